From an optimization exercise on the open Yosys and OpenROAD flow, aimed at small area; shortcuts taken in it are not production practice. Where RTL was checked, it was by simulation tests only, not by an equivalence proof against the original. The runs stand in the order in which they began. Some may have run side by side, so a run need not build on the results above it, and the first need not be the original design. Not every run is shown, and edits may drop behaviour that the tests do not exercise. Function not checked in runs 1 to 3: the RTL went through the layout flow alone. The clock port is modelled as an ideal driver; clocking choices that lean on that would not hold on a real chip.

==> design/flow/design.v <==
module uart_rx
(
    input clock,
    input n_reset,
    input rx,
    output reg [2:0] rx_class,
    output wire rx_ready
);
reg rx_sync_1;
reg rx_sync_2;
reg [3:0] st;
reg [7:0] baud_counter;
wire idle = (st == 4'd11) || (st == 4'd12);
wire tick = (baud_counter == 8'd233);
assign rx_ready = (st == 4'd11);
always @(posedge clock or negedge n_reset)
begin
    if (!n_reset)
      begin
        rx_sync_1 <= 1;
        rx_sync_2 <= 1;
        st <= 4'd12;
      end
    else
      begin
        rx_sync_1 <= rx;
        rx_sync_2 <= rx_sync_1;
        if (idle)
            st <= rx_sync_2 ? 4'd12 : 4'd15;
        else if (st == 4'd15)
          begin
            if (tick)
                st <= rx_sync_2 ? 4'd12 : 4'd0;
          end
        else if (st <= 4'd9)
          begin
            if (tick)
                st <= st + 1'b1;
          end
        else if (st == 4'd10)
            st <= 4'd11;
        else
            st <= 4'd12;
      end
end
always @(posedge clock)
begin
    if (idle)
        baud_counter <= 8'd117;
    else if (tick)
        baud_counter <= 0;
    else
        baud_counter <= baud_counter + 1'b1;
end
always @(posedge clock)
begin
    if (tick && st <= 4'd7)
      begin
        case (st[2:0])
            3'd0: rx_class <= {2'b00, rx_sync_2};
            3'd1: rx_class <= {1'b0, rx_sync_2, rx_class[0]};
            3'd2: case ({rx_sync_2, rx_class[1:0]})
                      3'd0: rx_class <= 3'b000;
                      3'd1: rx_class <= 3'b100;
                      3'd2: rx_class <= 3'b101;
                      3'd3: rx_class <= 3'b110;
                      3'd4: rx_class <= 3'b111;
                      default: rx_class <= 3'b001;
                  endcase
            3'd6: if (rx_class[2] ? !rx_sync_2 : (rx_sync_2 || rx_class != 3'b000))
                      rx_class <= 3'b001;
            default: if (rx_sync_2)
                      rx_class <= 3'b001;
        endcase
      end
end
endmodule
module uart_tx
(
    input clock,
    input n_reset,
    input send,
    input send_r,
    output wire tx,
    output wire tx_busy
);
reg [3:0] idx;
reg [7:0] baud_counter;
reg is_r;
wire tick = (baud_counter == 8'd234);
assign tx_busy = (idx <= 4'd11);
wire [9:0] frame = is_r ? {1'b1, 8'h52, 1'b0} : {1'b1, 8'h45, 1'b0};
assign tx = (idx >= 4'd1 && idx <= 4'd10) ? frame[idx - 1'b1] : 1'b1;
always @(posedge clock or negedge n_reset)
begin
    if (!n_reset)
        idx <= 4'd12;
    else if (idx == 4'd11 || idx == 4'd12 || idx == 4'd13 || idx == 4'd14)
        idx <= send ? 4'd15 : 4'd12;
    else if (idx == 4'd15)
        idx <= 4'd0;
    else if (tick)
        idx <= idx + 1'b1;
end
always @(posedge clock)
begin
    if (idx >= 4'd11)
        baud_counter <= 0;
    else if (tick)
        baud_counter <= 0;
    else
        baud_counter <= baud_counter + 1'b1;
end
always @(posedge clock)
begin
    if ((idx == 4'd11 || idx == 4'd12) && send)
        is_r <= send_r;
end
endmodule
module out_trigger
(
    input clock,
    input n_reset,
    input new_pattern_in,
    input [1:0] pulse_rate,
    output wire [5:0] led
);
reg [1:0] phase;
reg [18:0] pulse_counter;
assign led = {5'b11111, phase != 2'b10};
always @(posedge clock or negedge n_reset)
begin
    if (!n_reset)
        phase <= 2'b00;
    else
        case (phase)
            2'b00: if (new_pattern_in) phase <= 2'b01;
            2'b01: phase <= 2'b11;
            2'b11: phase <= 2'b10;
            2'b10: if (pulse_counter == 0) phase <= 2'b00;
        endcase
end
always @(posedge clock)
begin
    if (phase != 2'b10)
        case (pulse_rate)
            2'b00: pulse_counter <= 19'd26999;
            2'b01: pulse_counter <= 19'd53999;
            2'b10: pulse_counter <= 19'd134999;
            2'b11: pulse_counter <= 19'd269999;
        endcase
    else
        pulse_counter <= pulse_counter - 1'b1;
end
endmodule
module top #(parameter  BAUDRATE =  115200,
                        CLOCK_FREQ = 27000000)
(
    input sys_clk,           
    input sys_rst_n,         
    input rx,
    input button,
    output wire tx,
    output wire [5:0] led    
);
wire [2:0] rx_class;
wire rx_ready;
wire tx_busy;
reg button_prev;
reg [1:0] state;
uart_rx rx1 (.clock(sys_clk), .n_reset(sys_rst_n), .rx(rx), .rx_class(rx_class), .rx_ready(rx_ready));
uart_tx tx1 (.clock(sys_clk), .n_reset(sys_rst_n), .send(state[1]), .send_r(state[0]), .tx(tx), .tx_busy(tx_busy));
out_trigger outt1 (.clock(sys_clk), .n_reset(sys_rst_n), .new_pattern_in(state == 2'b11), .pulse_rate(rx_class[1:0]), .led(led));
always @(posedge sys_clk or negedge sys_rst_n)
begin
    if (!sys_rst_n)
      begin
        button_prev <= 0;
        state <= 2'b00;
      end
    else
      begin
        button_prev <= button;
        case (state)
            2'b00:
                if (rx_ready)
                  begin
                    if (rx_class != 3'b000)
                        state <= 2'b01;
                  end
                else if (button_prev && !button && !tx_busy)
                    state <= 2'b10;
            2'b01:
                state <= rx_class[2] ? 2'b11 : 2'b00;
            default:
                state <= 2'b00;
        endcase
      end
end
endmodule
==> design/flow/run.sh <==
#!/bin/bash
# synth_recipe.tcl (not shown) runs the flow's synth.tcl, then flattens the netlist and writes it again
# the make line also repeats each setting of config.mk as NAME=value (left out here)
make -C /OpenROAD-flow-scripts/flow DESIGN_CONFIG=/design/flow/config.mk WORK_HOME=/design/flow/orfs CLKGATE_MAP_FILE= SYNTH_SCRIPT=/design/flow/synth_recipe.tcl finish
==> design/flow/config.mk <==
export PLATFORM = sky130hd
export DESIGN_NAME = top
export DESIGN_NICKNAME = top
export VERILOG_FILES = /design/flow/design.v
export SDC_FILE = /design/flow/constraint.sdc
export NUM_CORES = 4
export LEC_CHECK = 0
export CAP_MARGIN = 20
export CORE_MARGIN = 2
export CORE_UTILIZATION = 40
export SLEW_MARGIN = 20
==> design/flow/constraint.sdc <==
create_clock -name core_clock -period 10.0 [get_ports {sys_clk}]
set_input_delay 2.0000 -clock core_clock [delete_from_list [all_inputs] [get_ports {sys_clk}]]
set_output_delay 2.0000 -clock core_clock [all_outputs]
set_load 0.01 [all_outputs]
==> results of run 1 <==
per-stage QoR:
stage	util	hold slack, ns
6_report	0.4370	0.3598
5_1_grt	0.4370	0.3702
4_1_cts	0.4370	0.3614
3_5_place_dp	0.4242	0.3473
3_3_place_gp	0.4242	0.3485
2_1_floorplan	-	0.3452
kinds of logic (layout without fill, tap and decap cells):
kind of cell,Yosys count,after routing,synth area share
fa+ha+maj,17,17,0.07252
simple gates,122,122,0.2236
buf+inv,33,30,0.04949
xor+xnor,27,27,0.08063
mux,6,6,0.02560
other cells,1,5,0.001279
compound gates,67,67,0.1365
flops,54,54,0.4104
worst max-delay path by stage:
stage               endpoint  depth (start not counted)
CTS                       tx                          7
detailed placement        tx                          7
finish                    tx                          7
floorplan                 tx                          6
global placement          tx                          7
global route              tx                          7
cell usage after synthesis, types with 8 or more instances:
library cell / count / area, sq um
nor3_1: 11 / 55.05
nand2_1: 24 / 90.09
o21ai_0: 23 / 115.1
clkbuf_1: 8 / 30.03
ha_1: 17 / 212.7
dfxtp_1: 35 / 700.7
nand3_1: 13 / 65.06
inv_1: 15 / 56.30
dfrtp_1: 9 / 225.2
nor2_1: 36 / 135.1
xnor2_1: 15 / 131.4
xor2_1: 12 / 105.1
a21oi_1: 17 / 85.08
final cells by class:
cell class,count,area (sq um)
inverters,16,60.06
multi-input cells,244,1599
clock buffers,7,86.33
fillers,702,4040
well taps,99,123.9
repair buffers,6,57.56
flip-flops and latches,54,1204
clock inverters,1,5.005
flip-flops by register name, summed over array words and instances, names as in the netlist:
| register | flops |
|---|---|
| rx1.st | 4 |
| state | 2 |
| tx1.baud_counter | 8 |
| outt1.pulse_counter | 19 |
| rx1.rx_sync_2 | 1 |
| rx1.baud_counter | 8 |
| outt1.phase | 2 |
| tx1.idx | 4 |
| rx1.rx_sync_1 | 1 |
| tx1.is_r | 1 |
| rx1.rx_class | 3 |
| button_prev | 1 |
routing by layer:
metal	up-vias	global-route usage	part of all wire
li1	1136	-	-
met1	1019	0.2028	0.50
met2	29	0.2360	0.45
met3	7	0.02925	0.027
met4	0	0.05156	0.015
met5	-	0	0
critical path: cells and delay by family, from the launching register on:
kind                       cells  cell delay [ns]
xor gates and xnor gates       1             0.24
muxes                          1             0.53
and+or+nand+nor                1             0.06
AOI/OAI and AO/OA              1             0.11
buffers and inverters          2             0.68
DFF                            1             0.48
adders and majority gates      1             0.26
==> reports/results.txt, run 1 <==
Hold Path Class: flip-flop to flip-flop
Hold Path Origin: rx1.rx_sync_1$_DFF_PN1_
Yosys cell types: 57
CP max-delay cell: mux4_2
Fmax: 214.6 MHz
Die W: 89.63 um
Slew Limit Fails: 0
Post-route cell area: 3136 sq um
Commonest non-fill, non-tap cells in the layout: nor2_1 (36), dfxtp_1 (35), nand2_1 (24)
Worst setup path startpoint: tx1.idx[0]$_DFFE_PN0P_
Minimum clock period: 4.659 ns
Worst EP required: 8.00 ns
Commonest non-fill, non-tap cell in the layout: nor2_1
Post-Syn Instances: 327
Vias in the first global route: 2086
GRT Residual Overflow: 0
GP Congestion: 0.7660
Clk pin slew, worst setup/hold paths: 0.09 ns
RSZ-0062 raised after global routing: no
Yosys synthesis warning count: 4
WL/cell: 12.26 um
R2R Setup Slk: 8.06 ns
Synth Area per Inst: 8.969 sq um
Final net count: 348
Chip Height: 89.63 um
Asr flop ratio synth: 0.2778
Pre-CTS setup slack: 5.654 ns
Main synth FF type: dfxtp_1
First-pass GRT wire length: 9453 um
Worst skew pair latency: 0.30 ns
Initial core utilization: 0.4087
Synth Register Bits: 54
Resized Gates After CTS: 0
Worst Hold Depth: 0
Vias: 2191
Dpl cells: 419
Setup CP Type: flip-flop to output pin
Post-CTS Setup Inserts: 0
Synthesis-to-layout area growth: 6.911%
CP Cell Sequence: inv_1 -> ha_1 -> xor2_1 -> mux4_2 -> nand2_1 -> o311ai_0 -> clkdlybuf4s50_1
Initial antenna violation count: 0
Final ANT Viol Nets: 0
Largest net degree at the start of global routing: 19
IO Port Bufs: 5
Total Neg Setup Slack: 0 ns
GR Util All Layers: 0.1488
Hold Buf Count CTS: 0
Placed Area: 3044 sq um
Number of vias per cell: 5.131
Final Worst Setup Slack: 5.341 ns
Crit-path max FO: 7
Post-Syn Area: 2933 sq um
Antenna fix cells: 0
Hold Vio Cnt, Final: 0
Cell Rows: 31
RR Endpoint: rx1.rx_class[0]$_DFFE_PP_
Post-synth EDFFs: 4
Drc violations: 0
Root Driver: clkbuf_8
I/O pins: 11
Crit path capture type: output pin
Share of layout cells above drive strength 1: 0.07317
Critical Path AT: 2.66 ns
Finished Layout Cells: 427
CTS tree: yes
CTS Buf Count: 5
Final setup vio count: 0
Clock Path Buffers: 2
Startpoint types: flip-flop
Final period util: 0.4659
Slew @ Worst Pin: 0.6691 ns
Max cap viols: 0
Hold Crit Endpoint: rx1.rx_sync_2$_DFF_PN1_
Dpl hpwl: 3856 um
Core Area: 7176 sq um
Max-slew headroom: 0.5525
WL final: 5233 um
DIE AREA: 8033 sq um
R2R cell count: 5
Part of the Yosys area used for sequential elements: 0.4104
Outcome: no timing/DRC/antenna violations
Fin Clk Skew: 0.004767 ns
Reg-to-reg startpoint: rx1.baud_counter[0]$_SDFF_PP1_
Initial DRC Count: 82
Clock Sinks: 54
Slowest Stage Delay on Critical Path: 0.53 ns
Pre-antenna DRT Iters: 4
# H-tree levels: 2
Power of run 1 is not shown: the default activity estimate is doubtful for this run.
==> run 2, diff against run 1 <==
==> design/flow/design.v (replaced) <==
module uart_rx
(
    input clock,
    input n_reset,
    input rx,
    output reg [2:0] rx_class,
    output wire rx_ready
);
localparam [3:0] S_IDLE = 4'd12, S_RDY = 4'd11, S_START = 4'd15, S_DONE = 4'd10,
                 S_B0 = 4'd0, S_B1 = 4'd1, S_B2 = 4'd2, S_B3 = 4'd3, S_B4 = 4'd4,
                 S_B5 = 4'd5, S_B6 = 4'd6, S_B7 = 4'd7, S_B8 = 4'd8, S_B9 = 4'd9;
reg rx_sync_1;
reg rx_sync_2;
reg [3:0] st;
reg [7:0] baud_counter;
wire idle = (st == S_IDLE) || (st == S_RDY);
wire tick = (baud_counter == 8'd233);
assign rx_ready = (st == S_RDY);
always @(posedge clock or negedge n_reset)
begin
    if (!n_reset)
      begin
        rx_sync_1 <= 1;
        rx_sync_2 <= 1;
        st <= S_IDLE;
      end
    else
      begin
        rx_sync_1 <= rx;
        rx_sync_2 <= rx_sync_1;
        case (st)
            S_IDLE, S_RDY: st <= rx_sync_2 ? S_IDLE : S_START;
            S_START: if (tick) st <= rx_sync_2 ? S_IDLE : S_B0;
            S_B0: if (tick) st <= S_B1;
            S_B1: if (tick) st <= S_B2;
            S_B2: if (tick) st <= S_B3;
            S_B3: if (tick) st <= S_B4;
            S_B4: if (tick) st <= S_B5;
            S_B5: if (tick) st <= S_B6;
            S_B6: if (tick) st <= S_B7;
            S_B7: if (tick) st <= S_B8;
            S_B8: if (tick) st <= S_B9;
            S_B9: if (tick) st <= S_DONE;
            S_DONE: st <= S_RDY;
            default: st <= S_IDLE;
        endcase
      end
end
always @(posedge clock)
begin
    if (idle)
        baud_counter <= 8'd150;
    else if (tick)
        baud_counter <= 8'd22;
    else
        baud_counter <= {baud_counter[6:0], ^(baud_counter & 8'h8e)};
end
wire b = rx_sync_2;
wire mis = ((st == S_B3 || st == S_B4 || st == S_B5 || st == S_B7) && b) || (st == S_B6 && (b != rx_class[2]));
always @(posedge clock)
begin
    if (tick)
      begin
        if (st == S_B0) rx_class[0] <= b;
        else if (mis) rx_class[0] <= 1'b1;
        if (st == S_B1) rx_class[1] <= b;
        if (st == S_B2) rx_class[2] <= b ^ (rx_class[1] | rx_class[0]);
        else if (mis) rx_class[2] <= 1'b0;
      end
end
endmodule
module uart_tx
(
    input clock,
    input n_reset,
    input send,
    input send_r,
    output reg tx,
    output wire tx_busy
);
localparam [3:0] T_IDLE = 4'd12, T_PEND = 4'd15, T_DONE = 4'd11,
                 T_B0 = 4'd0, T_B1 = 4'd1, T_B2 = 4'd2, T_B3 = 4'd3, T_B4 = 4'd4, T_B5 = 4'd5,
                 T_B6 = 4'd6, T_B7 = 4'd7, T_B8 = 4'd8, T_B9 = 4'd9, T_B10 = 4'd10;
reg [3:0] idx;
reg [7:0] baud_counter;
reg is_r;
wire tick = (baud_counter == 8'd11);
wire free = (idx == T_IDLE) || (idx == T_DONE);
assign tx_busy = !(idx == T_IDLE || idx == T_PEND);
always @(*)
    case (idx)
        T_B1, T_B5, T_B7, T_B9: tx = 1'b0;
        T_B2, T_B4: tx = !is_r;
        T_B3, T_B6: tx = is_r;
        default: tx = 1'b1;
    endcase
always @(posedge clock or negedge n_reset)
begin
    if (!n_reset)
        idx <= T_IDLE;
    else
        case (idx)
            T_IDLE, T_DONE: idx <= send ? T_PEND : T_IDLE;
            T_PEND: idx <= T_B0;
            T_B0: if (tick) idx <= T_B1;
            T_B1: if (tick) idx <= T_B2;
            T_B2: if (tick) idx <= T_B3;
            T_B3: if (tick) idx <= T_B4;
            T_B4: if (tick) idx <= T_B5;
            T_B5: if (tick) idx <= T_B6;
            T_B6: if (tick) idx <= T_B7;
            T_B7: if (tick) idx <= T_B8;
            T_B8: if (tick) idx <= T_B9;
            T_B9: if (tick) idx <= T_B10;
            T_B10: if (tick) idx <= T_DONE;
            default: idx <= T_IDLE;
        endcase
end
always @(posedge clock)
begin
    if (idx == T_PEND || tick)
        baud_counter <= 8'hff;
    else
        baud_counter <= {baud_counter[6:0], ^(baud_counter & 8'h8e)};
end
always @(posedge clock)
begin
    if (free && send)
        is_r <= send_r;
end
endmodule
module out_trigger
(
    input clock,
    input n_reset,
    input new_pattern_in,
    input [1:0] pulse_rate,    
    output wire [5:0] led
);
reg [1:0] phase;
reg [14:0] pre;
reg [3:0] mult;
wire pulse = phase[1] && !phase[0];
wire pre_end = (pre == 15'd21474);
wire last = pre_end && (mult == 4'd10);
assign led = {5'b11111, !pulse};
always @(posedge clock or negedge n_reset)
begin
    if (!n_reset)
        phase <= 2'b00;
    else
      begin
        phase[0] <= !phase[1] && (phase[0] || new_pattern_in);
        phase[1] <= phase[0] || (phase[1] && !last);
      end
end
always @(posedge clock)
begin
    if (!pulse || pre_end)
        pre <= 15'd1;
    else
        pre <= {pre[13:0], pre[14] ^ pre[13]};
    if (!pulse)
        mult <= {1'b1, !pulse_rate[0], pulse_rate[0] && !pulse_rate[1], pulse_rate[1]};
    else if (pre_end)
        mult <= {mult[2:0], mult[3] ^ mult[2]};
end
endmodule
module top #(parameter  BAUDRATE =  115200,
                        CLOCK_FREQ = 27000000)
(
    input sys_clk,           
    input sys_rst_n,         
    input rx,
    input button,
    output wire tx,
    output wire [5:0] led    
);
wire [2:0] rx_class;
wire rx_ready;
wire tx_busy;
reg button_prev;
reg [1:0] state;
uart_rx rx1 (.clock(sys_clk), .n_reset(sys_rst_n), .rx(rx), .rx_class(rx_class), .rx_ready(rx_ready));
uart_tx tx1 (.clock(sys_clk), .n_reset(sys_rst_n), .send(state[1]), .send_r(state[0]), .tx(tx), .tx_busy(tx_busy));
out_trigger outt1 (.clock(sys_clk), .n_reset(sys_rst_n), .new_pattern_in(state == 2'b11), .pulse_rate(rx_class[1:0]), .led(led));
always @(posedge sys_clk or negedge sys_rst_n)
begin
    if (!sys_rst_n)
      begin
        button_prev <= 0;
        state <= 2'b00;
      end
    else
      begin
        button_prev <= button;
        case (state)
            2'b00:
                if (rx_ready)
                    state <= {1'b0, rx_class != 3'b000};
                else if (button_prev && !button && !tx_busy)
                    state <= 2'b10;
            2'b01:
                state <= {rx_class[2], rx_class[2]};
            default:
                state <= 2'b00;
        endcase
      end
end
endmodule
==> reports/results.txt, run 2 <==
Asr flop ratio synth: 0.2778 (unchanged)
Max-slew headroom: 0.4021 (-0.1504)
Max cap viols: 0 (unchanged)
IO Port Bufs: 5 (unchanged)
Synth Area per Inst: 9.924 sq um (+11%)
Hold Vio Cnt, Final: 0 (unchanged)
Crit-path max FO: 18 (+11)
Pre-antenna DRT Iters: 4 (unchanged)
Worst skew pair latency: 0.30 ns (about the same)
Slew Limit Fails: 0 (unchanged)
Setup CP Type: flip-flop to output pin
Multi-input logic area: 969.7 sq um (-39%)
Fmax: 239.2 MHz (+11%)
Most common cell in the netlist: dfxtp_1
RSZ-0062 raised after global routing: no
I/O pins: 11 (unchanged)
Synth area leaders: dfxtp_1 (28%), dfrtp_1 (9.7%), edfxtp_1 (9.1%), dfstp_2 (6.8%), and3_1 (3.8%)
Yosys cell types: 51 (-11%)
Chip Height: 80.20 um (-11%)
Synth Register Bits: 54 (unchanged)
Synth top cells by count: dfxtp_1 (32), nand2_1 (23), and3_1 (14), nor2_1 (14), inv_1 (10)
Commonest non-fill, non-tap cell in the layout: dfxtp_1
WL final: 3572 um (-32%)
Dpl hpwl: 2493 um (-35%)
WL/cell: 11.64 um (-5.1%)
Core Area: 5540 sq um (-23%)
Final setup vio count: 0 (unchanged)
Hold Buf Count CTS: 0 (unchanged)
Post-Syn Area: 2322 sq um (-21%)
Drc violations: 0 (unchanged)
DIE AREA: 6431 sq um (-20%)
First-pass GRT wire length: 6327 um (-33%)
Total Neg Setup Slack: 0 ns (unchanged)
Startpoint types: flip-flop
Vias in the first global route: 1393 (-33%)
Vias: 1544 (-30%)
Final period util: 0.4181 (-0.04781)
Part of the Yosys area used for sequential elements: 0.5313 (+0.1208)
Crit path capture type: output pin
CTS tree: yes
Register Area: 1234 sq um (+2.5%)
# H-tree levels: 2 (unchanged)
Clock Sinks: 54 (unchanged)
Largest net degree at the start of global routing: 19 (unchanged)
Finished Layout Cells: 307 (-28%)
Final net count: 241 (-31%)
GRT Residual Overflow: 0 (unchanged)
FILL cells: 535 (-24%)
GP Congestion: 0.7496 (-2.1%)
Clk pin slew, worst setup/hold paths: 0.10 ns (about the same)
Share of layout cells above drive strength 1: 0.09362 (+0.02045)
Dominant cell type by area after synthesis: dfxtp_1
Main synth FF type: dfxtp_1
Final ANT Viol Nets: 0 (unchanged)
Post-synth EDFFs: 7 (+3)
Max reg flops: 15 (-4)
Initial DRC Count: 97 (+18%)
Resized Gates After CTS: 0 (unchanged)
Outcome: no timing/DRC/antenna violations
Post-CTS Setup Inserts: 0 (unchanged)
Initial antenna violation count: 0 (unchanged)
Cell Rows: 27 (-13%)
Clock Path Buffers: 2 (unchanged)
Commonest non-fill, non-tap cells in the layout: dfxtp_1 (32), nand2_1 (23), nor2_1 (14), and3_1 (14), inv_1 (10)
Worst EP required: 8.00 ns (about the same)
Number of vias per cell: 5.029 (-2.0%)
Synth top area share: 0.2759 (+0.03695)
Root Driver: clkbuf_8
Antenna fix cells: 0 (unchanged)
Initial core utilization: 0.4192 (+0.01043)
Slew @ Worst Pin: 0.8950 ns (+0.2259 ns)
Critical Path AT: 2.18 ns (-0.48 ns)
Fin util: 0.4503 (+0.01335)
Hold Path Class: flip-flop to flip-flop
Die W: 80.20 um (-11%)
Yosys synthesis warning count: 4 (unchanged)
Synthesis-to-layout area growth: 7.435%
Most flop-heavy register: outt1.pre
Regs by FF count: outt1.pre: 15 flops, rx1.baud_counter: 8 flops, tx1.baud_counter: 8 flops
Fin Clk Skew: 0.007854 ns (+0.003087 ns)
GR Util All Layers: 0.1236 (-0.02515)
Post-Syn Instances: 234 (-28%)
Dpl cells: 299 (-29%)
Minimum clock period: 4.181 ns (-0.4781 ns)
CTS Buf Count: 5 (unchanged)
Hold Slack: 0.3600 ns (+0.0002660 ns)
==> run 2: path summary, 6_finish.rpt <==
check / startpoint / end / slack, ns / cells after the start
max in group asynchronous: sys_rst_n / button_prev$_DFF_PN0_ / 7.46 / 1
worst max-delay path: outt1.phase[0]$_DFF_PN0_ / led[0] / 5.82 / 3
worst min register to register: rx1.rx_sync_1$_DFF_PN1_ / rx1.rx_sync_2$_DFF_PN1_ / 0.36 / 0
min in group asynchronous: sys_rst_n / outt1.phase[0]$_DFF_PN0_ / 2.10 / 1
worst min-delay path: rx1.rx_sync_1$_DFF_PN1_ / rx1.rx_sync_2$_DFF_PN1_ / 0.36 / 0
worst max register to register: rx1.baud_counter[2]$_SDFF_PP1_ / rx1.rx_class[1]$_DFFE_PP_ / 7.98 / 5
==> run 2: kinds of logic (layout without fill, tap and decap cells) <==
logic type	after synthesis	in the layout	synth area share
AND/OR/NAND/NOR	105	105	0.2559
flip-flops	54	54	0.5312
AO/OA/AOI/OAI	35	35	0.09806
buffers and inverters	26	23	0.05765
XOR/XNOR	8	8	0.03017
adder cells (fa/ha/maj)	3	3	0.01617
multiplexers	2	2	0.009159
other	1	5	0.001615
==> run 2: stage by stage <==
step / worst slack, ns / cell area, sq um
2_1_floorplan: 6.735 / 2337
3_3_place_gp: 6.170 / 2381
3_5_place_dp: 6.163 / 2381
4_1_cts: 5.818 / 2495
5_1_grt: 5.585 / 2495
6_report: 5.819 / 2495
==> run 2: per-layer routing <==
metal	share of wire	wire [um]	vias up	GRT usage
li1	-	-	807	-
met1	0.51	1836	715	0.1726
met2	0.45	1614	20	0.1850
met3	0.027	96	2	0.03371
met4	0.0070	25	0	0.04068
met5	0	0	-	0
==> run 2: layout make-up <==
cell class | count | share of cell area
sequential | 54 | 0.4945
clock buffer | 5 | 0.02758
tap | 72 | 0.03611
timing repair buffer | 5 | 0.02006
multi-input combinational | 158 | 0.3887
clock inverter | 3 | 0.01805
inverter | 10 | 0.01505
==> run 2: worst max-delay path, stage by stage (launching register included) <==
cell and delay (ns):
dfrtp_1 0.40, nor2b_1 0.70, inv_1 0.24, clkdlybuf4s50_1 0.54
Power of run 2 is not shown: the default activity estimate is doubtful for this run.
==> run 3, diff against run 2 <==
--- a/design/flow/config.mk
+++ b/design/flow/config.mk
@@ -8,4 +8,7 @@
 export CAP_MARGIN = 20
 export CORE_MARGIN = 2
 export CORE_UTILIZATION = 40
+export CTS_BUF_LIST = sky130_fd_sc_hd__clkbuf_16
+export CTS_CLUSTER_DIAMETER = 500
+export CTS_CLUSTER_SIZE = 60
 export SLEW_MARGIN = 20
==> reports/results.txt, run 3 <==
Post-CTS Setup Inserts: 0 (unchanged)
CTS Buf Count: 5 (unchanged)
Synth top area share: 0.2759 (unchanged)
Dpl cells: 299 (unchanged)
Hold Vio Cnt, Final: 0 (unchanged)
Total Neg Setup Slack: 0 ns (unchanged)
Setup CP Type: flip-flop to output pin
Slew @ Worst Pin: 0.8970 ns (+0.002040 ns)
Clk pin slew, worst setup/hold paths: 0.07 ns (-0.03 ns)
Finished Layout Cells: 307 (unchanged)
Post-Syn Instances: 234 (unchanged)
Post-synth EDFFs: 7 (unchanged)
DIE AREA: 6431 sq um (unchanged)
IO Port Bufs: 5 (unchanged)
FILL cells: 532 (-0.56%)
Critical Path End: led[0]
Initial core utilization: 0.4192 (unchanged)
Max reg flops: 15 (unchanged)
Most common cell in the netlist: dfxtp_1
Hold Path Class: flip-flop to flip-flop
Synth top cells by count: dfxtp_1 (32), nand2_1 (23), and3_1 (14), nor2_1 (14), inv_1 (10)
Post-Syn Area: 2322 sq um (unchanged)
Crit path capture type: output pin
WL final: 3633 um (+1.7%)
# H-tree levels: 2 (unchanged)
Synthesis-to-layout area growth: 9.860%
First-pass GRT wire length: 6396 um (+1.1%)
Clock Sinks: 54 (unchanged)
Reg-to-reg startpoint: rx1.baud_counter[2]$_SDFF_PP1_
Final setup vio count: 0 (unchanged)
Yosys cell types: 51 (unchanged)
Critical Path AT: 2.16 ns (-0.02 ns)
Minimum clock period: 4.158 ns (-0.02341 ns)
Vias: 1555 (+0.71%)
Die W: 80.20 um (unchanged)
Chip Height: 80.20 um (unchanged)
Pre-antenna DRT Iters: 4 (unchanged)
Max-slew headroom: 0.4008 (-0.001363)
WL/cell: 11.83 um (+1.7%)
Asr flop ratio synth: 0.2778 (unchanged)
Dominant cell type by area after synthesis: dfxtp_1
Final period util: 0.4157 (-0.002341)
R2R cell count: 5 (unchanged)
Final ANT Viol Nets: 0 (unchanged)
Regs by FF count: outt1.pre: 15 flops, rx1.baud_counter: 8 flops, tx1.baud_counter: 8 flops
Largest net degree at the start of global routing: 19 (unchanged)
Initial antenna violation count: 0 (unchanged)
CTS tree: yes
Cell Rows: 27 (unchanged)
Drc violations: 0 (unchanged)
Antenna fix cells: 0 (unchanged)
RR Endpoint: rx1.rx_class[1]$_DFFE_PP_
Dpl hpwl: 2493 um (unchanged)
Worst EP required: 8.00 ns (about the same)
Final net count: 241 (unchanged)
I/O pins: 11 (unchanged)
GRT Residual Overflow: 0 (unchanged)
GR Util All Layers: 0.1248 (+0.001191)
RSZ-0062 raised after global routing: no
Vias in the first global route: 1409 (+1.1%)
Share of layout cells above drive strength 1: 0.09362 (unchanged)
Synth area leaders: dfxtp_1 (28%), dfrtp_1 (9.7%), edfxtp_1 (9.1%), dfstp_2 (6.8%), and3_1 (3.8%)
Commonest non-fill, non-tap cells in the layout: dfxtp_1 (32), nand2_1 (23), nor2_1 (14), and3_1 (14), inv_1 (10)
Yosys synthesis warning count: 4 (unchanged)
Hold Buf Count CTS: 0 (unchanged)
Most flop-heavy register: outt1.pre
Fmax: 240.5 MHz (+0.56%)
Worst skew pair latency: 0.29 ns (about the same)
Root Driver: clkbuf_16
Outcome: no timing/DRC/antenna violations
Number of vias per cell: 5.065 (+0.71%)
Crit-path max FO: 18 (unchanged)
Commonest non-fill, non-tap cell in the layout: dfxtp_1
Part of the Yosys area used for sequential elements: 0.5313 (unchanged)
Fin Clk Skew: 0.004731 ns (-0.003123 ns)
Initial DRC Count: 92 (-5.2%)
Synth Area per Inst: 9.924 sq um (unchanged)
GP Congestion: 0.7496 (unchanged)
R2R Setup Slk: 7.97 ns (about the same)
Max cap viols: 0 (unchanged)
Startpoint types: flip-flop
Clock Path Buffers: 2 (unchanged)
Resized Gates After CTS: 0 (unchanged)
Core Area: 5540 sq um (unchanged)
Main synth FF type: dfxtp_1
Slew Limit Fails: 0 (unchanged)
Worst setup path startpoint: outt1.phase[0]$_DFF_PN0_
Synth Register Bits: 54 (unchanged)
==> run 3: cell count changes in the layout (fill, tap and decap cells not counted) <==
cell / change
clkbuf_8: -5
clkbuf_16: +5
==> run 3: metal layers <==
metal  GRT usage  wire, um
met4     0.04068        44
met1      0.1690      1821
met2      0.1958      1654
met5           0         0
met3     0.03034       113
==> run 3: cell type report <==
type	instances	area [sq um]	area share
sequential	54	1234	0.4836
multi-input combinational	158	969.7	0.3801
clock buffer	5	125.1	0.04904
tap	72	90.09	0.03531
timing repair buffer	5	50.05	0.01962
clock inverter	3	45.04	0.01766
inverter	10	37.54	0.01471
==> run 3: kinds of logic (layout without fill, tap and decap cells) <==
group,after synthesis,after routing,share of synthesized area
AO/OA/AOI/OAI,35,35,0.09806
XOR/XNOR,8,8,0.03017
adder cells (fa/ha/maj),3,3,0.01617
buffers and inverters,26,23,0.05765
flip-flops,54,54,0.5312
multiplexers,2,2,0.009159
other,1,5,0.001615
AND/OR/NAND/NOR,105,105,0.2559
==> run 3: critical path, stage by stage, from the launching register on <==
cell and delay, ns:
dfrtp_1 0.39, nor2b_1 0.70, inv_1 0.24, clkdlybuf4s50_1 0.54
==> run 3: worst min path at each step <==
stage	from	end	slack, ns	depth (start not counted)
finish	rx1.rx_sync_1$_DFF_PN1_	rx1.rx_sync_2$_DFF_PN1_	0.36	0
global route	rx1.rx_sync_1$_DFF_PN1_	rx1.rx_sync_2$_DFF_PN1_	0.36	0
CTS	rx1.rx_sync_1$_DFF_PN1_	rx1.rx_sync_2$_DFF_PN1_	0.36	0
detailed placement	rx1.rx_sync_1$_DFF_PN1_	rx1.rx_sync_2$_DFF_PN1_	0.35	0
global placement	rx1.rx_sync_1$_DFF_PN1_	rx1.rx_sync_2$_DFF_PN1_	0.35	0
floorplan	rx1.rx_sync_1$_DFF_PN1_	rx1.rx_sync_2$_DFF_PN1_	0.35	0
==> run 3: through the flow <==
step / hold WS, ns / cell area (sq um) / util / setup slack [ns]
4_1_cts: 0.3571 / 2551 / 0.4605 / 5.850
2_1_floorplan: 0.3452 / 2337 / - / 6.735
6_report: 0.3566 / 2551 / 0.4605 / 5.843
3_5_place_dp: 0.3472 / 2381 / 0.4298 / 6.163
5_1_grt: 0.3615 / 2551 / 0.4605 / 5.624
3_3_place_gp: 0.3463 / 2381 / 0.4298 / 6.170
Power of run 3 is not shown: the default activity estimate is doubtful for this run.
==> run 4, diff against run 3 <==
--- a/design/flow/design.v
+++ b/design/flow/design.v
@@ -6,9 +6,7 @@
     output reg [2:0] rx_class,
     output wire rx_ready
 );
-localparam [3:0] S_IDLE = 4'd12, S_RDY = 4'd11, S_START = 4'd15, S_DONE = 4'd10,
-                 S_B0 = 4'd0, S_B1 = 4'd1, S_B2 = 4'd2, S_B3 = 4'd3, S_B4 = 4'd4,
-                 S_B5 = 4'd5, S_B6 = 4'd6, S_B7 = 4'd7, S_B8 = 4'd8, S_B9 = 4'd9;
+localparam [3:0] S_IDLE = 4'd12, S_RDY = 4'd14, S_START = 4'd8, S_DONE = 4'd15, S_B0 = 4'd0, S_B1 = 4'd3, S_B2 = 4'd7, S_B3 = 4'd6, S_B4 = 4'd4, S_B5 = 4'd5, S_B6 = 4'd1, S_B7 = 4'd2, S_B8 = 4'd13, S_B9 = 4'd9;
 reg rx_sync_1;
 reg rx_sync_2;
 reg [3:0] st;
@@ -78,9 +76,7 @@
     output reg tx,
     output wire tx_busy
 );
-localparam [3:0] T_IDLE = 4'd12, T_PEND = 4'd15, T_DONE = 4'd11,
-                 T_B0 = 4'd0, T_B1 = 4'd1, T_B2 = 4'd2, T_B3 = 4'd3, T_B4 = 4'd4, T_B5 = 4'd5,
-                 T_B6 = 4'd6, T_B7 = 4'd7, T_B8 = 4'd8, T_B9 = 4'd9, T_B10 = 4'd10;
+localparam [3:0] T_IDLE = 4'd15, T_PEND = 4'd14, T_DONE = 4'd7, T_B0 = 4'd0, T_B1 = 4'd1, T_B2 = 4'd2, T_B3 = 4'd3, T_B4 = 4'd4, T_B5 = 4'd5, T_B6 = 4'd6, T_B7 = 4'd11, T_B8 = 4'd8, T_B9 = 4'd9, T_B10 = 4'd10;
 reg [3:0] idx;
 reg [7:0] baud_counter;
 reg is_r;
@@ -137,33 +133,51 @@
     input [1:0] pulse_rate,    
     output wire [5:0] led
 );
-reg [1:0] phase;
+localparam [3:0] P_IDLE = 4'd0, P_SEL = 4'd14, P_S0 = 4'd2, P_L1 = 4'd3, P_L2 = 4'd5, P_L3 = 4'd4, P_L4 = 4'd6, P_L5 = 4'd7, P_L6 = 4'd9, P_L7 = 4'd8, P_L8 = 4'd10, P_L9 = 4'd11, P_L10 = 4'd1;
+reg [3:0] st;
 reg [14:0] pre;
-reg [3:0] mult;
-wire pulse = phase[1] && !phase[0];
-wire pre_end = (pre == 15'd21474);
-wire last = pre_end && (mult == 4'd10);
+reg pulse;
+always @(*)
+    case (st)
+        P_L1, P_L2, P_L3, P_L4, P_L5, P_L6, P_L7, P_L8, P_L9, P_L10: pulse = 1'b1;
+        default: pulse = 1'b0;
+    endcase
+wire pre_end = (pre == (15'd21474 ^ 15'h2aaa));
 assign led = {5'b11111, !pulse};
 always @(posedge clock or negedge n_reset)
 begin
     if (!n_reset)
-        phase <= 2'b00;
-    else
-      begin
-        phase[0] <= !phase[1] && (phase[0] || new_pattern_in);
-        phase[1] <= phase[0] || (phase[1] && !last);
-      end
+        st <= P_IDLE;
+    else
+        case (st)
+            P_IDLE: if (new_pattern_in) st <= P_SEL;
+            P_SEL: st <= P_S0;
+            P_S0:
+                case (pulse_rate)
+                    2'b01: st <= P_L1;
+                    2'b10: st <= P_L2;
+                    2'b11: st <= P_L5;
+                    default: st <= P_L10;
+                endcase
+            P_L1: if (pre_end) st <= P_IDLE;
+            P_L2: if (pre_end) st <= P_L1;
+            P_L3: if (pre_end) st <= P_L2;
+            P_L4: if (pre_end) st <= P_L3;
+            P_L5: if (pre_end) st <= P_L4;
+            P_L6: if (pre_end) st <= P_L5;
+            P_L7: if (pre_end) st <= P_L6;
+            P_L8: if (pre_end) st <= P_L7;
+            P_L9: if (pre_end) st <= P_L8;
+            P_L10: if (pre_end) st <= P_L9;
+            default: st <= P_IDLE;
+        endcase
 end
 always @(posedge clock)
 begin
     if (!pulse || pre_end)
-        pre <= 15'd1;
-    else
-        pre <= {pre[13:0], pre[14] ^ pre[13]};
-    if (!pulse)
-        mult <= {1'b1, !pulse_rate[0], pulse_rate[0] && !pulse_rate[1], pulse_rate[1]};
-    else if (pre_end)
-        mult <= {mult[2:0], mult[3] ^ mult[2]};
+        pre <= 15'd1 ^ 15'h2aaa;
+    else
+        pre <= {~pre[13:0], pre[14] ~^ pre[13]};
 end
 endmodule
 module top #(parameter  BAUDRATE =  115200,
==> design/flow/flow/run.sh (new file) <==
#!/bin/bash
# Standard ORFS layout with two changes: ports are buffered with the smallest buffer, and the
# clock is buffered by hand (pre_cts.tcl: a few clkbuf_8, each feeding a group of nearby
# registers) instead of by TritonCTS's H-tree with its dummy loads.
set -euo pipefail
here=$(pwd)
export BUFFER_PORTS_ARGS="-buffer_cell sky130_fd_sc_hd__buf_1"
export MANUAL_CLK_BUF=sky130_fd_sc_hd__clkbuf_8
export MANUAL_CLK_N=3
export PRE_CTS_TCL="$here/flow/pre_cts.tcl"
bash standard.sh > "$here/standard.log" 2>&1
==> design/flow/flow/pre_cts.tcl (new file) <==
# clock buffers between the clock port and the register clock pins: the registers are split
# into MANUAL_CLK_N groups by position, each group fed by one buffer at its centre
set block [ord::get_db_block]
set clk_net [$block findNet sys_clk]
set dbu [[ord::get_db_tech] getDbUnitsPerMicron]
set sinks {}
foreach it [$clk_net getITerms] {
  set bb [[$it getInst] getBBox]
  lappend sinks [list [expr {([$bb xMin] + [$bb xMax]) / 2.0 / $dbu}] [expr {([$bb yMin] + [$bb yMax]) / 2.0 / $dbu}] [$it getInst]]
}
set ngroups $::env(MANUAL_CLK_N)
# split along the wider side
set xs [lmap s $sinks {lindex $s 0}]
set ys [lmap s $sinks {lindex $s 1}]
set xr [expr {[tcl::mathfunc::max {*}$xs] - [tcl::mathfunc::min {*}$xs]}]
set yr [expr {[tcl::mathfunc::max {*}$ys] - [tcl::mathfunc::min {*}$ys]}]
set key [expr {$xr >= $yr ? 0 : 1}]
set sinks [lsort -real -index $key $sinks]
set n [llength $sinks]
for {set g 0} {$g < $ngroups} {incr g} {
  set lo [expr {$g * $n / $ngroups}]
  set hi [expr {($g + 1) * $n / $ngroups - 1}]
  set grp [lrange $sinks $lo $hi]
  set sx 0; set sy 0; set pins {}
  foreach s $grp {
    set sx [expr {$sx + [lindex $s 0]}]
    set sy [expr {$sy + [lindex $s 1]}]
    lappend pins [get_pins [[lindex $s 2] getName]/CLK]
  }
  set x [expr {$sx / [llength $grp]}]
  set y [expr {$sy / [llength $grp]}]
  puts "clock buffer $g for [llength $grp] registers at $x $y"
  insert_buffer -buffer_cell $::env(MANUAL_CLK_BUF) -net sys_clk -load_pins $pins -location [list $x $y] -buffer_name clkbuf_$g -net_name clknet_$g
}
global_connect
detailed_placement
==> design/flow/standard.sh (new file) <==
#!/bin/bash
# synth_recipe.tcl (not shown) runs the flow's synth.tcl, then flattens the netlist and writes it again
# the make line also repeats each setting of config.mk as NAME=value (left out here)
make -C /OpenROAD-flow-scripts/flow DESIGN_CONFIG=/design/flow/config.mk WORK_HOME=/design/flow/orfs CLKGATE_MAP_FILE= SYNTH_SCRIPT=/design/flow/synth_recipe.tcl "${@:-finish}"
--- a/design/flow/config.mk
+++ b/design/flow/config.mk
@@ -8,7 +8,4 @@
 export CAP_MARGIN = 20
 export CORE_MARGIN = 2
 export CORE_UTILIZATION = 40
-export CTS_BUF_LIST = sky130_fd_sc_hd__clkbuf_16
-export CTS_CLUSTER_DIAMETER = 500
-export CTS_CLUSTER_SIZE = 60
 export SLEW_MARGIN = 20
removed: design/flow/run.sh
==> reports/results.txt, run 4 <==
Outcome: no timing/DRC/antenna violations
Number of stages on the worst setup path: 4 (+1)
Initial core utilization: 0.4186 (-0.0005200)
Cell Rows: 27 (unchanged)
Largest net degree at the start of global routing: 19 (unchanged)
Asr flop ratio synth: 0.3269 (+0.04915)
R2R cell count: 4 (-1)
Post-CTS Setup Inserts: 0 (unchanged)
Most common cell in the netlist: dfxtp_1
Dpl hpwl: 2646 um (+6.1%)
Final net count: 242 (+0.41%)
RSZ-0062 raised after global routing: no
Chip Height: 80.38 um (+0.23%)
Final setup vio count: 0 (unchanged)
CP Cell Sequence: nor2b_1 -> a21oi_1 -> o22a_1 -> buf_1
Post-synth EDFFs: 4 (-3)
Vias: 1548 (-0.45%)
Hold Slack: 0.3610 ns (+0.004333 ns)
I/O pins: 11 (unchanged)
Most flop-heavy register: outt1.pre
CP max-delay cell: dfstp_2
Max reg flops: 15 (unchanged)
Resized Gates After CTS: 0 (unchanged)
Synth top cells by count: dfxtp_1 (31), nand2_1 (26), nor2_1 (25)
Startpoint types: flip-flop
Total Neg Setup Slack: 0 ns (unchanged)
Critical Path End: tx
Worst skew pair latency: 0.16 ns (-0.13 ns)
WL/cell: 11.94 um (+0.91%)
Regs by FF count: outt1.pre: 15 flops, rx1.baud_counter: 8 flops, tx1.baud_counter: 8 flops
GR Util All Layers: 0.1199 (-0.004936)
Share of layout cells above drive strength 1: 0.1368 (+0.04314)
Post-Syn Instances: 241 (+3.0%)
Commonest non-fill, non-tap cell in the layout: dfxtp_1
GP Congestion: 0.7227 (-3.6%)
Worst EP required: 8.00 ns (about the same)
Part of the Yosys area used for sequential elements: 0.5040 (-0.02723)
Pre-antenna DRT Iters: 4 (unchanged)
Initial DRC Count: 100 (+8.7%)
Yosys synthesis warning count: 4 (unchanged)
DIE AREA: 6461 sq um (+0.46%)
Clk pin slew, worst setup/hold paths: 0.10 ns (+0.03 ns)
Hold Path Class: flip-flop to flip-flop
Slowest Stage Delay on Critical Path: 0.62 ns (-0.08 ns)
Initial antenna violation count: 0 (unchanged)
Slew @ Worst Pin: 0.5500 ns (-0.3470 ns)
Setup CP Type: flip-flop to output pin
RR Endpoint: rx1.rx_class[2]$_SDFFCE_PN0P_
Max cap viols: 0 (unchanged)
IO Port Bufs: 5 (unchanged)
Crit-path max FO: 9 (-9)
Register Area: 1176 sq um (-4.7%)
Critical Path AT: 1.44 ns (-0.72 ns)
Finished Layout Cells: 306 (-0.33%)
Yosys cell types: 63 (+24%)
Reg-to-reg startpoint: rx1.st[2]$_DFFE_PN1P_
Die W: 80.38 um (+0.23%)
Antenna fix cells: 0 (unchanged)
Fmax: 291.1 MHz (+21%)
Synth area leaders: dfxtp_1 (27%), dfrtp_1 (9.7%), dfstp_2 (9.0%), edfxtp_1 (5.1%), nand2_1 (4.2%)
Crit path max-delay family: flip-flops
Max-slew headroom: 0.6333 (+0.2326)
FILL cells: 559 (+5.1%)
Synthesis-to-layout area growth: 2.359%
Multi-input logic area: 1020 sq um (+5.2%)
Synth Area per Inst: 9.683 sq um (-2.4%)
Fin util: 0.4285 (-0.03197)
Drc violations: 0 (unchanged)
Post-Syn Area: 2333 sq um (+0.48%)
Final period util: 0.3436 (-0.07219)
Fin Clk Skew: 0.006455 ns (+0.001724 ns)
Core Area: 5574 sq um (+0.61%)
Hold Vio Cnt, Final: 0 (unchanged)
Slew Limit Fails: 0 (unchanged)
Dominant cell type by area after synthesis: dfxtp_1
First-pass GRT wire length: 6555 um (+2.5%)
GRT Residual Overflow: 0 (unchanged)
Hold Buf Count CTS: 0 (unchanged)
Vias in the first global route: 1466 (+4.0%)
Number of vias per cell: 5.059 (-0.12%)
Commonest non-fill, non-tap cells in the layout: dfxtp_1 (31), nand2_1 (26), nor2_1 (25)
WL final: 3654 um (+0.58%)
Worst path bufs/invs: 1 (-1)
Main synth FF type: dfxtp_1
Crit path capture type: output pin
Final ANT Viol Nets: 0 (unchanged)
Minimum clock period: 3.436 ns (-0.7219 ns)
Worst setup path startpoint: tx1.idx[1]$_DFFE_PN1P_
Synth Register Bits: 52 (-3.7%)
Dpl cells: 303 (+1.3%)
R2R Setup Slk: 8.26 ns (+0.29 ns)
Synth top area share: 0.2660 (-0.009910)
run 4: layer usage:
metal	up-vias	wire length [um]	GRT usage
met1	709	2019	0.1867
li1	813	-	-
met3	5	97	0.005618
met4	0	44	0.01186
met5	-	0	0
met2	21	1492	0.1900
run 4: area by class of cell, clock buffers not listed:
cell class,instances,area share
Timing Repair Buffer,5,0.008381
Inverter,11,0.01729
Multi-Input combinational cell,163,0.4269
Sequential cell,52,0.4924
Tap cell,72,0.03772
run 4: kinds of logic (layout without fill, tap and decap cells):
| kind of cell | count (synthesis) | in the layout | synth area share |
|---|---|---|---|
| buf+inv | 30 | 19 | 0.06542 |
| flops | 52 | 52 | 0.5040 |
| simple gates | 100 | 100 | 0.2316 |
| other cells | 1 | 5 | 0.001607 |
| xor+xnor | 7 | 7 | 0.02627 |
| mux | 2 | 2 | 0.01126 |
| fa+ha+maj | 3 | 3 | 0.01501 |
| compound gates | 46 | 46 | 0.1448 |
run 4: worst min-delay path by stage:
stage | startpoint | end | slack, ns | cells past startpoint
floorplan | rx1.rx_sync_1$_DFF_PN1_ | rx1.rx_sync_2$_DFF_PN1_ | 0.35 | 0
global placement | rx1.rx_sync_1$_DFF_PN1_ | rx1.rx_sync_2$_DFF_PN1_ | 0.35 | 0
detailed placement | rx1.rx_sync_1$_DFF_PN1_ | rx1.rx_sync_2$_DFF_PN1_ | 0.35 | 0
CTS | rx1.rx_sync_1$_DFF_PN1_ | rx1.rx_sync_2$_DFF_PN1_ | 0.35 | 0
global route | rx1.rx_sync_1$_DFF_PN1_ | rx1.rx_sync_2$_DFF_PN1_ | 0.37 | 0
finish | rx1.rx_sync_1$_DFF_PN1_ | rx1.rx_sync_2$_DFF_PN1_ | 0.36 | 0
run 4: worst register-to-register path, cell delays in order (launching register included):
cell      delay [ns]
dfstp_2         0.68
nor2_1          0.10
mux2_2          0.27
a222oi_1        0.35
nor3_1          0.10
run 4: metrics by stage:
stage	cell area (sq um)	worst slack, ns
final	2389	6.564
after global routing	2389	6.457
after CTS	2387	6.758
after detailed placement	2346	6.767
after global placement	2346	6.799
after floorplan	2349	6.778
Power of run 4 is not shown: the default activity estimate is doubtful for this run.
==> run 5, diff against run 4 <==
--- a/design/flow/design.v
+++ b/design/flow/design.v
@@ -6,13 +6,14 @@
     output reg [2:0] rx_class,
     output wire rx_ready
 );
-localparam [3:0] S_IDLE = 4'd12, S_RDY = 4'd14, S_START = 4'd8, S_DONE = 4'd15, S_B0 = 4'd0, S_B1 = 4'd3, S_B2 = 4'd7, S_B3 = 4'd6, S_B4 = 4'd4, S_B5 = 4'd5, S_B6 = 4'd1, S_B7 = 4'd2, S_B8 = 4'd13, S_B9 = 4'd9;
+localparam [3:0] S_IDLE = 4'd12, S_RDY = 4'd14, S_START = 4'd8, S_DONE = 4'd11, S_B0 = 4'd4, S_B1 = 4'd3, S_B2 = 4'd7, S_B3 = 4'd0, S_B4 = 4'd6, S_B5 = 4'd5, S_B6 = 4'd1, S_B7 = 4'd2, S_B8 = 4'd13, S_B9 = 4'd9;
 reg rx_sync_1;
 reg rx_sync_2;
 reg [3:0] st;
 reg [7:0] baud_counter;
+wire [7:0] bc_true = baud_counter ^ 8'd85;
 wire idle = (st == S_IDLE) || (st == S_RDY);
-wire tick = (baud_counter == 8'd233);
+wire tick = (baud_counter == (8'd233 ^ 8'd85));
 assign rx_ready = (st == S_RDY);
 always @(posedge clock or negedge n_reset)
 begin
@@ -47,11 +48,11 @@
 always @(posedge clock)
 begin
     if (idle)
-        baud_counter <= 8'd150;
+        baud_counter <= 8'd157 ^ 8'd85;
     else if (tick)
-        baud_counter <= 8'd22;
-    else
-        baud_counter <= {baud_counter[6:0], ^(baud_counter & 8'h8e)};
+        baud_counter <= 8'd158 ^ 8'd85;
+    else
+        baud_counter <= {bc_true[6:0], bc_true[7] ^ (bc_true[3] | bc_true[4])} ^ 8'd85;
 end
 wire b = rx_sync_2;
 wire mis = ((st == S_B3 || st == S_B4 || st == S_B5 || st == S_B7) && b) || (st == S_B6 && (b != rx_class[2]));
@@ -76,11 +77,12 @@
     output reg tx,
     output wire tx_busy
 );
-localparam [3:0] T_IDLE = 4'd15, T_PEND = 4'd14, T_DONE = 4'd7, T_B0 = 4'd0, T_B1 = 4'd1, T_B2 = 4'd2, T_B3 = 4'd3, T_B4 = 4'd4, T_B5 = 4'd5, T_B6 = 4'd6, T_B7 = 4'd11, T_B8 = 4'd8, T_B9 = 4'd9, T_B10 = 4'd10;
+localparam [3:0] T_IDLE = 4'd15, T_PEND = 4'd14, T_DONE = 4'd7, T_B0 = 4'd0, T_B1 = 4'd1, T_B2 = 4'd2, T_B3 = 4'd3, T_B4 = 4'd4, T_B5 = 4'd12, T_B6 = 4'd6, T_B7 = 4'd11, T_B8 = 4'd8, T_B9 = 4'd9, T_B10 = 4'd10;
 reg [3:0] idx;
 reg [7:0] baud_counter;
+wire [7:0] bc_true = baud_counter ^ 8'd85;
 reg is_r;
-wire tick = (baud_counter == 8'd11);
+wire tick = (baud_counter == (8'd233 ^ 8'd85));
 wire free = (idx == T_IDLE) || (idx == T_DONE);
 assign tx_busy = !(idx == T_IDLE || idx == T_PEND);
 always @(*)
@@ -115,9 +117,9 @@
 always @(posedge clock)
 begin
     if (idx == T_PEND || tick)
-        baud_counter <= 8'hff;
-    else
-        baud_counter <= {baud_counter[6:0], ^(baud_counter & 8'h8e)};
+        baud_counter <= 8'd207 ^ 8'd85;
+    else
+        baud_counter <= {bc_true[6:0], bc_true[7] ^ (bc_true[3] | bc_true[4])} ^ 8'd85;
 end
 always @(posedge clock)
 begin
@@ -133,51 +135,36 @@
     input [1:0] pulse_rate,    
     output wire [5:0] led
 );
-localparam [3:0] P_IDLE = 4'd0, P_SEL = 4'd14, P_S0 = 4'd2, P_L1 = 4'd3, P_L2 = 4'd5, P_L3 = 4'd4, P_L4 = 4'd6, P_L5 = 4'd7, P_L6 = 4'd9, P_L7 = 4'd8, P_L8 = 4'd10, P_L9 = 4'd11, P_L10 = 4'd1;
-reg [3:0] st;
-reg [14:0] pre;
-reg pulse;
+reg [1:0] phase;
+reg [18:0] cnt;
+wire [18:0] ct = cnt ^ 19'd174762;
+wire pulse = phase[1] && !phase[0];
+wire done = (cnt == (19'd266405 ^ 19'd174762));
+reg [18:0] seed;
 always @(*)
-    case (st)
-        P_L1, P_L2, P_L3, P_L4, P_L5, P_L6, P_L7, P_L8, P_L9, P_L10: pulse = 1'b1;
-        default: pulse = 1'b0;
+    case (pulse_rate)
+        2'b01: seed = 19'd147069;    
+        2'b10: seed = 19'd210556;    
+        2'b11: seed = 19'd81533;    
+        default: seed = 19'd210029;  
     endcase
-wire pre_end = (pre == (15'd21474 ^ 15'h2aaa));
 assign led = {5'b11111, !pulse};
 always @(posedge clock or negedge n_reset)
 begin
     if (!n_reset)
-        st <= P_IDLE;
-    else
-        case (st)
-            P_IDLE: if (new_pattern_in) st <= P_SEL;
-            P_SEL: st <= P_S0;
-            P_S0:
-                case (pulse_rate)
-                    2'b01: st <= P_L1;
-                    2'b10: st <= P_L2;
-                    2'b11: st <= P_L5;
-                    default: st <= P_L10;
-                endcase
-            P_L1: if (pre_end) st <= P_IDLE;
-            P_L2: if (pre_end) st <= P_L1;
-            P_L3: if (pre_end) st <= P_L2;
-            P_L4: if (pre_end) st <= P_L3;
-            P_L5: if (pre_end) st <= P_L4;
-            P_L6: if (pre_end) st <= P_L5;
-            P_L7: if (pre_end) st <= P_L6;
-            P_L8: if (pre_end) st <= P_L7;
-            P_L9: if (pre_end) st <= P_L8;
-            P_L10: if (pre_end) st <= P_L9;
-            default: st <= P_IDLE;
-        endcase
-end
-always @(posedge clock)
-begin
-    if (!pulse || pre_end)
-        pre <= 15'd1 ^ 15'h2aaa;
-    else
-        pre <= {~pre[13:0], pre[14] ~^ pre[13]};
+        phase <= 2'b00;
+    else
+      begin
+        phase[0] <= !phase[1] && (phase[0] || new_pattern_in);
+        phase[1] <= phase[0] || (phase[1] && !done);
+      end
+end
+always @(posedge clock)
+begin
+    if (!pulse)
+        cnt <= seed ^ 19'd174762;
+    else
+        cnt <= {ct[17:0], ct[18] ^ (ct[13] | ct[17])} ^ 19'd174762;
 end
 endmodule
 module top #(parameter  BAUDRATE =  115200,
==> design/flow/flow/run.sh (replaced) <==
#!/bin/bash
# ORFS layout with three changes from the standard one:
#  - synthesis is ORFS's own script, run unchanged except that abc maps with an
#    area-oriented script (abc_area_iter.script) in place of ORFS's delay-oriented one;
#    the flip-flops are mapped before abc, so they are the standard synthesis's;
#  - ports are buffered with the smallest buffer (buf_1);
#  - the clock is buffered by hand (pre_cts.tcl: a few clkbuf_8, each feeding a group of
#    nearby registers) in place of TritonCTS's H-tree with its dummy loads.
# Each tool's output goes to a log file in this folder (and ORFS's own logs under orfs/logs).
set -euo pipefail
here=$(pwd)

# a copy of ORFS's scripts whose synthesis takes the abc script from ABC_SCRIPT_OVERRIDE
rm -rf "$here/orfs_scripts"
cp -r "$FLOW_HOME/scripts" "$here/orfs_scripts"
python3 - "$here/orfs_scripts/synth_preamble.tcl" <<'PY'
import sys
f = sys.argv[1]
s = open(f).read()
old = "set abc_args [list -script $abc_script"
assert old in s
s = s.replace(old, "if { [info exists ::env(ABC_SCRIPT_OVERRIDE)] } { set abc_script $::env(ABC_SCRIPT_OVERRIDE) }\n" + old, 1)
open(f, "w").write(s)
PY
export ABC_SCRIPT_OVERRIDE="$here/flow/abc_area_iter.script"

# synthesis: the make call of standard.sh, with the scripts copy
sed -e "s#make -C \([^ ]*\) #make -C \1 SCRIPTS_DIR=$here/orfs_scripts #" standard.sh > "$here/synth_only.sh"
grep -q "SCRIPTS_DIR=$here/orfs_scripts" "$here/synth_only.sh"
bash "$here/synth_only.sh" synth > "$here/synth.log" 2>&1
unset ABC_SCRIPT_OVERRIDE

# the rest of the layout with the standard scripts
export BUFFER_PORTS_ARGS="-buffer_cell sky130_fd_sc_hd__buf_1"
export MANUAL_CLK_BUF=sky130_fd_sc_hd__clkbuf_8
export MANUAL_CLK_N=3
export PRE_CTS_TCL="$here/flow/pre_cts.tcl"
bash standard.sh > "$here/standard.log" 2>&1
==> design/flow/flow/abc_area_iter.script (new file) <==
&get -n
&st
&syn3
&dc2
&dch -f
&nf -R 1000 -p
&st
&syn3
&dc2
&dch -f
&nf -R 1000 -p
&st
&syn3
&dc2
&dch -f
&nf -R 1000 -p
&st
&dch -f
&nf -R 1000 -p
&put
topo
dnsize -c
==> reports/results.txt, run 5 <==
Minimum clock period: 3.926 ns (+0.4907 ns)
Final period util: 0.3926 (+0.04907)
Total Neg Setup Slack: 0 ns (unchanged)
RSZ-0062 raised after global routing: no
Synthesis-to-layout area growth: 6.063%
Number of vias per cell: 5.000 (-1.2%)
Most common cell in the netlist: dfxtp_1
Fmax: 254.7 MHz (-12%)
Main synth FF type: dfxtp_1
GRT Residual Overflow: 0 (unchanged)
Dpl hpwl: 2418 um (-8.6%)
Initial core utilization: 0.4183 (about the same)
Most flop-heavy register: outt1.cnt
Worst setup path startpoint: outt1.phase[0]$_DFF_PN0_
Max-slew headroom: 0.4400 (-0.1934)
Core Area: 4786 sq um (-14%)
IO Port Bufs: 5 (unchanged)
I/O pins: 11 (unchanged)
Outcome: no timing/DRC/antenna violations
Vias: 1405 (-9.2%)
Worst skew pair latency: 0.16 ns (about the same)
Synth area leaders: dfxtp_1 (35%), dfstp_2 (11%), dfrtp_1 (8.8%), edfxtp_1 (6.0%), nor2_1 (5.6%)
Startpoint types: flip-flop
Slew @ Worst Pin: 0.8383 ns (+0.2883 ns)
Clk pin slew, worst setup/hold paths: 0.10 ns (about the same)
Reg-to-reg startpoint: outt1.phase[0]$_DFF_PN0_
Hold Vio Cnt, Final: 0 (unchanged)
Yosys synthesis warning count: 4 (unchanged)
Share of layout cells above drive strength 1: 0.05140 (-0.08535)
Drc violations: 0 (unchanged)
Crit path capture type: output pin
Cell Rows: 25 (-7.4%)
FILL cells: 463 (-17%)
Multi-input logic area: 743.2 sq um (-27%)
Part of the Yosys area used for sequential elements: 0.6025 (+0.09848)
Post-Syn Instances: 207 (-14%)
WL/cell: 11.84 um (-0.82%)
Worst EP required: 8.00 ns (about the same)
Initial DRC Count: 26 (-74%)
WL final: 3328 um (-8.9%)
Post-synth EDFFs: 4 (unchanged)
DIE AREA: 5587 sq um (-14%)
Antenna fix cells: 0 (unchanged)
Slew Limit Fails: 0 (unchanged)
Post-Syn Area: 2002 sq um (-14%)
First-pass GRT wire length: 5664 um (-14%)
Max reg flops: 19 (+4)
Die W: 74.75 um (-7.0%)
Initial antenna violation count: 0 (unchanged)
Hold Path Class: flip-flop to flip-flop
Hold Path Origin: rx1.rx_sync_1$_DFF_PN1_
GP Congestion: 0.8060 (+12%)
Setup CP Type: flip-flop to output pin
Resized Gates After CTS: 0 (unchanged)
Vias in the first global route: 1316 (-10%)
Crit-path max FO: 14 (+5)
Chip Height: 74.75 um (-7.0%)
Pre-antenna DRT Iters: 4 (unchanged)
Dominant cell type by area after synthesis: dfxtp_1
Final setup vio count: 0 (unchanged)
Regs by FF count: outt1.cnt: 19 flops, rx1.baud_counter: 8 flops, tx1.baud_counter: 8 flops
Register Area: 1206 sq um (+2.6%)
Yosys cell types: 36 (-43%)
Fin Clk Skew: 0.009746 ns (+0.003291 ns)
Asr flop ratio synth: 0.2778 (-0.04915)
Synth top area share: 0.3500 (+0.08405)
Post-CTS Setup Inserts: 0 (unchanged)
Synth top cells by count: dfxtp_1 (35), nor2_1 (30), nand2_1 (28)
Commonest non-fill, non-tap cell in the layout: dfxtp_1
Commonest non-fill, non-tap cells in the layout: dfxtp_1 (35), nor2_1 (30), nand2_1 (28)
Synth Area per Inst: 9.671 sq um (-0.12%)
Hold Buf Count CTS: 0 (unchanged)
Largest net degree at the start of global routing: 19 (unchanged)
GR Util All Layers: 0.1224 (+0.002552)
Final net count: 220 (-9.1%)
Final ANT Viol Nets: 0 (unchanged)
Max cap viols: 0 (unchanged)
Synth Register Bits: 54 (+3.8%)
Critical Path AT: 1.93 ns (+0.49 ns)
-- run 5: cell count changes in the layout (fill, tap and decap cells not counted), moves of 3 or more --
cell / change
a21oi_1: +4
a31oi_1: +4
clkinv_1: +8
dfxtp_1: +4
inv_1: -11
nor2_1: +5
nor3_1: +7
o21ai_0: -3
or2_2: -5
xnor2_1: -3
-- run 5: per-stage QoR --
| stage | instance area [sq um] | hold WS, ns | util | std cells | worst slack (ns) |
|---|---|---|---|---|---|
| after floorplan | 2017 | 0.3452 | - | 211 | 6.697 |
| after global placement | 2082 | 0.3470 | 0.4350 | 278 | 6.306 |
| after detailed placement | 2082 | 0.3485 | 0.4350 | 278 | 6.285 |
| after CTS | 2123 | 0.3485 | 0.4437 | 281 | 6.285 |
| after global routing | 2123 | 0.3655 | 0.4437 | 281 | 5.903 |
| final | 2123 | 0.3624 | 0.4437 | 281 | 6.074 |
-- run 5: cell type report, clock buffers not listed --
class / count / share of cell area
Tap cell: 67 / 0.03948
Timing Repair Buffer: 5 / 0.008839
Sequential cell: 54 / 0.5681
Multi-Input combinational cell: 144 / 0.3500
Inverter: 8 / 0.01414
-- run 5: worst paths after layout --
path | to | slack, ns | cells after the start
setup reg to reg | outt1.cnt[11]$_DFF_P_ | 7.99 | 4
setup / recovery | led[0] | 6.07 | 3
min in group asynchronous | state[1]$_DFFE_PN0P_ | 1.89 | 1
hold / removal | rx1.rx_sync_2$_DFF_PN1_ | 0.36 | 0
max in group asynchronous | rx1.st[1]$_DFFE_PN0P_ | 7.62 | 1
hold reg to reg | rx1.rx_sync_2$_DFF_PN1_ | 0.36 | 0
-- run 5: cells by family (layout without fill, tap and decap cells) --
kind of cell    Yosys count  in the layout  share of synthesized area
simple gates             94             94                     0.2169
other cells               1              5                   0.001873
xor+xnor                  3              3                    0.01313
compound gates           42             42                     0.1319
buf+inv                  13             16                    0.03375
flops                    54             54                     0.6025
-- run 5: metal layers --
metal	vias to the layer above	wire (um)	track usage
met1	652	1706	0.1629
met2	12	1514	0.2203
met4	0	36	0.01786
li1	737	-	-
met5	-	0	0
met3	4	71	0.01339
-- run 5: worst max-delay path, stage by stage, from the launching register on --
cell and delay [ns]:
dfrtp_1 0.40, nor2b_1 0.66, clkinv_1 0.48, buf_1 0.23
Power of run 5 is not shown: the default activity estimate is doubtful for this run.
==> run 6, diff against run 5 <==
--- a/design/flow/design.v
+++ b/design/flow/design.v
@@ -77,12 +77,12 @@
     output reg tx,
     output wire tx_busy
 );
-localparam [3:0] T_IDLE = 4'd15, T_PEND = 4'd14, T_DONE = 4'd7, T_B0 = 4'd0, T_B1 = 4'd1, T_B2 = 4'd2, T_B3 = 4'd3, T_B4 = 4'd4, T_B5 = 4'd12, T_B6 = 4'd6, T_B7 = 4'd11, T_B8 = 4'd8, T_B9 = 4'd9, T_B10 = 4'd10;
+localparam [3:0] T_IDLE = 4'd15, T_PEND = 4'd14, T_DONE = 4'd7, T_B0 = 4'd0, T_B1 = 4'd1, T_B2 = 4'd2, T_B3 = 4'd3, T_B4 = 4'd4, T_B5 = 4'd12, T_B6 = 4'd6, T_B7 = 4'd8, T_B8 = 4'd11, T_B9 = 4'd9, T_B10 = 4'd10;
 reg [3:0] idx;
 reg [7:0] baud_counter;
 wire [7:0] bc_true = baud_counter ^ 8'd85;
 reg is_r;
-wire tick = (baud_counter == (8'd233 ^ 8'd85));
+wire tick = (baud_counter == (8'd138 ^ 8'd85));
 wire free = (idx == T_IDLE) || (idx == T_DONE);
 assign tx_busy = !(idx == T_IDLE || idx == T_PEND);
 always @(*)
@@ -117,7 +117,7 @@
 always @(posedge clock)
 begin
     if (idx == T_PEND || tick)
-        baud_counter <= 8'd207 ^ 8'd85;
+        baud_counter <= 8'd51 ^ 8'd85;
     else
         baud_counter <= {bc_true[6:0], bc_true[7] ^ (bc_true[3] | bc_true[4])} ^ 8'd85;
 end
@@ -137,16 +137,16 @@
 );
 reg [1:0] phase;
 reg [18:0] cnt;
-wire [18:0] ct = cnt ^ 19'd174762;
+wire [18:0] ct = cnt ^ 19'd349525;
 wire pulse = phase[1] && !phase[0];
-wire done = (cnt == (19'd266405 ^ 19'd174762));
+wire done = (cnt == (19'd175916 ^ 19'd349525));
 reg [18:0] seed;
 always @(*)
     case (pulse_rate)
-        2'b01: seed = 19'd147069;    
-        2'b10: seed = 19'd210556;    
-        2'b11: seed = 19'd81533;    
-        default: seed = 19'd210029;  
+        2'b01: seed = 19'd49511;    
+        2'b10: seed = 19'd311782;    
+        2'b11: seed = 19'd49975;    
+        default: seed = 19'd313702;  
     endcase
 assign led = {5'b11111, !pulse};
 always @(posedge clock or negedge n_reset)
@@ -162,9 +162,9 @@
 always @(posedge clock)
 begin
     if (!pulse)
-        cnt <= seed ^ 19'd174762;
-    else
-        cnt <= {ct[17:0], ct[18] ^ (ct[13] | ct[17])} ^ 19'd174762;
+        cnt <= seed ^ 19'd349525;
+    else
+        cnt <= {ct[17:0], ct[18] ^ (ct[13] | ct[17])} ^ 19'd349525;
 end
 endmodule
 module top #(parameter  BAUDRATE =  115200,
--- a/design/flow/flow/run.sh
+++ b/design/flow/flow/run.sh
@@ -1,9 +1,10 @@
 #!/bin/bash
-# ORFS layout with three changes from the standard one:
+# ORFS layout with four changes from the standard one:
 #  - synthesis is ORFS's own script, run unchanged except that abc maps with an
 #    area-oriented script (abc_area_iter.script) in place of ORFS's delay-oriented one;
 #    the flip-flops are mapped before abc, so they are the standard synthesis's;
 #  - ports are buffered with the smallest buffer (buf_1);
+#  - the constant outputs share one tie cell (SKIP_REPAIR_TIE_FANOUT) instead of one each;
 #  - the clock is buffered by hand (pre_cts.tcl: a few clkbuf_8, each feeding a group of
 #    nearby registers) in place of TritonCTS's H-tree with its dummy loads.
 # Each tool's output goes to a log file in this folder (and ORFS's own logs under orfs/logs).
@@ -31,6 +32,7 @@
 unset ABC_SCRIPT_OVERRIDE
 
 # the rest of the layout with the standard scripts
+export SKIP_REPAIR_TIE_FANOUT=1
 export BUFFER_PORTS_ARGS="-buffer_cell sky130_fd_sc_hd__buf_1"
 export MANUAL_CLK_BUF=sky130_fd_sc_hd__clkbuf_8
 export MANUAL_CLK_N=3
==> reports/results.txt, run 6 <==
Finished Layout Cells: 272 (-3.2%)
Yosys cell types: 39 (+8.3%)
GRT busiest layer: met1
Slew Limit Fails: 0 (unchanged)
Core Area: 4755 sq um (-0.65%)
Regs by FF count: outt1.cnt: 19 flops, rx1.baud_counter: 8 flops, tx1.baud_counter: 8 flops
Share of layout cells above drive strength 1: 0.05366 (+0.002257)
Total Neg Setup Slack: 0 ns (unchanged)
Number of vias per cell: 5.011 (+0.22%)
Post-CTS Setup Inserts: 0 (unchanged)
Minimum clock period: 3.862 ns (-0.06399 ns)
Setup CP Type: flip-flop to output pin
Post-Syn Area: 1984 sq um (-0.88%)
Clk pin slew, worst setup/hold paths: 0.10 ns (about the same)
Fin Clk Skew: 0.003427 ns (-0.006320 ns)
Synth Area per Inst: 9.824 sq um (+1.6%)
RSZ-0062 raised after global routing: no
Grt met1 use: 0.1933 (+0.03046)
Vias: 1363 (-3.0%)
Synthesis-to-layout area growth: 5.360%
R2R cell count: 4 (unchanged)
Max cap viols: 0 (unchanged)
Dominant cell type by area after synthesis: dfxtp_1
Cell Rows: 25 (unchanged)
Most common cell in the netlist: nor2_1
Worst EP required: 8.00 ns (about the same)
Critical Path AT: 1.86 ns (-0.07 ns)
Post-synth EDFFs: 4 (unchanged)
Synth top area share: 0.3531 (+0.003090)
Vias in the first global route: 1234 (-6.2%)
Initial DRC Count: 93 (+260%)
Die W: 74.44 um (-0.41%)
Slew @ Worst Pin: 0.9755 ns (+0.1372 ns)
WL/cell: 11.76 um (-0.73%)
Crit-path max FO: 13 (-1)
IO Port Bufs: 5 (unchanged)
Largest net degree at the start of global routing: 19 (unchanged)
Final setup vio count: 0 (unchanged)
WL final: 3198 um (-3.9%)
Final period util: 0.3862 (-0.006399)
Fmax: 258.9 MHz (+1.7%)
FILL cells: 468 (+1.1%)
Resized Gates After CTS: 0 (unchanged)
GR Util All Layers: 0.1230 (+0.0005828)
Main synth FF type: dfxtp_1
Max-slew headroom: 0.3405 (-0.09946)
Post-Syn Instances: 202 (-2.4%)
Hold Path Class: flip-flop to flip-flop
Initial antenna violation count: 0 (unchanged)
Yosys synthesis warning count: 4 (unchanged)
Worst skew pair latency: 0.16 ns (about the same)
Drc violations: 0 (unchanged)
Hold Buf Count CTS: 0 (unchanged)
GRT met2 Usage: 0.1917 (-0.02852)
GP Congestion: 0.7593 (-5.8%)
Synth top cells by count: nor2_1 (36), dfxtp_1 (35), nand2_1 (25)
Synth Register Bits: 54 (unchanged)
Commonest non-fill, non-tap cells in the layout: nor2_1 (36), dfxtp_1 (35), nand2_1 (25)
Hold Slack: 0.3614 ns (-0.0009510 ns)
First-pass GRT wire length: 5623 um (-0.72%)
Crit path capture type: output pin
Pre-CTS setup slack: 6.308 ns (+0.02344 ns)
Max reg flops: 19 (unchanged)
Final net count: 211 (-4.1%)
Dpl hpwl: 2328 um (-3.8%)
Register Area: 1206 sq um (unchanged)
Initial core utilization: 0.4174 (-0.0009323)
DIE AREA: 5541 sq um (-0.83%)
Asr flop ratio synth: 0.2778 (unchanged)
Final Worst Setup Slack: 6.138 ns (+0.06399 ns)
Synth area leaders: dfxtp_1 (35%), dfstp_2 (11%), dfrtp_1 (8.8%), nor2_1 (6.8%), edfxtp_1 (6.1%)
Pre-antenna DRT Iters: 4 (unchanged)
Final ANT Viol Nets: 0 (unchanged)
Dpl cells: 269 (-3.2%)
Startpoint types: flip-flop
Multi-input logic area: 729.5 sq um (-1.9%)
Hold Vio Cnt, Final: 0 (unchanged)
Chip Height: 74.44 um (-0.41%)
Part of the Yosys area used for sequential elements: 0.6078 (+0.005318)
Most flop-heavy register: outt1.cnt
Worst Hold Depth: 0 (unchanged)
Met3 Usage GRT: 0.009485 (-0.003902)
Outcome: no timing/DRC/antenna violations
Antenna fix cells: 0 (unchanged)
GRT Residual Overflow: 0 (unchanged)
I/O pins: 11 (unchanged)
Commonest non-fill, non-tap cell in the layout: nor2_1
## run 6: per-stage QoR
stage / util / instance area, sq um
finish: 0.4397 / 2091
global route: 0.4397 / 2091
CTS: 0.4397 / 2091
detailed placement: 0.4311 / 2049
global placement: 0.4311 / 2049
floorplan: - / 1984
## run 6: cells by family after synthesis
kind of cell    after synthesis  share of synthesized area
simple gates                102                     0.2434
flops                        54                     0.6078
compound gates               33                     0.1040
buf+inv                       8                    0.02459
xor+xnor                      3                    0.01324
fa+ha+maj                     1                   0.005044
other cells                   1                   0.001890
## run 6: area by class of cell, clock buffers not listed
class | instances | area share
Sequential cell | 54 | 0.5769
Multi-Input combinational cell | 140 | 0.3489
Tap cell | 67 | 0.04010
Timing Repair Buffer | 5 | 0.008977
Inverter | 3 | 0.005386
## run 6: per-layer routing
metal,part of all wire,wire length (um),vias up
met5,0,0,-
met4,0.015,49,0
met3,0.018,59,4
met2,0.44,1399,11
met1,0.53,1690,634
li1,-,-,714
## run 6: worst paths after layout
path / start / to / slack [ns]
worst min register to register: rx1.rx_sync_1$_DFF_PN1_ / rx1.rx_sync_2$_DFF_PN1_ / 0.36
min in group asynchronous: sys_rst_n / button_prev$_DFF_PN0_ / 1.91
worst min-delay path: rx1.rx_sync_1$_DFF_PN1_ / rx1.rx_sync_2$_DFF_PN1_ / 0.36
worst max-delay path: outt1.phase[0]$_DFF_PN0_ / led[0] / 6.14
worst max register to register: outt1.phase[0]$_DFF_PN0_ / outt1.cnt[4]$_DFF_P_ / 7.99
max in group asynchronous: sys_rst_n / state[1]$_DFFE_PN0P_ / 7.58
## run 6: worst max-delay path, cell delays in order (launching register included)
cell and delay, ns:
dfrtp_1 0.41, nor2b_1 0.60, clkinv_1 0.46, buf_1 0.23
Power of run 6 is not shown: the default activity estimate is doubtful for this run.
==> run 7, diff against run 6 <==
--- a/design/flow/design.v
+++ b/design/flow/design.v
@@ -6,30 +6,29 @@
     output reg [2:0] rx_class,
     output wire rx_ready
 );
-localparam [3:0] S_IDLE = 4'd12, S_RDY = 4'd14, S_START = 4'd8, S_DONE = 4'd11, S_B0 = 4'd4, S_B1 = 4'd3, S_B2 = 4'd7, S_B3 = 4'd0, S_B4 = 4'd6, S_B5 = 4'd5, S_B6 = 4'd1, S_B7 = 4'd2, S_B8 = 4'd13, S_B9 = 4'd9;
+localparam [3:0] S_IDLE = 4'd12, S_R1 = 4'd14, S_START = 4'd8, S_DONE = 4'd11, S_B0 = 4'd4, S_B1 = 4'd0, S_B2 = 4'd5, S_B3 = 4'd3, S_B4 = 4'd7, S_B5 = 4'd6, S_B6 = 4'd1, S_B7 = 4'd2, S_B8 = 4'd13, S_B9 = 4'd9, S_IR = 4'd10, S_SR = 4'd15;
 reg rx_sync_1;
-reg rx_sync_2;
 reg [3:0] st;
 reg [7:0] baud_counter;
 wire [7:0] bc_true = baud_counter ^ 8'd85;
-wire idle = (st == S_IDLE) || (st == S_RDY);
+wire idle = (st == S_IDLE) || (st == S_IR) || (st == S_R1);
 wire tick = (baud_counter == (8'd233 ^ 8'd85));
-assign rx_ready = (st == S_RDY);
+assign rx_ready = (st == S_IR) || (st == S_SR);
 always @(posedge clock or negedge n_reset)
 begin
     if (!n_reset)
       begin
         rx_sync_1 <= 1;
-        rx_sync_2 <= 1;
         st <= S_IDLE;
       end
     else
       begin
         rx_sync_1 <= rx;
-        rx_sync_2 <= rx_sync_1;
         case (st)
-            S_IDLE, S_RDY: st <= rx_sync_2 ? S_IDLE : S_START;
-            S_START: if (tick) st <= rx_sync_2 ? S_IDLE : S_B0;
+            S_IDLE, S_IR: st <= rx_sync_1 ? S_IDLE : S_START;
+            S_R1: st <= rx_sync_1 ? S_IR : S_SR;
+            S_SR: st <= S_START;
+            S_START: if (tick) st <= rx_sync_1 ? S_IDLE : S_B0;
             S_B0: if (tick) st <= S_B1;
             S_B1: if (tick) st <= S_B2;
             S_B2: if (tick) st <= S_B3;
@@ -40,7 +39,7 @@
             S_B7: if (tick) st <= S_B8;
             S_B8: if (tick) st <= S_B9;
             S_B9: if (tick) st <= S_DONE;
-            S_DONE: st <= S_RDY;
+            S_DONE: st <= S_R1;
             default: st <= S_IDLE;
         endcase
       end
@@ -54,7 +53,7 @@
     else
         baud_counter <= {bc_true[6:0], bc_true[7] ^ (bc_true[3] | bc_true[4])} ^ 8'd85;
 end
-wire b = rx_sync_2;
+wire b = rx_sync_1;
 wire mis = ((st == S_B3 || st == S_B4 || st == S_B5 || st == S_B7) && b) || (st == S_B6 && (b != rx_class[2]));
 always @(posedge clock)
 begin
@@ -77,12 +76,12 @@
     output reg tx,
     output wire tx_busy
 );
-localparam [3:0] T_IDLE = 4'd15, T_PEND = 4'd14, T_DONE = 4'd7, T_B0 = 4'd0, T_B1 = 4'd1, T_B2 = 4'd2, T_B3 = 4'd3, T_B4 = 4'd4, T_B5 = 4'd12, T_B6 = 4'd6, T_B7 = 4'd8, T_B8 = 4'd11, T_B9 = 4'd9, T_B10 = 4'd10;
+localparam [3:0] T_IDLE = 4'd15, T_PEND = 4'd14, T_DONE = 4'd11, T_B0 = 4'd0, T_B1 = 4'd13, T_B2 = 4'd9, T_B3 = 4'd5, T_B4 = 4'd4, T_B5 = 4'd12, T_B6 = 4'd6, T_B7 = 4'd8, T_B8 = 4'd7, T_B9 = 4'd2, T_B10 = 4'd10;
 reg [3:0] idx;
 reg [7:0] baud_counter;
 wire [7:0] bc_true = baud_counter ^ 8'd85;
 reg is_r;
-wire tick = (baud_counter == (8'd138 ^ 8'd85));
+wire tick = (baud_counter == (8'd171 ^ 8'd85));
 wire free = (idx == T_IDLE) || (idx == T_DONE);
 assign tx_busy = !(idx == T_IDLE || idx == T_PEND);
 always @(*)
@@ -117,7 +116,7 @@
 always @(posedge clock)
 begin
     if (idx == T_PEND || tick)
-        baud_counter <= 8'd51 ^ 8'd85;
+        baud_counter <= 8'd104 ^ 8'd85;
     else
         baud_counter <= {bc_true[6:0], bc_true[7] ^ (bc_true[3] | bc_true[4])} ^ 8'd85;
 end
@@ -139,7 +138,7 @@
 reg [18:0] cnt;
 wire [18:0] ct = cnt ^ 19'd349525;
 wire pulse = phase[1] && !phase[0];
-wire done = (cnt == (19'd175916 ^ 19'd349525));
+wire done = (((cnt ^ 19'd349525) ^ 19'd175916) & 19'd245747) == 19'd0;
 reg [18:0] seed;
 always @(*)
     case (pulse_rate)
==> reports/results.txt, run 7 <==
Outcome: no timing/DRC/antenna violations
Slowest Stage Delay on Critical Path: 0.59 ns (about the same)
Vias: 1358 (-0.37%)
Commonest non-fill, non-tap cell in the layout: dfxtp_1
Die W: 74.21 um (-0.30%)
Regs by FF count: outt1.cnt: 19 flops, rx1.baud_counter: 8 flops, tx1.baud_counter: 8 flops
Synth top area share: 0.3553 (+0.002240)
Post-Syn Instances: 201 (-0.50%)
Core Area: 4723 sq um (-0.66%)
Final period util: 0.3827 (-0.003498)
Slew Limit Fails: 0 (unchanged)
Vias in the first global route: 1294 (+4.9%)
Chip Height: 74.21 um (-0.30%)
Synth top cells by count: dfxtp_1 (35), nand2_1 (32), nor2_1 (31)
WL/cell: 12.07 um (+2.7%)
Synthesis-to-layout area growth: 5.393% (about the same)
R2R cell count: 5 (+1)
Synth Register Bits: 53 (-1.9%)
Setup CP Type: flip-flop to output pin
Asr flop ratio synth: 0.2642 (-0.01363)
Slew @ Worst Pin: 0.7442 ns (-0.2313 ns)
GP Congestion: 0.8064 (+6.2%)
Yosys cell types: 41 (+5.1%)
Part of the Yosys area used for sequential elements: 0.5984 (-0.009468)
Initial DRC Count: 93 (unchanged)
Worst EP required: 8.00 ns (about the same)
Most common cell in the netlist: dfxtp_1
CP max-delay cell: nor2b_1
Post-synth EDFFs: 4 (unchanged)
I/O pins: 11 (unchanged)
Final net count: 210 (-0.47%)
Share of layout cells above drive strength 1: 0.04902 (-0.004639)
Hold Path Origin: outt1.cnt[14]$_SDFF_PN0_
DIE AREA: 5507 sq um (-0.60%)
Cell Rows: 25 (unchanged)
Yosys synthesis warning count: 4 (unchanged)
Max-slew headroom: 0.5039 (+0.1634)
Hold Path Class: flip-flop to flip-flop
Minimum clock period: 3.827 ns (-0.03498 ns)
Final ANT Viol Nets: 0 (unchanged)
Reg-to-reg startpoint: rx1.baud_counter[4]$_SDFF_PP0_
Initial antenna violation count: 0 (unchanged)
Hold Crit Endpoint: outt1.cnt[15]$_SDFF_PN1_
IO Port Bufs: 5 (unchanged)
Synth area leaders: dfxtp_1 (36%), dfstp_2 (9.3%), dfrtp_1 (8.9%), edfxtp_1 (6.1%), nand2_1 (6.1%)
Total Neg Setup Slack: 0 ns (unchanged)
Hold Buf Count CTS: 0 (unchanged)
Synth Area per Inst: 9.810 sq um (-0.14%)
Dpl hpwl: 2323 um (-0.18%)
Post-CTS Setup Inserts: 0 (unchanged)
GR Util All Layers: 0.1233 (+0.0003139)
Antenna fix cells: 0 (unchanged)
Max reg flops: 19 (unchanged)
CP Cell Sequence: nor2b_1 -> clkinv_1 -> buf_1
Pre-antenna DRT Iters: 4 (unchanged)
Most flop-heavy register: outt1.cnt
Worst Hold Depth: 1 (+1)
Main synth FF type: dfxtp_1
Largest net degree at the start of global routing: 19 (unchanged)
Dpl cells: 268 (-0.37%)
GRT Residual Overflow: 0 (unchanged)
Hold Vio Cnt, Final: 0 (unchanged)
Commonest non-fill, non-tap cells in the layout: dfxtp_1 (35), nand2_1 (32), nor2_1 (31)
Dominant cell type by area after synthesis: dfxtp_1
RSZ-0062 raised after global routing: no
R2R Setup Slk: 7.85 ns (-0.14 ns)
Drc violations: 0 (unchanged)
WL final: 3272 um (+2.3%)
Max cap viols: 0 (unchanged)
Startpoint types: flip-flop
Finished Layout Cells: 271 (-0.37%)
Clk pin slew, worst setup/hold paths: 0.10 ns (about the same)
FILL cells: 465 (-0.64%)
First-pass GRT wire length: 5671 um (+0.85%)
Final setup vio count: 0 (unchanged)
Post-Syn Area: 1972 sq um (-0.63%)
Resized Gates After CTS: 0 (unchanged)
Critical Path AT: 1.83 ns (-0.03 ns)
Crit-path max FO: 13 (unchanged)
RR Endpoint: rx1.rx_class[0]$_SDFFCE_PN1P_
Number of vias per cell: 5.011 (about the same)
Initial core utilization: 0.4175 (about the same)
Crit path capture type: output pin
Fmax: 261.3 MHz (+0.91%)
Worst skew pair latency: 0.16 ns (about the same)
Fin Clk Skew: 0.005091 ns (+0.001664 ns)
## run 7: critical path: cells and delay by family, from the launching register on
kind | cells | cell delay [ns]
buffers and inverters | 2 | 0.67
flip-flops | 1 | 0.40
AND/OR/NAND/NOR | 1 | 0.59
## run 7: routing by layer
layer | up-vias | wire, um | global-route usage
li1 | 710 | - | -
met1 | 634 | 1640 | 0.1771
met2 | 9 | 1524 | 0.2143
met3 | 5 | 59 | 0.006775
met4 | 0 | 46 | 0.01389
met5 | - | 0 | 0
## run 7: worst max path at each step
stage,slack (ns),start,depth (start not counted),to
6_report,6.17,outt1.phase[0]$_DFF_PN0_,3,led[0]
5_1_grt,5.94,outt1.phase[0]$_DFF_PN0_,3,led[0]
4_1_cts,6.33,outt1.phase[0]$_DFF_PN0_,3,led[0]
3_5_place_dp,6.33,outt1.phase[0]$_DFF_PN0_,3,led[0]
3_3_place_gp,6.33,outt1.phase[0]$_DFF_PN0_,3,led[0]
2_1_floorplan,6.76,outt1.phase[0]$_DFF_PN0_,2,led[0]
## run 7: stage by stage
| stage | cell area [sq um] | utilization | worst slack, ns | hold slack [ns] |
|---|---|---|---|---|
| 6_report | 2078 | 0.4400 | 6.173 | 0.3779 |
| 5_1_grt | 2078 | 0.4400 | 5.939 | 0.3963 |
| 3_3_place_gp | 2037 | 0.4313 | 6.329 | 0.3587 |
| 4_1_cts | 2078 | 0.4400 | 6.332 | 0.3612 |
| 3_5_place_dp | 2037 | 0.4313 | 6.329 | 0.3609 |
| 2_1_floorplan | 1972 | - | 6.755 | 0.3434 |
## run 7: logic make-up after synthesis
| logic type | share of synthesized area |
|---|---|
| buffers and inverters | 0.02856 |
| XOR/XNOR | 0.01777 |
| other | 0.001902 |
| flip-flops | 0.5984 |
| AND/OR/NAND/NOR | 0.2018 |
| AO/OA/AOI/OAI | 0.1517 |
## run 7: final cells by class, clock buffers not listed
| type | instances | area [sq um] | area share |
|---|---|---|---|
| well taps | 67 | 83.83 | 0.04034 |
| multi-input cells | 138 | 735.7 | 0.3540 |
| inverters | 5 | 18.77 | 0.009031 |
| repair buffers | 5 | 18.77 | 0.009031 |
| flip-flops and latches | 53 | 1180 | 0.5677 |
Power of run 7 is not shown: the default activity estimate is doubtful for this run.
==> run 8, diff against run 7 <==
--- a/design/flow/design.v
+++ b/design/flow/design.v
@@ -6,13 +6,13 @@
     output reg [2:0] rx_class,
     output wire rx_ready
 );
-localparam [3:0] S_IDLE = 4'd12, S_R1 = 4'd14, S_START = 4'd8, S_DONE = 4'd11, S_B0 = 4'd4, S_B1 = 4'd0, S_B2 = 4'd5, S_B3 = 4'd3, S_B4 = 4'd7, S_B5 = 4'd6, S_B6 = 4'd1, S_B7 = 4'd2, S_B8 = 4'd13, S_B9 = 4'd9, S_IR = 4'd10, S_SR = 4'd15;
+localparam [3:0] S_IDLE = 4'd12, S_R1 = 4'd14, S_START = 4'd8, S_DONE = 4'd11, S_B0 = 4'd4, S_B1 = 4'd0, S_B2 = 4'd5, S_B3 = 4'd3, S_B4 = 4'd7, S_B5 = 4'd1, S_B6 = 4'd6, S_B7 = 4'd2, S_B8 = 4'd13, S_B9 = 4'd9, S_IR = 4'd10, S_SR = 4'd15;
 reg rx_sync_1;
 reg [3:0] st;
 reg [7:0] baud_counter;
 wire [7:0] bc_true = baud_counter ^ 8'd85;
 wire idle = (st == S_IDLE) || (st == S_IR) || (st == S_R1);
-wire tick = (baud_counter == (8'd233 ^ 8'd85));
+wire tick = (baud_counter == (8'd122 ^ 8'd85));
 assign rx_ready = (st == S_IR) || (st == S_SR);
 always @(posedge clock or negedge n_reset)
 begin
@@ -47,11 +47,11 @@
 always @(posedge clock)
 begin
     if (idle)
-        baud_counter <= 8'd157 ^ 8'd85;
+        baud_counter <= 8'd152 ^ 8'd85;
     else if (tick)
         baud_counter <= 8'd158 ^ 8'd85;
     else
-        baud_counter <= {bc_true[6:0], bc_true[7] ^ (bc_true[3] | bc_true[4])} ^ 8'd85;
+        baud_counter <= {bc_true[6:0], bc_true[7] ^ (bc_true[0] | bc_true[4])} ^ 8'd85;
 end
 wire b = rx_sync_1;
 wire mis = ((st == S_B3 || st == S_B4 || st == S_B5 || st == S_B7) && b) || (st == S_B6 && (b != rx_class[2]));
@@ -76,12 +76,12 @@
     output reg tx,
     output wire tx_busy
 );
-localparam [3:0] T_IDLE = 4'd15, T_PEND = 4'd14, T_DONE = 4'd11, T_B0 = 4'd0, T_B1 = 4'd13, T_B2 = 4'd9, T_B3 = 4'd5, T_B4 = 4'd4, T_B5 = 4'd12, T_B6 = 4'd6, T_B7 = 4'd8, T_B8 = 4'd7, T_B9 = 4'd2, T_B10 = 4'd10;
+localparam [3:0] T_IDLE = 4'd10, T_PEND = 4'd14, T_DONE = 4'd11, T_B0 = 4'd0, T_B1 = 4'd13, T_B2 = 4'd9, T_B3 = 4'd5, T_B4 = 4'd4, T_B5 = 4'd12, T_B6 = 4'd6, T_B7 = 4'd8, T_B8 = 4'd7, T_B9 = 4'd2, T_B10 = 4'd1;
 reg [3:0] idx;
 reg [7:0] baud_counter;
 wire [7:0] bc_true = baud_counter ^ 8'd85;
 reg is_r;
-wire tick = (baud_counter == (8'd171 ^ 8'd85));
+wire tick = (baud_counter == (8'd110 ^ 8'd85));
 wire free = (idx == T_IDLE) || (idx == T_DONE);
 assign tx_busy = !(idx == T_IDLE || idx == T_PEND);
 always @(*)
@@ -116,9 +116,9 @@
 always @(posedge clock)
 begin
     if (idx == T_PEND || tick)
-        baud_counter <= 8'd104 ^ 8'd85;
-    else
-        baud_counter <= {bc_true[6:0], bc_true[7] ^ (bc_true[3] | bc_true[4])} ^ 8'd85;
+        baud_counter <= 8'd82 ^ 8'd85;
+    else
+        baud_counter <= {bc_true[6:0], bc_true[7] ^ (bc_true[2] | bc_true[3])} ^ 8'd85;
 end
 always @(posedge clock)
 begin
@@ -138,14 +138,14 @@
 reg [18:0] cnt;
 wire [18:0] ct = cnt ^ 19'd349525;
 wire pulse = phase[1] && !phase[0];
-wire done = (((cnt ^ 19'd349525) ^ 19'd175916) & 19'd245747) == 19'd0;
+wire done = (((cnt ^ 19'd349525) ^ 19'd309397) & 19'd524141) == 19'd0;
 reg [18:0] seed;
 always @(*)
     case (pulse_rate)
-        2'b01: seed = 19'd49511;    
-        2'b10: seed = 19'd311782;    
-        2'b11: seed = 19'd49975;    
-        default: seed = 19'd313702;  
+        2'b01: seed = 19'd505606;    
+        2'b10: seed = 19'd497510;    
+        2'b11: seed = 19'd506630;    
+        default: seed = 19'd374630;  
     endcase
 assign led = {5'b11111, !pulse};
 always @(posedge clock or negedge n_reset)
==> reports/results.txt, run 8 <==
Number of vias per cell: 5.273 (+5.2%)
GP Congestion: 0.7609 (-5.6%)
Max reg flops: 19 (unchanged)
Synth top cells by count: dfxtp_1 (35), nor2_1 (34), nand2_1 (23)
CP max-delay cell: clkinv_1
Outcome: no timing/DRC/antenna violations
Slew @ Worst Pin: 0.9804 ns (+0.2362 ns)
Worst path bufs/invs: 2 (unchanged)
R2R cell count: 4 (-1)
DIE AREA: 5424 sq um (-1.5%)
Worst EP required: 8.00 ns (about the same)
Dpl hpwl: 2337 um (+0.60%)
Post-synth EDFFs: 4 (unchanged)
Regs by FF count: outt1.cnt: 19 flops, rx1.baud_counter: 8 flops, tx1.baud_counter: 8 flops
Initial DRC Count: 74 (-20%)
Fmax: 271.9 MHz (+4.1%)
Worst skew pair latency: 0.16 ns (about the same)
Asr flop ratio synth: 0.2642 (unchanged)
Die W: 73.65 um (-0.75%)
Worst Hold Depth: 1 (unchanged)
Final net count: 208 (-0.95%)
Vias: 1350 (-0.59%)
GRT Residual Overflow: 0 (unchanged)
First-pass GRT wire length: 5513 um (-2.8%)
R2R Setup Slk: 8.08 ns (+0.23 ns)
Clk pin slew, worst setup/hold paths: 0.10 ns (about the same)
Synthesis-to-layout area growth: 4.642%
Post-CTS Setup Inserts: 0 (unchanged)
Max-slew headroom: 0.3404 (-0.1635)
Yosys synthesis warning count: 4 (unchanged)
Cell Rows: 25 (unchanged)
Commonest non-fill, non-tap cell in the layout: dfxtp_1
Largest net degree at the start of global routing: 19 (unchanged)
Drc violations: 0 (unchanged)
RSZ-0062 raised after global routing: no
Vias in the first global route: 1243 (-3.9%)
Max cap viols: 0 (unchanged)
Resized Gates After CTS: 0 (unchanged)
Commonest non-fill, non-tap cells in the layout: dfxtp_1 (35), nor2_1 (34), nand2_1 (23)
Minimum clock period: 3.678 ns (-0.1494 ns)
Crit path capture type: output pin
Crit-path max FO: 15 (+2)
Worst setup path startpoint: outt1.phase[0]$_DFF_PN0_
Core Area: 4692 sq um (-0.66%)
Final period util: 0.3678 (-0.01494)
Hold Buf Count CTS: 0 (unchanged)
Synth Register Bits: 53 (unchanged)
Initial core utilization: 0.4136 (-0.003883)
Synth top area share: 0.3611 (+0.005727)
Hold Vio Cnt, Final: 0 (unchanged)
Total Neg Setup Slack: 0 ns (unchanged)
Pre-antenna DRT Iters: 4 (unchanged)
Reg-to-reg startpoint: tx1.baud_counter[6]$_SDFF_PP0_
RR Endpoint: tx1.idx[2]$_DFFE_PN0P_
Most flop-heavy register: outt1.cnt
I/O pins: 11 (unchanged)
Chip Height: 73.65 um (-0.75%)
GR Util All Layers: 0.1225 (-0.0008794)
Critical Path AT: 1.68 ns (-0.15 ns)
Hold Path Class: flip-flop to flip-flop
Final setup vio count: 0 (unchanged)
Most common cell in the netlist: dfxtp_1
WL final: 3186 um (-2.6%)
Dominant cell type by area after synthesis: dfxtp_1
Crit path max-delay family: buffers and inverters
IO Port Bufs: 5 (unchanged)
Setup CP Type: flip-flop to output pin
Yosys cell types: 36 (-12%)
Antenna fix cells: 0 (unchanged)
Slew Limit Fails: 0 (unchanged)
Critical Path End: led[0]
Slowest Stage Delay on Critical Path: 0.45 ns (-0.14 ns)
Fin Clk Skew: 0.004002 ns (-0.001089 ns)
Initial antenna violation count: 0 (unchanged)
Part of the Yosys area used for sequential elements: 0.6067 (+0.008355)
Post-Syn Instances: 199 (-1.0%)
Post-Syn Area: 1941 sq um (-1.6%)
Startpoint types: flip-flop
Number of stages on the worst setup path: 3 (unchanged)
Synth Area per Inst: 9.752 sq um (-0.60%)
Share of layout cells above drive strength 1: 0.03960 (-0.009416)
Main synth FF type: dfxtp_1
WL/cell: 12.45 um (+3.1%)
Final ANT Viol Nets: 0 (unchanged)
CP Cell Sequence: nor2b_1 -> clkinv_1 -> buf_1
Synth area leaders: dfxtp_1 (36%), dfrtp_1 (12%), dfstp_2 (6.8%), nor2_1 (6.6%), edfxtp_1 (6.2%)
## run 8: changes by cell type after synthesis, moves of 3 or more
cell / before / now
nand2_1: 32 / 23
nor2_1: 31 / 34
o21ai_0: 10 / 18
o41ai_1: 3 / 0
## run 8: cell families after synthesis
group / synth area share
and+or+nand+nor: 0.1831
DFF: 0.6067
AOI/OAI and AO/OA: 0.1612
buffers and inverters: 0.02902
xor gates and xnor gates: 0.01806
other: 0.001932
## run 8: worst min-delay path by stage
stage	start	to	slack, ns
final	outt1.cnt[7]$_SDFF_PN0_	outt1.cnt[8]$_SDFF_PN0_	0.39
after global placement	rx1.baud_counter[6]$_SDFF_PP1_	rx1.baud_counter[7]$_SDFF_PP1_	0.37
after global routing	rx1.baud_counter[2]$_SDFF_PP1_	rx1.baud_counter[3]$_SDFF_PP1_	0.41
after CTS	rx1.baud_counter[2]$_SDFF_PP1_	rx1.baud_counter[3]$_SDFF_PP1_	0.37
after detailed placement	rx1.baud_counter[2]$_SDFF_PP1_	rx1.baud_counter[3]$_SDFF_PP1_	0.37
after floorplan	rx1.baud_counter[2]$_SDFF_PP1_	rx1.baud_counter[3]$_SDFF_PP1_	0.35
## run 8: worst reg2reg max path: cells and delay by family, from the launching register on
kind             cells  cell delay, ns
flip-flops           1            0.32
AND/OR/NAND/NOR      2            0.98
AO/OA/AOI/OAI        2            0.52
## run 8: layout make-up, clock buffers not listed
| cell class | count | area, sq um |
|---|---|---|
| inverter | 5 | 18.77 |
| fill | 457 | 2661 |
| multi-input combinational | 136 | 706.9 |
| timing repair buffer | 5 | 18.77 |
| tap | 54 | 67.56 |
| sequential | 53 | 1177 |
## run 8: layer usage
layer / vias to the layer above / wire [um] / global-route usage
li1: 705 / - / -
met2: 10 / 1474 / 0.2103
met5: - / 0 / 0
met1: 630 / 1582 / 0.1713
met3: 5 / 56 / 0.006859
met4: 0 / 73 / 0.02424
## run 8: per-stage QoR
step	instance area [sq um]	instances	util	setup slack, ns	hold slack [ns]
finish	2031	256	0.4328	6.322	0.3854
floorplan	1941	199	-	6.873	0.3538
global route	2031	256	0.4328	6.116	0.4132
global placement	1989	253	0.4240	6.530	0.3662
CTS	2031	256	0.4328	6.509	0.3696
detailed placement	1989	253	0.4240	6.512	0.3702
Power of run 8 is not shown: the default activity estimate is doubtful for this run.
==> run 9, diff against run 8 <==
--- a/design/flow/design.v
+++ b/design/flow/design.v
@@ -12,7 +12,7 @@
 reg [7:0] baud_counter;
 wire [7:0] bc_true = baud_counter ^ 8'd85;
 wire idle = (st == S_IDLE) || (st == S_IR) || (st == S_R1);
-wire tick = (baud_counter == (8'd122 ^ 8'd85));
+wire tick = (baud_counter == (8'd255 ^ 8'd85));
 assign rx_ready = (st == S_IR) || (st == S_SR);
 always @(posedge clock or negedge n_reset)
 begin
@@ -47,9 +47,9 @@
 always @(posedge clock)
 begin
     if (idle)
-        baud_counter <= 8'd152 ^ 8'd85;
+        baud_counter <= 8'd28 ^ 8'd85;
     else if (tick)
-        baud_counter <= 8'd158 ^ 8'd85;
+        baud_counter <= 8'd139 ^ 8'd85;
     else
         baud_counter <= {bc_true[6:0], bc_true[7] ^ (bc_true[0] | bc_true[4])} ^ 8'd85;
 end
@@ -81,7 +81,7 @@
 reg [7:0] baud_counter;
 wire [7:0] bc_true = baud_counter ^ 8'd85;
 reg is_r;
-wire tick = (baud_counter == (8'd110 ^ 8'd85));
+wire tick = (baud_counter == (8'd49 ^ 8'd85));
 wire free = (idx == T_IDLE) || (idx == T_DONE);
 assign tx_busy = !(idx == T_IDLE || idx == T_PEND);
 always @(*)
@@ -116,9 +116,9 @@
 always @(posedge clock)
 begin
     if (idx == T_PEND || tick)
-        baud_counter <= 8'd82 ^ 8'd85;
-    else
-        baud_counter <= {bc_true[6:0], bc_true[7] ^ (bc_true[2] | bc_true[3])} ^ 8'd85;
+        baud_counter <= 8'd234 ^ 8'd85;
+    else
+        baud_counter <= {bc_true[6:0], bc_true[7] ^ (bc_true[2] | bc_true[6])} ^ 8'd85;
 end
 always @(posedge clock)
 begin
@@ -138,14 +138,14 @@
 reg [18:0] cnt;
 wire [18:0] ct = cnt ^ 19'd349525;
 wire pulse = phase[1] && !phase[0];
-wire done = (((cnt ^ 19'd349525) ^ 19'd309397) & 19'd524141) == 19'd0;
+wire done = (((cnt ^ 19'd349525) ^ 19'd519737) & 19'd507519) == 19'd0;
 reg [18:0] seed;
 always @(*)
     case (pulse_rate)
-        2'b01: seed = 19'd505606;    
-        2'b10: seed = 19'd497510;    
-        2'b11: seed = 19'd506630;    
-        default: seed = 19'd374630;  
+        2'b01: seed = 19'd489474;    
+        2'b10: seed = 19'd352346;    
+        2'b11: seed = 19'd354882;    
+        default: seed = 19'd356442;  
     endcase
 assign led = {5'b11111, !pulse};
 always @(posedge clock or negedge n_reset)
@@ -163,7 +163,7 @@
     if (!pulse)
         cnt <= seed ^ 19'd349525;
     else
-        cnt <= {ct[17:0], ct[18] ^ (ct[13] | ct[17])} ^ 19'd349525;
+        cnt <= {ct[17:0], ct[18] ^ (ct[16] & ct[17])} ^ 19'd349525;
 end
 endmodule
 module top #(parameter  BAUDRATE =  115200,
==> reports/results.txt, run 9 <==
Vias: 1337 (-0.96%)
Final setup vio count: 0 (unchanged)
Crit path capture type: output pin
Initial antenna violation count: 0 (unchanged)
Minimum clock period: 3.874 ns (+0.1958 ns)
Clk pin slew, worst setup/hold paths: 0.10 ns (about the same)
Hold Buf Count CTS: 0 (unchanged)
Reg-to-reg startpoint: rx1.baud_counter[7]$_SDFF_PP0_
Largest net degree at the start of global routing: 19 (unchanged)
Vias in the first global route: 1292 (+3.9%)
Synth top cells by count: nor2_1 (36), dfxtp_1 (35), nand2_1 (22)
Initial DRC Count: 72 (-2.7%)
Final net count: 210 (+0.96%)
Placed Area: 1986 sq um (-0.19%)
Dpl cells: 255 (+0.79%)
Post-synth EDFFs: 4 (unchanged)
Most flop-heavy register: outt1.cnt
RSZ-0062 raised after global routing: no
Finished Layout Cells: 258 (+0.78%)
Post-Syn Instances: 201 (+1.0%)
Max cap viols: 0 (unchanged)
Asr flop ratio synth: 0.2642 (unchanged)
WL/cell: 12.07 um (-3.0%)
Yosys synthesis warning count: 4 (unchanged)
Startpoint types: flip-flop
Dominant cell type by area after synthesis: dfxtp_1
Hold Path Origin: outt1.cnt[7]$_SDFF_PN0_
Slowest Stage Delay on Critical Path: 0.63 ns (+0.18 ns)
Part of the Yosys area used for sequential elements: 0.6079 (+0.001176)
Main synth FF type: dfxtp_1
Setup CP Type: flip-flop to output pin
Worst skew pair latency: 0.16 ns (about the same)
Hold Crit Endpoint: outt1.cnt[8]$_SDFF_PN1_
Core Area: 4692 sq um (unchanged)
Commonest non-fill, non-tap cell in the layout: nor2_1
Worst EP required: 8.00 ns (about the same)
GRT Residual Overflow: 0 (unchanged)
Crit-path max FO: 13 (-2)
First-pass GRT wire length: 5844 um (+6.0%)
IO Port Bufs: 5 (unchanged)
CP max-delay cell: nor2b_1
Pre-antenna DRT Iters: 4 (unchanged)
Antenna fix cells: 0 (unchanged)
Final ANT Viol Nets: 0 (unchanged)
Dpl hpwl: 2262 um (-3.2%)
FILL cells: 474 (+3.7%)
R2R Setup Slk: 8.04 ns (-0.04 ns)
Worst Hold Depth: 1 (unchanged)
Regs by FF count: outt1.cnt: 19 flops, rx1.baud_counter: 8 flops, tx1.baud_counter: 8 flops
Most common cell in the netlist: nor2_1
RR Endpoint: rx1.rx_class[1]$_DFFE_PP_
Final period util: 0.3874 (+0.01958)
Synth top area share: 0.3618 (+0.0006997)
Die W: 73.59 um (about the same)
Post-route cell area: 2027 sq um (-0.19%)
Drc violations: 0 (unchanged)
Crit path max-delay family: buffers and inverters
Max-slew headroom: 0.4675 (+0.1272)
Chip Height: 73.59 um (about the same)
Cell Rows: 25 (unchanged)
GR Util All Layers: 0.1281 (+0.005669)
Resized Gates After CTS: 0 (unchanged)
Outcome: no timing/DRC/antenna violations
Synth Register Bits: 53 (unchanged)
Share of layout cells above drive strength 1: 0.03922 (-0.0003883)
Synthesis-to-layout area growth: 4.651% (about the same)
DIE AREA: 5415 sq um (-0.18%)
Hold Path Class: flip-flop to flip-flop
Fin util: 0.4320 (-0.0008000)
Synth area leaders: dfxtp_1 (36%), dfrtp_1 (12%), nor2_1 (7.0%), dfstp_2 (6.8%), edfxtp_1 (6.2%)
Hold Vio Cnt, Final: 0 (unchanged)
GP Congestion: 0.8354 (+9.8%)
Critical Path AT: 1.87 ns (+0.19 ns)
Fin Clk Skew: 0.003170 ns (-0.0008315 ns)
CP Cell Sequence: nor2b_1 -> clkinv_1 -> buf_1
Slew Limit Fails: 0 (unchanged)
Initial core utilization: 0.4128 (-0.0007999)
Commonest non-fill, non-tap cells in the layout: nor2_1 (36), dfxtp_1 (35), nand2_1 (22)
Post-CTS Setup Inserts: 0 (unchanged)
Worst path bufs/invs: 2 (unchanged)
Max reg flops: 19 (unchanged)
Number of vias per cell: 5.182 (-1.7%)
I/O pins: 11 (unchanged)
Total Neg Setup Slack: 0 ns (unchanged)
Synth Area per Inst: 9.636 sq um (-1.2%)
R2R cell count: 5 (+1)
Yosys cell types: 36 (unchanged)
Post-Syn Area: 1937 sq um (-0.19%)
WL final: 3114 um (-2.3%)
Slew @ Worst Pin: 0.7971 ns (-0.1833 ns)
Fmax: 258.2 MHz (-5.1%)
-- run 9: worst max path at each step --
stage                     slack, ns  cells past startpoint     end                     start
after floorplan                6.75                      2  led[0]  outt1.phase[0]$_DFF_PN0_
after global placement         6.36                      3  led[0]  outt1.phase[0]$_DFF_PN0_
after detailed placement       6.27                      3  led[0]  outt1.phase[0]$_DFF_PN0_
after CTS                      6.27                      3  led[0]  outt1.phase[0]$_DFF_PN0_
after global routing           5.89                      3  led[0]  outt1.phase[0]$_DFF_PN0_
final                          6.13                      3  led[0]  outt1.phase[0]$_DFF_PN0_
-- run 9: worst reg2reg max path, delay by kind of cell (launching register included) --
kind / cells / cell delay [ns]
flip-flops: 1 / 0.35
AND/OR/NAND/NOR: 5 / 1.31
-- run 9: final cells by class, clock buffers not listed --
class / instances / area, sq um / share of cell area
tap: 54 / 67.56 / 0.03333
timing repair buffer: 5 / 18.77 / 0.009259
inverter: 6 / 22.52 / 0.01111
multi-input combinational: 137 / 699.4 / 0.3451
sequential: 53 / 1177 / 0.5809
-- run 9: stage by stage --
step | hold slack [ns] | setup slack (ns)
after floorplan | 0.3434 | 6.747
after global placement | 0.3591 | 6.361
after detailed placement | 0.3662 | 6.270
after CTS | 0.3634 | 6.269
after global routing | 0.4052 | 5.893
final | 0.3821 | 6.126
-- run 9: layer usage --
layer,global-route usage,vias up,part of all wire
li1,-,700,-
met1,0.1948,625,0.52
met2,0.2083,9,0.45
met3,0.008230,3,0.020
met4,0.01212,0,0.0074
met5,0,-,0
-- run 9: cell families (layout without fill, tap and decap cells) --
logic type	count (synthesis)	in the layout	synth area share
AND/OR/NAND/NOR	86	86	0.1996
flip-flops	53	53	0.6079
AO/OA/AOI/OAI	46	46	0.1415
buffers and inverters	11	14	0.03101
XOR/XNOR	4	4	0.01809
other	1	1	0.001936
Power of run 9 is not shown: the default activity estimate is doubtful for this run.
==> run 10, diff against run 9 <==
--- a/design/flow/design.v
+++ b/design/flow/design.v
@@ -6,13 +6,13 @@
     output reg [2:0] rx_class,
     output wire rx_ready
 );
-localparam [3:0] S_IDLE = 4'd12, S_R1 = 4'd14, S_START = 4'd8, S_DONE = 4'd11, S_B0 = 4'd4, S_B1 = 4'd0, S_B2 = 4'd5, S_B3 = 4'd3, S_B4 = 4'd7, S_B5 = 4'd1, S_B6 = 4'd6, S_B7 = 4'd2, S_B8 = 4'd13, S_B9 = 4'd9, S_IR = 4'd10, S_SR = 4'd15;
+localparam [3:0] S_IDLE = 4'd0, S_R1 = 4'd2, S_START = 4'd4, S_DONE = 4'd6, S_B0 = 4'd8, S_B1 = 4'd12, S_B2 = 4'd13, S_B3 = 4'd15, S_B4 = 4'd11, S_B5 = 4'd10, S_B6 = 4'd14, S_B7 = 4'd9, S_B8 = 4'd1, S_B9 = 4'd5, S_IR = 4'd7, S_SR = 4'd3;
 reg rx_sync_1;
 reg [3:0] st;
 reg [7:0] baud_counter;
-wire [7:0] bc_true = baud_counter ^ 8'd85;
+wire [7:0] bc_true = baud_counter ^ 8'd170;
 wire idle = (st == S_IDLE) || (st == S_IR) || (st == S_R1);
-wire tick = (baud_counter == (8'd255 ^ 8'd85));
+wire tick = (baud_counter == (8'd92 ^ 8'd170));
 assign rx_ready = (st == S_IR) || (st == S_SR);
 always @(posedge clock or negedge n_reset)
 begin
@@ -47,11 +47,11 @@
 always @(posedge clock)
 begin
     if (idle)
-        baud_counter <= 8'd28 ^ 8'd85;
+        baud_counter <= 8'd75 ^ 8'd170;
     else if (tick)
-        baud_counter <= 8'd139 ^ 8'd85;
-    else
-        baud_counter <= {bc_true[6:0], bc_true[7] ^ (bc_true[0] | bc_true[4])} ^ 8'd85;
+        baud_counter <= 8'd125 ^ 8'd170;
+    else
+        baud_counter <= {bc_true[6:0], bc_true[7] ^ (bc_true[2] | bc_true[3])} ^ 8'd170;
 end
 wire b = rx_sync_1;
 wire mis = ((st == S_B3 || st == S_B4 || st == S_B5 || st == S_B7) && b) || (st == S_B6 && (b != rx_class[2]));
@@ -76,12 +76,12 @@
     output reg tx,
     output wire tx_busy
 );
-localparam [3:0] T_IDLE = 4'd10, T_PEND = 4'd14, T_DONE = 4'd11, T_B0 = 4'd0, T_B1 = 4'd13, T_B2 = 4'd9, T_B3 = 4'd5, T_B4 = 4'd4, T_B5 = 4'd12, T_B6 = 4'd6, T_B7 = 4'd8, T_B8 = 4'd7, T_B9 = 4'd2, T_B10 = 4'd1;
+localparam [3:0] T_IDLE = 4'd12, T_PEND = 4'd9, T_DONE = 4'd4, T_B0 = 4'd11, T_B1 = 4'd7, T_B2 = 4'd6, T_B3 = 4'd10, T_B4 = 4'd15, T_B5 = 4'd3, T_B6 = 4'd14, T_B7 = 4'd2, T_B8 = 4'd8, T_B9 = 4'd13, T_B10 = 4'd5;
 reg [3:0] idx;
 reg [7:0] baud_counter;
 wire [7:0] bc_true = baud_counter ^ 8'd85;
 reg is_r;
-wire tick = (baud_counter == (8'd49 ^ 8'd85));
+wire tick = (baud_counter == (8'd62 ^ 8'd85));
 wire free = (idx == T_IDLE) || (idx == T_DONE);
 assign tx_busy = !(idx == T_IDLE || idx == T_PEND);
 always @(*)
@@ -116,9 +116,9 @@
 always @(posedge clock)
 begin
     if (idx == T_PEND || tick)
-        baud_counter <= 8'd234 ^ 8'd85;
-    else
-        baud_counter <= {bc_true[6:0], bc_true[7] ^ (bc_true[2] | bc_true[6])} ^ 8'd85;
+        baud_counter <= 8'd238 ^ 8'd85;
+    else
+        baud_counter <= {bc_true[6:0], bc_true[7] ^ (bc_true[0] | bc_true[4])} ^ 8'd85;
 end
 always @(posedge clock)
 begin
@@ -138,14 +138,14 @@
 reg [18:0] cnt;
 wire [18:0] ct = cnt ^ 19'd349525;
 wire pulse = phase[1] && !phase[0];
-wire done = (((cnt ^ 19'd349525) ^ 19'd519737) & 19'd507519) == 19'd0;
+wire done = (((cnt ^ 19'd349525) ^ 19'd378027) & 19'd524287) == 19'd0;
 reg [18:0] seed;
 always @(*)
     case (pulse_rate)
-        2'b01: seed = 19'd489474;    
-        2'b10: seed = 19'd352346;    
-        2'b11: seed = 19'd354882;    
-        default: seed = 19'd356442;  
+        2'b01: seed = 19'd374832;    
+        2'b10: seed = 19'd310064;    
+        2'b11: seed = 19'd383024;    
+        default: seed = 19'd375602;  
     endcase
 assign led = {5'b11111, !pulse};
 always @(posedge clock or negedge n_reset)
@@ -163,7 +163,7 @@
     if (!pulse)
         cnt <= seed ^ 19'd349525;
     else
-        cnt <= {ct[17:0], ct[18] ^ (ct[16] & ct[17])} ^ 19'd349525;
+        cnt <= {ct[17:0], ct[18] ^ (ct[13] | ct[17])} ^ 19'd349525;
 end
 endmodule
 module top #(parameter  BAUDRATE =  115200,
==> reports/results.txt, run 10 <==
Hold Path Class: flip-flop to flip-flop
Slew Limit Fails: 0 (unchanged)
Regs by FF count: outt1.cnt: 19 flops, rx1.baud_counter: 8 flops, tx1.baud_counter: 8 flops
DIE AREA: 5388 sq um (-0.49%)
Slew @ Worst Pin: 0.7550 ns (-0.04210 ns)
Setup CP Type: flip-flop to output pin
Worst Hold Depth: 1 (unchanged)
Pre-antenna DRT Iters: 4 (unchanged)
WL final: 3173 um (+1.9%)
Commonest non-fill, non-tap cells in the layout: dfxtp_1 (35), nor2_1 (29), nand2_1 (28)
Minimum clock period: 3.845 ns (-0.02883 ns)
Post-CTS Setup Inserts: 0 (unchanged)
Max cap viols: 0 (unchanged)
Share of layout cells above drive strength 1: 0.03941 (+0.0001932)
Synth top area share: 0.3636 (+0.001879)
Crit path max-delay family: buffers and inverters
Dpl hpwl: 2268 um (+0.24%)
Max reg flops: 19 (unchanged)
Cell Rows: 25 (unchanged)
Hold Buf Count CTS: 0 (unchanged)
Core Area: 4692 sq um (unchanged)
Post-Syn Instances: 198 (-1.5%)
Number of stages on the worst setup path: 3 (unchanged)
Hold Path Origin: tx1.baud_counter[2]$_SDFF_PP0_
Initial core utilization: 0.4107 (-0.002133)
WL/cell: 12.35 um (+2.3%)
Synth area leaders: dfxtp_1 (36%), dfrtp_1 (14%), edfxtp_1 (6.2%), nor2_1 (5.6%), nand2_1 (5.5%)
First-pass GRT wire length: 5733 um (-1.9%)
Final period util: 0.3845 (-0.002883)
Fmax: 260.1 MHz (+0.75%)
Resized Gates After CTS: 0 (unchanged)
Main synth FF type: dfxtp_1
Worst setup path startpoint: outt1.phase[0]$_DFF_PN0_
Crit path capture type: output pin
Outcome: no timing/DRC/antenna violations
Reg-to-reg startpoint: outt1.phase[0]$_DFF_PN0_
Synth Register Bits: 53 (unchanged)
Hold Slack: 0.3907 ns (+0.008590 ns)
Initial DRC Count: 82 (+14%)
Hold Crit Endpoint: tx1.baud_counter[3]$_SDFF_PP1_
CP max-delay cell: nor2b_1
I/O pins: 11 (unchanged)
Worst EP required: 8.00 ns (about the same)
Dominant cell type by area after synthesis: dfxtp_1
Worst path bufs/invs: 2 (unchanged)
GRT Residual Overflow: 0 (unchanged)
Die W: 73.41 um (-0.24%)
Critical Path AT: 1.84 ns (-0.03 ns)
Vias: 1374 (+2.8%)
R2R cell count: 4 (-1)
Synth top cells by count: dfxtp_1 (35), nor2_1 (29), nand2_1 (28)
Final ANT Viol Nets: 0 (unchanged)
Post-synth EDFFs: 4 (unchanged)
Finished Layout Cells: 257 (-0.39%)
Yosys cell types: 36 (unchanged)
Startpoint types: flip-flop
Hold Vio Cnt, Final: 0 (unchanged)
Drc violations: 0 (unchanged)
Vias in the first global route: 1299 (+0.54%)
Max-slew headroom: 0.4967 (+0.02916)
Yosys synthesis warning count: 4 (unchanged)
Synth Area per Inst: 9.732 sq um (+0.99%)
Largest net degree at the start of global routing: 19 (unchanged)
Initial antenna violation count: 0 (unchanged)
Commonest non-fill, non-tap cell in the layout: dfxtp_1
Chip Height: 73.41 um (-0.24%)
Clk pin slew, worst setup/hold paths: 0.11 ns (about the same)
Antenna fix cells: 0 (unchanged)
Dpl cells: 254 (-0.39%)
Slowest Stage Delay on Critical Path: 0.58 ns (-0.05 ns)
Crit-path max FO: 13 (unchanged)
Most common cell in the netlist: dfxtp_1
Final setup vio count: 0 (unchanged)
Asr flop ratio synth: 0.2642 (unchanged)
Number of vias per cell: 5.346 (+3.2%)
Post-route cell area: 2032 sq um (+0.25%)
Part of the Yosys area used for sequential elements: 0.6097 (+0.001859)
Placed Area: 1991 sq um (+0.25%)
GR Util All Layers: 0.1290 (+0.0009082)
Worst skew pair latency: 0.16 ns (about the same)
R2R Setup Slk: 8.02 ns (-0.02 ns)
CP Cell Sequence: nor2b_1 -> clkinv_1 -> buf_1
RSZ-0062 raised after global routing: no
Total Neg Setup Slack: 0 ns (unchanged)
GP Congestion: 0.7606 (-9.0%)
Fin Clk Skew: 0.007954 ns (+0.004784 ns)
Final net count: 209 (-0.48%)
Post-Syn Area: 1927 sq um (-0.52%)
RR Endpoint: outt1.cnt[13]$_DFF_P_
Synthesis-to-layout area growth: 5.455%
IO Port Bufs: 5 (unchanged)
Most flop-heavy register: outt1.cnt
## run 10: cell count changes in the layout (fill, tap and decap cells not counted), moves of 3 or more
cell and change:
a211oi_1 -3, nand2b_1 +3, a21oi_1 -6, nand2_1 +6
o21ai_0 -4, nand3_1 +8, nor2_1 -7
## run 10: metal layers
| metal | track usage | vias up | share of wire |
|---|---|---|---|
| met2 | 0.2092 | 15 | 0.43 |
| met4 | 0.02222 | 0 | 0.017 |
| li1 | - | 708 | - |
| met5 | 0 | - | 0 |
| met1 | 0.1904 | 646 | 0.52 |
| met3 | 0.01235 | 5 | 0.031 |
## run 10: kinds of logic (layout without fill, tap and decap cells)
family	Yosys count	count (layout)	synth area share
and+or+nand+nor	99	99	0.2396
DFF	53	53	0.6097
AOI/OAI and AO/OA	33	33	0.1078
buffers and inverters	9	14	0.02727
xor gates and xnor gates	3	3	0.01364
other	1	1	0.001946
## run 10: layout make-up, clock buffers not listed
class	count	area, sq um
multi-input combinational	136	699.4
fill	464	2660
tap	54	67.56
timing repair buffer	7	33.78
sequential	53	1175
inverter	4	15.01
## run 10: metrics by stage
step | util | setup WS [ns]
after floorplan | - | 6.759
after global placement | 0.4243 | 6.345
after detailed placement | 0.4243 | 6.348
after CTS | 0.4331 | 6.347
after global routing | 0.4331 | 5.909
final | 0.4331 | 6.155
## run 10: worst max path at each step
stage | end | slack [ns]
finish | led[0] | 6.16
global route | led[0] | 5.91
CTS | led[0] | 6.35
detailed placement | led[0] | 6.35
global placement | led[0] | 6.34
floorplan | led[0] | 6.76
Power of run 10 is not shown: the default activity estimate is doubtful for this run.
==> run 11, diff against run 10 <==
--- a/design/flow/design.v
+++ b/design/flow/design.v
@@ -6,29 +6,30 @@
     output reg [2:0] rx_class,
     output wire rx_ready
 );
-localparam [3:0] S_IDLE = 4'd0, S_R1 = 4'd2, S_START = 4'd4, S_DONE = 4'd6, S_B0 = 4'd8, S_B1 = 4'd12, S_B2 = 4'd13, S_B3 = 4'd15, S_B4 = 4'd11, S_B5 = 4'd10, S_B6 = 4'd14, S_B7 = 4'd9, S_B8 = 4'd1, S_B9 = 4'd5, S_IR = 4'd7, S_SR = 4'd3;
+localparam [3:0] S_IDLE = 4'd12, S_RDY = 4'd14, S_START = 4'd8, S_DONE = 4'd11, S_B0 = 4'd4, S_B1 = 4'd3, S_B2 = 4'd7, S_B3 = 4'd9, S_B4 = 4'd6, S_B5 = 4'd5, S_B6 = 4'd1, S_B7 = 4'd2, S_B8 = 4'd13, S_B9 = 4'd0;
 reg rx_sync_1;
+reg rx_sync_2;
 reg [3:0] st;
 reg [7:0] baud_counter;
-wire [7:0] bc_true = baud_counter ^ 8'd170;
-wire idle = (st == S_IDLE) || (st == S_IR) || (st == S_R1);
-wire tick = (baud_counter == (8'd92 ^ 8'd170));
-assign rx_ready = (st == S_IR) || (st == S_SR);
+wire [7:0] bc_true = baud_counter ^ 8'd85;
+wire idle = (st == S_IDLE) || (st == S_RDY);
+wire tick = (baud_counter == (8'd233 ^ 8'd85));
+assign rx_ready = (st == S_RDY);
 always @(posedge clock or negedge n_reset)
 begin
     if (!n_reset)
       begin
         rx_sync_1 <= 1;
+        rx_sync_2 <= 1;
         st <= S_IDLE;
       end
     else
       begin
         rx_sync_1 <= rx;
+        rx_sync_2 <= rx_sync_1;
         case (st)
-            S_IDLE, S_IR: st <= rx_sync_1 ? S_IDLE : S_START;
-            S_R1: st <= rx_sync_1 ? S_IR : S_SR;
-            S_SR: st <= S_START;
-            S_START: if (tick) st <= rx_sync_1 ? S_IDLE : S_B0;
+            S_IDLE, S_RDY: st <= rx_sync_2 ? S_IDLE : S_START;
+            S_START: if (tick) st <= rx_sync_2 ? S_IDLE : S_B0;
             S_B0: if (tick) st <= S_B1;
             S_B1: if (tick) st <= S_B2;
             S_B2: if (tick) st <= S_B3;
@@ -39,7 +40,7 @@
             S_B7: if (tick) st <= S_B8;
             S_B8: if (tick) st <= S_B9;
             S_B9: if (tick) st <= S_DONE;
-            S_DONE: st <= S_R1;
+            S_DONE: st <= S_RDY;
             default: st <= S_IDLE;
         endcase
       end
@@ -47,13 +48,13 @@
 always @(posedge clock)
 begin
     if (idle)
-        baud_counter <= 8'd75 ^ 8'd170;
+        baud_counter <= 8'd157 ^ 8'd85;
     else if (tick)
-        baud_counter <= 8'd125 ^ 8'd170;
-    else
-        baud_counter <= {bc_true[6:0], bc_true[7] ^ (bc_true[2] | bc_true[3])} ^ 8'd170;
-end
-wire b = rx_sync_1;
+        baud_counter <= 8'd158 ^ 8'd85;
+    else
+        baud_counter <= {bc_true[6:0], bc_true[7] ^ (bc_true[3] | bc_true[4])} ^ 8'd85;
+end
+wire b = rx_sync_2;
 wire mis = ((st == S_B3 || st == S_B4 || st == S_B5 || st == S_B7) && b) || (st == S_B6 && (b != rx_class[2]));
 always @(posedge clock)
 begin
@@ -76,12 +77,12 @@
     output reg tx,
     output wire tx_busy
 );
-localparam [3:0] T_IDLE = 4'd12, T_PEND = 4'd9, T_DONE = 4'd4, T_B0 = 4'd11, T_B1 = 4'd7, T_B2 = 4'd6, T_B3 = 4'd10, T_B4 = 4'd15, T_B5 = 4'd3, T_B6 = 4'd14, T_B7 = 4'd2, T_B8 = 4'd8, T_B9 = 4'd13, T_B10 = 4'd5;
+localparam [3:0] T_IDLE = 4'd15, T_PEND = 4'd14, T_DONE = 4'd7, T_B0 = 4'd0, T_B1 = 4'd1, T_B2 = 4'd2, T_B3 = 4'd3, T_B4 = 4'd4, T_B5 = 4'd12, T_B6 = 4'd6, T_B7 = 4'd8, T_B8 = 4'd11, T_B9 = 4'd9, T_B10 = 4'd10;
 reg [3:0] idx;
 reg [7:0] baud_counter;
 wire [7:0] bc_true = baud_counter ^ 8'd85;
 reg is_r;
-wire tick = (baud_counter == (8'd62 ^ 8'd85));
+wire tick = (baud_counter == (8'd138 ^ 8'd85));
 wire free = (idx == T_IDLE) || (idx == T_DONE);
 assign tx_busy = !(idx == T_IDLE || idx == T_PEND);
 always @(*)
@@ -116,9 +117,9 @@
 always @(posedge clock)
 begin
     if (idx == T_PEND || tick)
-        baud_counter <= 8'd238 ^ 8'd85;
-    else
-        baud_counter <= {bc_true[6:0], bc_true[7] ^ (bc_true[0] | bc_true[4])} ^ 8'd85;
+        baud_counter <= 8'd51 ^ 8'd85;
+    else
+        baud_counter <= {bc_true[6:0], bc_true[7] ^ (bc_true[3] | bc_true[4])} ^ 8'd85;
 end
 always @(posedge clock)
 begin
@@ -138,14 +139,14 @@
 reg [18:0] cnt;
 wire [18:0] ct = cnt ^ 19'd349525;
 wire pulse = phase[1] && !phase[0];
-wire done = (((cnt ^ 19'd349525) ^ 19'd378027) & 19'd524287) == 19'd0;
+wire done = (((cnt ^ 19'd349525) ^ 19'd175916) & 19'd245747) == 19'd0;
 reg [18:0] seed;
 always @(*)
     case (pulse_rate)
-        2'b01: seed = 19'd374832;    
-        2'b10: seed = 19'd310064;    
-        2'b11: seed = 19'd383024;    
-        default: seed = 19'd375602;  
+        2'b01: seed = 19'd49511;    
+        2'b10: seed = 19'd311782;    
+        2'b11: seed = 19'd49975;    
+        default: seed = 19'd313702;  
     endcase
 assign led = {5'b11111, !pulse};
 always @(posedge clock or negedge n_reset)
==> reports/results.txt, run 11 <==
Worst setup path startpoint: outt1.phase[0]$_DFF_PN0_
Post-route cell area: 2097 sq um (+3.2%)
Asr flop ratio synth: 0.2778 (+0.01363)
Minimum clock period: 3.865 ns (+0.02058 ns)
RSZ-0062 raised after global routing: no
Final net count: 215 (+2.9%)
Final period util: 0.3865 (+0.002058)
Clk pin slew, worst setup/hold paths: 0.10 ns (about the same)
Pre-antenna DRT Iters: 4 (unchanged)
Synth area leaders: dfxtp_1 (35%), dfstp_2 (11%), dfrtp_1 (8.8%), nor2_1 (6.4%), edfxtp_1 (6.1%)
Crit-path max FO: 13 (unchanged)
IO Port Bufs: 5 (unchanged)
Initial core utilization: 0.4171 (+0.006439)
WL/cell: 11.39 um (-7.7%)
Reg-to-reg startpoint: outt1.phase[0]$_DFF_PN0_
Drc violations: 0 (unchanged)
Placed Area: 2056 sq um (+3.3%)
Largest net degree at the start of global routing: 19 (unchanged)
Crit path capture type: output pin
Hold Path Class: flip-flop to flip-flop
Post-Syn Instances: 205 (+3.5%)
Setup CP Type: flip-flop to output pin
Commonest non-fill, non-tap cells in the layout: dfxtp_1 (35), nor2_1 (34), nand2_1 (26)
Hold Path Origin: rx1.rx_sync_1$_DFF_PN1_
Hold Buf Count CTS: 0 (unchanged)
First-pass GRT wire length: 5561 um (-3.0%)
Final setup vio count: 0 (unchanged)
Slew @ Worst Pin: 0.8104 ns (+0.05547 ns)
Antenna fix cells: 0 (unchanged)
GP Congestion: 0.8464 (+11%)
Dpl hpwl: 2309 um (+1.8%)
Initial DRC Count: 73 (-11%)
Critical Path AT: 1.87 ns (+0.03 ns)
Vias in the first global route: 1217 (-6.3%)
Dominant cell type by area after synthesis: dfxtp_1
Slowest Stage Delay on Critical Path: 0.60 ns (+0.02 ns)
Fin Clk Skew: 0.005781 ns (-0.002172 ns)
Final ANT Viol Nets: 0 (unchanged)
Main synth FF type: dfxtp_1
WL final: 3145 um (-0.88%)
Yosys cell types: 34 (-5.6%)
Die W: 74.41 um (+1.4%)
Core Area: 4755 sq um (+1.3%)
Most flop-heavy register: outt1.cnt
Regs by FF count: outt1.cnt: 19 flops, rx1.baud_counter: 8 flops, tx1.baud_counter: 8 flops
Fmax: 258.7 MHz (-0.53%)
Cell Rows: 25 (unchanged)
Max cap viols: 0 (unchanged)
CP Cell Sequence: nor2b_1 -> clkinv_1 -> buf_1
Number of vias per cell: 4.902 (-8.3%)
CP max-delay cell: nor2b_1
Part of the Yosys area used for sequential elements: 0.6082 (-0.001538)
Hold Vio Cnt, Final: 0 (unchanged)
Max-slew headroom: 0.4597 (-0.03698)
Most common cell in the netlist: dfxtp_1
Slew Limit Fails: 0 (unchanged)
Post-CTS Setup Inserts: 0 (unchanged)
GRT Residual Overflow: 0 (unchanged)
Commonest non-fill, non-tap cell in the layout: dfxtp_1
Max reg flops: 19 (unchanged)
Outcome: no timing/DRC/antenna violations
Share of layout cells above drive strength 1: 0.05742 (+0.01801)
Synthesis-to-layout area growth: 5.741%
Fin util: 0.4411 (+0.007986)
Post-Syn Area: 1983 sq um (+2.9%)
Pre-CTS setup slack: 6.333 ns (-0.01529 ns)
Resized Gates After CTS: 0 (unchanged)
Total Neg Setup Slack: 0 ns (unchanged)
Initial antenna violation count: 0 (unchanged)
Synth Area per Inst: 9.674 sq um (-0.59%)
Yosys synthesis warning count: 4 (unchanged)
Post-synth EDFFs: 4 (unchanged)
Worst skew pair latency: 0.16 ns (about the same)
Vias: 1353 (-1.5%)
Synth Register Bits: 54 (+1.9%)
I/O pins: 11 (unchanged)
Startpoint types: flip-flop
Synth top cells by count: dfxtp_1 (35), nor2_1 (34), nand2_1 (26)
Worst EP required: 8.00 ns (about the same)
Synth top area share: 0.3533 (-0.01032)
DIE AREA: 5537 sq um (+2.8%)
Final Worst Setup Slack: 6.135 ns (-0.02058 ns)
Chip Height: 74.41 um (+1.4%)
GR Util All Layers: 0.1216 (-0.007426)
## run 11: layout make-up, clock buffers not listed
cell class	count	area, sq um
Fill cell	468	2658
Inverter	4	15.01
Multi-Input combinational cell	142	724.4
Sequential cell	54	1206
Tap cell	67	83.83
Timing Repair Buffer	6	26.28
## run 11: stage by stage
stage	cells	hold slack [ns]
2_1_floorplan	205	0.3434
3_3_place_gp	273	0.3467
3_5_place_dp	273	0.3481
4_1_cts	276	0.3481
5_1_grt	276	0.3729
6_report	276	0.3634
## run 11: cell families (layout without fill, tap and decap cells)
| kind of cell | Yosys count | in the layout | synth area share |
|---|---|---|---|
| simple gates | 93 | 93 | 0.2158 |
| flops | 54 | 54 | 0.6082 |
| compound gates | 45 | 45 | 0.1344 |
| buf+inv | 9 | 13 | 0.02650 |
| xor+xnor | 3 | 3 | 0.01325 |
| other cells | 1 | 1 | 0.001891 |
## run 11: layer usage
layer	track usage	up-vias	part of all wire
li1	-	719	-
met1	0.1967	621	0.54
met2	0.1849	10	0.43
met3	0.008130	3	0.019
met4	0.01190	0	0.013
met5	0	-	0
## run 11: path summary, 6_finish.rpt
kind	cells after the start	endpoint	slack, ns
worst max register to register	4	outt1.cnt[4]$_DFF_P_	8.04
worst max-delay path	3	led[0]	6.13
min in group asynchronous	1	rx1.st[0]$_DFFE_PN0P_	1.89
worst min register to register	0	rx1.rx_sync_2$_DFF_PN1_	0.36
max in group asynchronous	1	state[1]$_DFFE_PN0P_	7.61
worst min-delay path	0	rx1.rx_sync_2$_DFF_PN1_	0.36
## run 11: worst max-delay path, delay by kind of cell, from the launching register on
family	cells	cell delay, ns
flip-flops	1	0.40
AND/OR/NAND/NOR	1	0.60
buffers and inverters	2	0.71
Power of run 11 is not shown: the default activity estimate is doubtful for this run.

afterwards: timing with drivers on the ports:
The results above use ideal ports. As a check the final layouts listed here were re-extracted and re-timed, cells and wires unchanged.
Step 1 sets driving cells, clkbuf_16 on the clock port and buf_2 on the other inputs (assumed; they add their load-dependent delay and slew).
Step 2 adds t to the input delays and takes it off the output delays; t is the mean of the earliest and latest rising clock arrival at the registers after step 1. Input paths then give back, and output paths get back, about the clock's delay inside the block.
Slacks: ideal ports / drivers / drivers and shift; pairs: ideal ports / drivers.
| run | t (ns) | slack for setup (ns) | latest minus earliest clock arrival (ns) |
|---|---|---|---|
| run 1 | 0.327 | 5.341 / 5.311 / 5.638 | 0.006 / 0.005 |
| run 2 | 0.321 | 5.819 / 5.791 / 6.112 | 0.010 / 0.010 |
| run 3 | 0.316 | 5.842 / 5.809 / 6.125 | 0.005 / 0.006 |
| run 4 | 0.200 | 6.564 / 6.520 / 6.720 | 0.007 / 0.008 |
| run 5 | 0.201 | 6.074 / 6.031 / 6.232 | 0.010 / 0.010 |
| run 6 | 0.201 | 6.138 / 6.095 / 6.296 | 0.003 / 0.004 |
| run 7 | 0.199 | 6.173 / 6.131 / 6.329 | 0.005 / 0.005 |
| run 8 | 0.208 | 6.322 / 6.271 / 6.479 | 0.005 / 0.004 |
| run 9 | 0.199 | 6.126 / 6.084 / 6.283 | 0.004 / 0.003 |
| run 10 | 0.203 | 6.155 / 6.109 / 6.312 | 0.009 / 0.009 |
| run 11 | 0.198 | 6.135 / 6.093 / 6.291 | 0.007 / 0.008 |
After both steps setup and hold are still met in every run listed.
